Background: an optimization exercise with open tools, aiming at small area and a short achievable clock period. Do not read the settings as production practice. RTL that was checked went through simulation tests only; none was proved equivalent to the original. Order is by start time. A run may have started before the one above it ended, and the first run may already hold edits. Some runs may be left out. An edit can pass the tests and still lose a function that they never use. For runs 1 and 2, only the layout was checked, not whether the RTL still works. Power is estimated from default activity; no workload was simulated.

**design/flow/config.mk**
```make
export PLATFORM = sky130hd
export DESIGN_NAME = cpu
export DESIGN_NICKNAME = cpu
export VERILOG_FILES = /design/flow/design.v
export SDC_FILE = /design/flow/constraint.sdc
export NUM_CORES = 4
export LEC_CHECK = 0
export CAP_MARGIN = 20
export CORE_MARGIN = 2
export CORE_UTILIZATION = 40
export PLACE_DENSITY = 0.6
export SLEW_MARGIN = 20
```
**design/flow/constraint.sdc**
```tcl
create_clock -name core_clock -period 10.0 [get_ports {clk}]
set_input_delay 2.0000 -clock core_clock [delete_from_list [all_inputs] [get_ports {clk}]]
set_output_delay 2.0000 -clock core_clock [all_outputs]
set_load 0.01 [all_outputs]
```
**design/flow/design.v**
```verilog
module cpu
(
  input wire clk,
  input wire res,
  output wire [31:0] a,
  input wire [17:0] din,
  output wire [17:0] dout,
  output wire wr
);
  localparam I_LL = 2'b00;
  localparam I_LH = 2'b01;
  localparam I_RI = 2'b10;
  localparam I_RR = 2'b11;
  localparam OP_LD    = 4'd0;
  localparam OP_ADD   = 4'd1;
  localparam OP_SUB   = 4'd2;
  localparam OP_AND   = 4'd3;
  localparam OP_OR    = 4'd4;
  localparam OP_XOR   = 4'd5;
  localparam OP_TST   = 4'd6;
  localparam OP_CP    = 4'd7;
  localparam OP_MUL   = 4'd8;
  localparam OP_DIV   = 4'd9;
  localparam OP_RD    = 4'd10;
  localparam OP_WR    = 4'd11;
  localparam OP_SH    = 4'd12;
  localparam OP_13    = 4'd13;
  localparam OP_14    = 4'd14;
  localparam OP_MISC  = 4'd15;
  localparam SH_RL  = 3'd0;
  localparam SH_RLC = 3'd1;
  localparam SH_SL0 = 3'd2;
  localparam SH_SL1 = 3'd3;
  localparam SH_RR  = 3'd4;
  localparam SH_RRC = 3'd5;
  localparam SH_SRU = 3'd6;
  localparam SH_SRS = 3'd7;
  localparam IM_SKIP = 8'b11111110;
  localparam IM_RSEL = 8'b11111111;
  reg [31:0] r[0:15];    
  reg c, z;
  reg [3:0] r_pfx;       
  wire [17:0] i = din;
  reg di_valid;
  wire [17:0] d = 18'b0;
  assign a = r[15];
  assign dout = d;
  assign wr = 1'b0;
  always @(posedge clk)
  begin
    if (res)
    begin
      r[15] <= 0;
      r_pfx <= 0;
      di_valid <= 0;
    end
    else
    begin
      di_valid <= 1'b1;
      r[15] <= r[15] + 32'b1;
      if (di_valid)
        case (i[17:16])
          I_LL:
          begin
            r[r_pfx][15:0] <= i[15:0];   
            r[r_pfx][31:16] <= 0;        
          end
          I_LH:
            r[r_pfx][31:16] <= i[15:0];  
          I_RI:
          begin
            r_pfx <= 0;    
            case (i[15:12])
              OP_LD   : r[i[11:8]] <= i[7:0];
              OP_ADD  : r[i[11:8]] <= r[i[11:8]] + i[7:0];
              OP_SUB  : r[i[11:8]] <= r[i[11:8]] - i[7:0];
              OP_AND  : r[i[11:8]] <= r[i[11:8]] & i[7:0];
              OP_OR   : r[i[11:8]] <= r[i[11:8]] | i[7:0];
              OP_XOR  : r[i[11:8]] <= r[i[11:8]] ^ i[7:0];
              OP_TST  : z <= ~|{r[i[11:8]][7:0] & i[7:0]};
              OP_SH:
                case (i[7:5])
                  SH_RL : begin r[i[11:8]] <= {r[i[11:8]][30:0], c}; c <= r[i[11:8]][31]; end
                  SH_RLC: begin r[i[11:8]] <= {r[i[11:8]][30:0], r[i[11:8]][31]}; c <= r[i[11:8]][31]; end
                  SH_SL0: begin r[i[11:8]] <= {r[i[11:8]][30:0], 1'b0}; c <= r[i[11:8]][31]; end
                  SH_SL1: begin r[i[11:8]] <= {r[i[11:8]][30:0], 1'b1}; c <= r[i[11:8]][31]; end
                  SH_RR : begin r[i[11:8]] <= {c, r[i[11:8]][31:1]}; c <= r[i[11:8]][0]; end
                  SH_RRC: begin r[i[11:8]] <= {r[i[11:8]][0], r[i[11:8]][31:1]}; c <= r[i[11:8]][0]; end
                  SH_SRU: begin r[i[11:8]] <= {1'b0, r[i[11:8]][31:1]}; c <= r[i[11:8]][0]; end
                  SH_SRS: begin r[i[11:8]] <= {r[i[11:8]][31], r[i[11:8]][31:1]}; c <= r[i[11:8]][0]; end
                endcase  
            endcase  
          end
          I_RR:
          begin
            r_pfx <= 0;    
            case (i[15:12])
              OP_LD   : r[i[11:8]] <= r[i[7:4]];
              OP_ADD  : r[i[11:8]] <= r[i[7:4]] + r[i[3:0]];
              OP_SUB  : r[i[11:8]] <= r[i[7:4]] - r[i[3:0]];
              OP_AND  : r[i[11:8]] <= r[i[7:4]] & r[i[3:0]];
              OP_OR   : r[i[11:8]] <= r[i[7:4]] | r[i[3:0]];
              OP_XOR  : r[i[11:8]] <= r[i[7:4]] ^ r[i[3:0]];
              OP_TST  : z <= ~|{r[i[7:4]] & r[i[3:0]]};
              OP_SH:
                case (i[7:5])
                  SH_RL : begin r[i[11:8]] <= {r[i[7:4]][30:0], c}; c <= r[i[7:4]][31]; end
                  SH_RLC: begin r[i[11:8]] <= {r[i[7:4]][30:0], r[i[7:4]][31]}; c <= r[i[7:4]][31]; end
                  SH_SL0: begin r[i[11:8]] <= {r[i[7:4]][30:0], 1'b0}; c <= r[i[7:4]][31]; end
                  SH_SL1: begin r[i[11:8]] <= {r[i[7:4]][30:0], 1'b1}; c <= r[i[7:4]][31]; end
                  SH_RR : begin r[i[11:8]] <= {c, r[i[7:4]][31:1]}; c <= r[i[7:4]][0]; end
                  SH_RRC: begin r[i[11:8]] <= {r[i[7:4]][0], r[i[7:4]][31:1]}; c <= r[i[7:4]][0]; end
                  SH_SRU: begin r[i[11:8]] <= {1'b0, r[i[7:4]][31:1]}; c <= r[i[7:4]][0]; end
                  SH_SRS: begin r[i[11:8]] <= {r[i[7:4]][31], r[i[7:4]][31:1]}; c <= r[i[7:4]][0]; end
                endcase   
              OP_MISC:
                case (i[11:4])
                  IM_RSEL:
                    r_pfx <= i[3:0];   
                  IM_SKIP:
                    ;
                endcase  
            endcase   
          end
        endcase   
    end
  end
endmodule
```
**design/flow/run.sh**
```bash
#!/bin/bash
# synth_recipe.tcl (not shown) runs the flow's synth.tcl, then flattens the netlist and writes it again
# the make line also repeats each setting of config.mk as NAME=value (left out here)
make -C /OpenROAD-flow-scripts/flow DESIGN_CONFIG=/design/flow/config.mk WORK_HOME=/design/flow/orfs CLKGATE_MAP_FILE= SYNTH_SCRIPT=/design/flow/synth_recipe.tcl finish
```
==> impl_metrics.json, run 1 <==
{
  "drc": 0,
  "min_path_type": "reg2reg",
  "initial_core_util_pct": 40.2,
  "ys_seq_area_share_pct": 39.9,
  "synthArstFlopShare_pct": 0,
  "clock_latency_ns": 0.64,
  "grt_first_pass_wirelength_microns": 203000,
  "rsz0062_at_grt": "no",
  "worstPathMaxFanout": 78,
  "cp.required_ns": 10.52,
  "path_buf_inv": 5,
  "rows": 113,
  "reg2regPathDepth": 16,
  "dr.pass1.iters": 7,
  "fin_crit_ns": 7.73,
  "cts.sinks": 518,
  "overflow": 0,
  "cp-endpoint": "r[15][31]$_DFF_P_",
  "grt_max_degree": 84,
  "routabilityCongestion": 1.01,
  "area_delta_synth_final_pct": 10.0,
  "routed_wl_microns": 140000,
  "grt_usage_pct": 28.0,
  "setup_viol": 0,
  "p_leak_nw": 14.3,
  "fin_area_sq_mm": 0.0418,
  "final_nets": 3214,
  "holdWs_ns": 0.616,
  "n_fill_cell": 8644,
  "yosysUniqueCellTypes": 92,
  "cp-end-kind": "flop",
  "postCtsSetupRepairBufs": 0,
  "synth_edf_count": 481,
  "die_w_microns": 312,
  "avgViaCountPerCell": 6.88,
  "ant_nets": 0,
  "finClkSkew_ns": 0.0212,
  "cp_top_family": "buffers and inverters",
  "antenna_found_initial": 3,
  "syn_area_sq_mm": 0.0380,
  "clkSlewWorstSetupHoldPaths_ns": 0.06,
  "cts_root_buf": "clkbuf_16",
  "critPathKind": "in2reg",
  "grt_pass1_vias": 28961,
  "ios": 71,
  "num_vias": 30139,
  "synth_area_leaders": "edfxtp_1, mux4_2, ha_1, nand2_1, nor2_1",
  "ys.flop_type": "edfxtp_1",
  "p_per_area_mw_per_mm2": 140,
  "fin_tns_setup_ns": 0,
  "slew_violations": 0,
  "die_y_microns": 312,
  "yosysWarnings": 1,
  "core-area_sq_mm": 0.0946,
  "portBuffers": 51,
  "fmax_mhz": 129,
  "crit_chain": "buf_8 > buf_4 > mux4_2 > mux4_2 > inv_1 > ha_1 > nor3_1 > nand2b_1 > nor2_1 > inv_1 > a211oi_1 > nor3_1 > o41ai_1 > mux2_2 > a21oi_1 > a32oi_1 > buf_2 > a22o_1",
  "hold_viol_final": 0,
  "crit_path_top_delay_cell": "buf_4",
  "htree_num_levels": 2,
  "synth_cells": 3085,
  "crit_path_start_kind": "input port",
  "worst_slew_pin_slew_ns": 1.09,
  "slew_headroom_pct": 27.1,
  "die_area_sq_mm": 0.0975,
  "ff2ff_setup_slack_ns": 4.05,
  "cts_buffers": 55,
  "drt_iter0_drc": 4303,
  "hold_buffers": 0,
  "seq_area_sq_mm": 0.0152,
  "status": "timing/DRC/antenna clean",
  "period_share_pct": 77.3,
  "maxCapViolCount": 0,
  "place_area_sq_mm": 0.0400,
  "cts_tree": "yes",
  "synth_top_area_share_pct": 38.0,
  "cts_resized": 0,
  "multiInputGateArea_sq_mm": 0.0213,
  "syn_avg_cell_area_sq_um": 12.3,
  "r2r-start": "r[15][0]$_DFF_P_",
  "finalPower_mw": 5.85,
  "cpPeakStageDelay_ns": 0.68,
  "critical_path.startpoint": "din[5]",
  "dp_hpwl_microns": 95800,
  "ctsLongestPathBuffers": 3,
  "critical_path_depth": 18,
  "ir_drop_v": 0.000130,
  "drive_gt1_share_pct": 23.0,
  "timing.rr.end": "r[2][30]$_DFFE_PP_",
  "wl_per_cell_microns": 31.9,
  "yosys.area.top_type": "edfxtp_1",
  "synth-seq-cells": 518,
  "crit_arrival_ns": 8.25
}
-- worst min-delay path: cells and delay by family, from the launching register on --
kind	cells	cell delay [ns]
AOI/OAI and AO/OA	1	0.17
DFF	1	0.35
and+or+nand+nor	1	0.05
-- report_power, final --
part	switching [mW]	leakage, nW	internal [mW]	total, mW
logic	0.817	8.74	0.477	1.29
registers	0.00917	4.67	2.41	2.42
clock network	0.875	0.902	1.26	2.13
-- flip-flops by register name, indices dropped and copies added, names as in the netlist --
name and flops:
c 1, di_valid 1, r 512, r_pfx 4
-- through the flow --
step / setup slack [ns] / instances / utilization (%)
6_report: 2.27 / 4381 / 44.2
5_1_grt: 1.98 / 4380 / 44.2
4_1_cts: 2.18 / 4379 / 44.2
3_5_place_dp: 1.54 / 4277 / 42.2
3_3_place_gp: 1.59 / 4276 / 42.2
2_1_floorplan: 2.62 / 3103 / -
-- cells by family (layout without fill, tap and decap cells) --
logic type      count (synthesis)  after routing  synth area share, %
mux                           484            484                 26.2
buf+inv                       395            407                 4.61
simple gates                  716            716                 8.93
fa+ha+maj                     124            124                 4.14
compound gates                768            768                 14.3
flops                         518            518                 39.9
xor+xnor                       79             79                 1.82
other cells                     1             20              0.00987
-- cell type report --
| type | count | area share [%] |
|---|---|---|
| clock inverters | 31 | 0.853 |
| inverters | 138 | 1.24 |
| diodes | 1 | 0.00598 |
| multi-input cells | 2190 | 50.9 |
| repair buffers | 167 | 3.33 |
| well taps | 1265 | 3.78 |
| flip-flops and latches | 518 | 36.3 |
| clock buffers | 71 | 3.58 |
-- metal layers --
layer  vias up  GRT usage (%)  part of all wire (%)
li1      12398              -                     -
met4         4           11.6                   4.6
met3       382           5.04                    11
met5         -              0                 0.015
met2      2057           43.8                    46
met1     15298           38.6                    39
-- how the worst min path moves through the flow --
stage	start	end	slack, ns	cells after the start
floorplan	r_pfx[2]$_SDFFE_PP0P_	r_pfx[2]$_SDFFE_PP0P_	0.54	2
finish	r_pfx[0]$_SDFFE_PP0P_	r_pfx[0]$_SDFFE_PP0P_	0.62	2
CTS	r_pfx[0]$_SDFFE_PP0P_	r_pfx[0]$_SDFFE_PP0P_	0.61	2
global route	r_pfx[3]$_SDFFE_PP0P_	r_pfx[3]$_SDFFE_PP0P_	0.65	2
global placement	r_pfx[3]$_SDFFE_PP0P_	r_pfx[3]$_SDFFE_PP0P_	0.58	2
detailed placement	r_pfx[0]$_SDFFE_PP0P_	r_pfx[0]$_SDFFE_PP0P_	0.59	2
-- cell usage in the layout (no fill, tap or decap), types with 57 or more instances in the layout --
cell,Yosys,routed
clkbuf_16,0,57
inv_1,133,133
o21ai_0,129,128
nor2_1,213,177
buf_4,28,115
a21oi_1,154,153
nand2_1,230,230
ha_1,121,121
edfxtp_1,481,481
mux4_2,408,408
mux2i_1,67,67
-- cells in the mapped netlist, types with 53 or more instances --
library cell and count:
edfxtp_1 481, mux4_2 408, nand2_1 230, nor2_1 213, a21oi_1 154, clkbuf_1 150
inv_1 133, o21ai_0 129, ha_1 121, mux2i_1 67, nor3_1 54, a221oi_1 53
==> run 2: changes to the inputs <==
==> design/flow/design.v (replaced) <==
module cpu
(
  input wire clk,
  input wire res,
  output wire [31:0] a,
  input wire [17:0] din,
  output wire [17:0] dout,
  output wire wr
);
  reg [31:0] r [0:14];   
  reg [31:0] pc;         
  reg        c;
  reg [3:0]  r_pfx;
  reg        di_valid;
  wire [17:0] i = din;
  wire [1:0]  cls = i[17:16];
  wire [3:0]  op  = i[15:12];
  wire [2:0]  sh  = i[7:5];
  assign a    = pc;
  assign dout = 18'b0;
  assign wr   = 1'b0;
  wire [3:0] xa = i[16] ? i[7:4] : i[11:8];
  wire [3:0] ya = i[3:0];
  wire [31:0] rx = (xa == 4'd15) ? pc : r[xa];
  wire [31:0] ry = (ya == 4'd15) ? pc : r[ya];
  wire [31:0] y = i[16] ? ry : {24'b0, i[7:0]};
  wire [31:0] sum = (op == 4'd2) ? rx - y : rx + y;
  reg [31:0] res_v;
  reg        c_n;
  always @* begin
    c_n = c;
    case (op)
      4'd0:    res_v = i[16] ? rx : y;
      4'd1,
      4'd2:    res_v = sum;
      4'd3:    res_v = rx & y;
      4'd4:    res_v = rx | y;
      4'd5:    res_v = rx ^ y;
      default: begin
        if (!sh[2]) begin
          res_v = {rx[30:0], sh[1] ? sh[0] : (sh[0] ? rx[31] : c)};
          c_n = rx[31];
        end else begin
          res_v = {sh[1] ? (sh[0] & rx[31]) : (sh[0] ? rx[0] : c), rx[31:1]};
          c_n = rx[0];
        end
      end
    endcase
  end
  wire run   = di_valid;
  wire is_l  = run & ~cls[1];                  
  wire is_op = run & cls[1];
  wire alu_w = is_op & ((op <= 4'd5) | (op == 4'd12));
  wire sh_w  = is_op & (op == 4'd12);
  wire rsel  = is_op & cls[0] & (op == 4'd15) & (i[11:4] == 8'hFF);
  wire [3:0]  wa    = is_l ? r_pfx : i[11:8];
  wire        we_lo = alu_w | (is_l & ~cls[0]);
  wire        we_hi = alu_w | is_l;
  wire [15:0] wd_lo = is_l ? i[15:0] : res_v[15:0];
  wire [15:0] wd_hi = is_l ? (cls[0] ? i[15:0] : 16'b0) : res_v[31:16];
  integer k;
  always @(posedge clk) begin
    for (k = 0; k < 15; k = k + 1) begin
      if (!res && we_lo && wa == k) r[k][15:0]  <= wd_lo;
      if (!res && we_hi && wa == k) r[k][31:16] <= wd_hi;
    end
  end
  wire [31:0] pc1 = pc + 32'd1;
  always @(posedge clk) begin
    if (res) begin
      pc       <= 32'b0;
      r_pfx    <= 4'b0;
      di_valid <= 1'b0;
    end else begin
      di_valid <= 1'b1;
      pc[15:0]  <= (we_lo && wa == 4'd15) ? wd_lo : pc1[15:0];
      pc[31:16] <= (we_hi && wa == 4'd15) ? wd_hi : pc1[31:16];
      if (is_op)
        r_pfx <= rsel ? i[3:0] : 4'b0;
      if (sh_w)
        c <= c_n;
    end
  end
endmodule
==> impl_metrics.json, run 2 <==
{
  "status": "timing/DRC/antenna clean",
  "finClkSkew_ns": 0.0392,
  "cts_buffers": 54,
  "rows": 100,
  "htree_num_levels": 2,
  "cp.required_ns": 10.27,
  "n_fill_cell": 6845,
  "cts_tree": "yes",
  "grt_pass1_vias": 26153,
  "period_share_pct": 89.3,
  "fin_tns_setup_ns": 0,
  "worst_slew_pin_slew_ns": 1.35,
  "area_delta_synth_final_pct": 14.3,
  "synth_most_common_cell": "edfxtp_1",
  "p_per_area_mw_per_mm2": 173,
  "cts_resized": 0,
  "wl_per_cell_microns": 39.4,
  "drive_gt1_share_pct": 14.1,
  "routabilityCongestion": 1.05,
  "ff2ff_setup_slack_ns": 2.96,
  "critPathKind": "in2reg",
  "fin_cells": 3880,
  "drc": 0,
  "cts.sinks": 518,
  "grt_first_pass_wirelength_microns": 208000,
  "dr.pass1.iters": 14,
  "final_nets": 2977,
  "ys_seq_area_share_pct": 50.3,
  "seq_area_sq_mm": 0.0152,
  "hold_viol_final": 0,
  "die_area_sq_mm": 0.0777,
  "drt_iter0_drc": 6326,
  "fmax_mhz": 112,
  "synth_area_leaders": "edfxtp_1, a22oi_1, ha_1, a21oi_1, dfxtp_1",
  "ys.flop_type": "edfxtp_1",
  "ctsLongestPathBuffers": 3,
  "timing.rr.end": "r[9][29]$_DFFE_PP_",
  "rsz0062_at_grt": "no",
  "syn_avg_cell_area_sq_um": 10.9,
  "slew_violations": 0,
  "synth_cells": 2784,
  "cp-end-kind": "flop",
  "die_w_microns": 279,
  "critical_path.startpoint": "din[1]",
  "maxCapViolCount": 0,
  "final_cell_mix": "edfxtp_1, a22oi_1, buf_4, a21oi_1, nand2_1",
  "hp-start": "r_pfx[1]$_SDFFE_PP0P_",
  "yosysUniqueCellTypes": 94,
  "yosys.area.top_type": "edfxtp_1",
  "dp_hpwl_microns": 105000,
  "clkSlewWorstSetupHoldPaths_ns": 0.06,
  "portBuffers": 51,
  "setup_viol": 0,
  "synth_top_area_share_pct": 47.8,
  "crit_path_start_kind": "input port",
  "hold_end": "r_pfx[1]$_SDFFE_PP0P_",
  "die_y_microns": 279,
  "r2r-start": "r[9][8]$_DFFE_PP_",
  "top_register": "r",
  "num_vias": 28489,
  "hold_buffers": 0,
  "core-area_sq_mm": 0.0746,
  "syn_area_sq_mm": 0.0302,
  "fin_crit_ns": 8.93,
  "overflow": 0,
  "reg2regPathDepth": 21,
  "antenna_found_initial": 9,
  "synth_commonest_cells": "edfxtp_1, a22oi_1, nor2_1, a21oi_1, nand2_1",
  "worstPathMaxFanout": 36,
  "ir_drop_v": 0.000107,
  "cts_root_buf": "clkbuf_16",
  "p_leak_nw": 11.9,
  "routed_wl_microns": 153000,
  "avgViaCountPerCell": 7.34,
  "postCtsSetupRepairBufs": 0,
  "synth-seq-cells": 518,
  "synthArstFlopShare_pct": 0,
  "slew_headroom_pct": 10.2,
  "finalPower_mw": 5.97,
  "yosysWarnings": 2,
  "initial_core_util_pct": 40.5,
  "clock_latency_ns": 0.64,
  "ios": 71,
  "final_common_cell": "edfxtp_1",
  "min_path_type": "reg2reg",
  "ant_nets": 0,
  "multiInputGateArea_sq_mm": 0.0139,
  "grt_usage_pct": 37.9,
  "grt_max_degree": 47,
  "whs_path_depth": 2,
  "crit_arrival_ns": 9.20,
  "synth_edf_count": 481,
  "largest_register_ffs": 480,
  "dp.cells": 3775,
  "top_regs": "r: 480 flops, pc: 32 flops, r_pfx: 4 flops"
}
[run 2: changes by cell type in the layout (fill, tap and decap cells not counted), moves of 23 or more]
cell / before / now
inv_1: 133 / 84
nand2_1: 230 / 167
nor2_1: 177 / 147
o22ai_1: 24 / 53
buf_4: 115 / 192
a21oi_1: 153 / 176
a222oi_1: 5 / 42
a22oi_1: 46 / 212
nand3b_1: 4 / 28
mux4_2: 408 / 6
ha_1: 121 / 94
[run 2: critical path: stages]
cell	delay, ns
buf_4	0.45
buf_4	0.37
mux4_2	0.53
nand2_1	0.08
o311ai_1	0.08
a211oi_1	0.66
or3_1	0.40
nand4_1	0.25
nor2_1	0.28
and2_1	0.25
nor2_1	0.07
xor2_1	0.14
ha_1	0.41
a21oi_1	0.32
o21ai_0	0.18
o41ai_1	0.42
o21ai_0	0.15
a41oi_1	0.40
o21ai_1	0.19
a211oi_1	0.33
xnor2_1	0.16
a21oi_1	0.09
nor2_1	0.91
[run 2: logic make-up (layout without fill, tap and decap cells)]
family / count (synthesis) / in the layout / share of synthesized area (%)
flops: 518 / 518 / 50.3
simple gates: 681 / 681 / 11.5
buf+inv: 323 / 428 / 4.89
compound gates: 982 / 982 / 23.2
xor+xnor: 81 / 81 / 2.35
other cells: 1 / 23 / 0.0124
fa+ha+maj: 95 / 95 / 3.96
mux: 103 / 103 / 3.81
[run 2: layout make-up]
type                       count  area share, %
antenna                        4         0.0290
inverter                      86          0.935
tap                          969           3.51
clock inverter                38           1.38
sequential                   518           44.0
multi-input combinational   1961           40.4
timing repair buffer         241           5.62
clock buffer                  63           4.16
[run 2: power breakdown]
| group | total (mW) | switching, mW | internal (mW) |
|---|---|---|---|
| registers | 2.49 | 0.0155 | 2.47 |
| clock network | 2.20 | 0.910 | 1.29 |
| logic | 1.29 | 0.904 | 0.384 |
[run 2: metal layers]
layer	routed length (microns)	part of all wire, %	track usage (%)
met5	184	0.12	1.25
met4	10200	6.7	20.4
met3	24100	16	14.2
met2	61300	40	53.2
met1	57000	37	50.5
[run 2: worst max path at each step]
stage | cells past startpoint | slack, ns | end
global route | 23 | 0.93 | r[2][29]$_DFFE_PP_
detailed placement | 25 | 0.82 | r[13][29]$_DFFE_PP_
CTS | 25 | 1.47 | r[1][29]$_DFFE_PP_
finish | 23 | 1.07 | r[9][29]$_DFFE_PP_
global placement | 23 | 0.96 | r[11][29]$_DFFE_PP_
floorplan | 27 | 2.11 | r[0][27]$_DFFE_PP_
[run 2: metrics by stage]
stage | hold WS, ns | cell area, sq um | util [%] | setup WS, ns
final | 0.608 | 34500 | 46.3 | 1.07
after global routing | 0.647 | 34500 | 46.3 | 0.930
after CTS | 0.607 | 34500 | 46.3 | 1.47
after detailed placement | 0.589 | 32600 | 43.7 | 0.819
after global placement | 0.575 | 32600 | 43.7 | 0.961
after floorplan | 0.528 | 30300 | - | 2.11
==> run 3: changes to the inputs <==
==> design/flow/design.v (replaced) <==
module cpu
(
  input wire clk,
  input wire res,
  output wire [31:0] a,
  input wire [17:0] din,
  output wire [17:0] dout,
  output wire wr
);
  reg [31:0] r [0:14];   
  reg [31:0] pc;         
  reg        c;
  reg [3:0]  r_pfx;
  reg        di_valid;
  reg [31:0] p_q, g_q;
  reg        cin_q;      
  reg        s_p_q;      
  reg        s_g_q;      
  reg        s_c_q;      
  reg        s_sl_q;     
  reg        s_sr_q;     
  reg [1:0]  shb_q;      
  reg        w_lo_q, w_hi_q, w_c_q;
  reg [3:0]  w_d_q;      
  assign dout = 18'b0;
  assign wr   = 1'b0;
  wire [31:0] cy;        
  cpu_carry u_cy (.p(p_q), .g(g_q), .cin(cin_q), .c(cy));
  wire b_in = shb_q[1] ? (shb_q[0] & (s_sr_q ? p_q[31] : 1'b1))
                       : (shb_q[0] ? (s_sr_q ? p_q[0] : p_q[31]) : c);
  wire [31:0] rb = ({32{s_p_q}} & p_q) ^ ({32{s_g_q}} & g_q) ^ ({32{s_c_q}} & cy)
                 | ({32{s_sl_q}} & {p_q[30:0], b_in})
                 | ({32{s_sr_q}} & {b_in, p_q[31:1]});
  wire pc_lo_w = w_lo_q & (w_d_q == 4'd15);
  wire pc_hi_w = w_hi_q & (w_d_q == 4'd15);
  assign a = {pc_hi_w ? rb[31:16] : pc[31:16], pc_lo_w ? rb[15:0] : pc[15:0]};
  integer k;
  always @(posedge clk) begin
    for (k = 0; k < 15; k = k + 1) begin
      if (w_lo_q && w_d_q == k) r[k][15:0]  <= rb[15:0];
      if (w_hi_q && w_d_q == k) r[k][31:16] <= rb[31:16];
    end
    if (w_c_q)
      c <= s_sl_q ? p_q[31] : p_q[0];
  end
  wire [17:0] i = din;
  wire [1:0]  cls = i[17:16];
  wire [3:0]  op  = i[15:12];
  wire        run = di_valid & ~res;
  wire is_ll = (cls == 2'b00);
  wire is_lh = (cls == 2'b01);
  wire is_ri = (cls == 2'b10);
  wire is_rr = (cls == 2'b11);
  wire o_ld  = (op == 4'd0);
  wire o_add = (op == 4'd1);
  wire o_sub = (op == 4'd2);
  wire o_and = (op == 4'd3);
  wire o_or  = (op == 4'd4);
  wire o_xor = (op == 4'd5);
  wire o_sh  = (op == 4'd12);
  wire alu_w = cls[1] & (o_ld | o_add | o_sub | o_and | o_or | o_xor | o_sh);
  wire rsel  = is_rr & (op == 4'd15) & (i[11:4] == 8'hFF);
  wire x_use = cls[1] & ~(is_ri & o_ld);
  wire y_use = is_rr & ~o_ld & ~o_sh;
  wire [3:0]  xa  = i[16] ? i[7:4] : i[11:8];
  wire [15:0] sx  = (16'b1 << xa)   & {16{x_use}};
  wire [15:0] sy  = (16'b1 << i[3:0]) & {16{y_use}};
  wire [31:0] rx, ry;
  genvar gb, gk;
  generate
    for (gb = 0; gb < 32; gb = gb + 1) begin : g_rd
      wire [15:0] col;
      for (gk = 0; gk < 15; gk = gk + 1) begin : g_col
        assign col[gk] = r[gk][gb];
      end
      assign col[15] = pc[gb];
      cpu_rmux16 u_x (.d(col), .s(sx), .y(rx[gb]));
      cpu_rmux16 u_y (.d(col), .s(sy), .y(ry[gb]));
    end
  endgenerate
  wire fx_lo = x_use & w_lo_q & (w_d_q == xa);
  wire fx_hi = x_use & w_hi_q & (w_d_q == xa);
  wire fy_lo = y_use & w_lo_q & (w_d_q == i[3:0]);
  wire fy_hi = y_use & w_hi_q & (w_d_q == i[3:0]);
  wire [31:0] xf = {fx_hi ? rb[31:16] : rx[31:16], fx_lo ? rb[15:0] : rx[15:0]};
  wire [31:0] yr = {fy_hi ? rb[31:16] : ry[31:16], fy_lo ? rb[15:0] : ry[15:0]};
  wire [31:0] yi = is_ll ? {16'b0, i[15:0]} :
                   is_lh ? {i[15:0], i[15:0]} :
                   is_ri ? {24'b0, i[7:0]} : 32'b0;
  wire        sub = cls[1] & o_sub;
  wire [31:0] yf  = (yr | (yi & {32{~(is_ri & o_sh)}})) ^ {32{sub}};
  wire [31:0] pn = xf ^ yf;
  wire [31:0] gn = xf & yf;
  always @(posedge clk) begin
    p_q    <= pn;
    g_q    <= gn;
    cin_q  <= sub;
    s_p_q  <= ~cls[1] | o_ld | o_or | o_xor | o_add | o_sub;
    s_g_q  <= cls[1] & (o_and | o_or);
    s_c_q  <= cls[1] & (o_add | o_sub);
    s_sl_q <= cls[1] & o_sh & ~i[7];
    s_sr_q <= cls[1] & o_sh & i[7];
    shb_q  <= i[6:5];
    w_d_q  <= cls[1] ? i[11:8] : r_pfx;
    w_lo_q <= run & (alu_w | is_ll);
    w_hi_q <= run & (alu_w | ~cls[1]);
    w_c_q  <= run & cls[1] & o_sh;
  end
  wire [31:0] a1 = a + 32'd1;
  always @(posedge clk) begin
    if (res) begin
      pc       <= 32'b0;
      r_pfx    <= 4'b0;
      di_valid <= 1'b0;
    end else begin
      di_valid <= 1'b1;
      pc       <= a1;
      if (run && cls[1])
        r_pfx <= rsel ? i[3:0] : 4'b0;
    end
  end
endmodule
module cpu_carry (input wire [31:0] p, input wire [31:0] g, input wire cin,
                  output wire [31:0] c);
  reg [31:0] gg, pp;
  integer l, j;
  always @* begin
    gg = g;
    pp = p;
    gg[0] = g[0] | (p[0] & cin);
    for (l = 0; l < 5; l = l + 1)
      for (j = 0; j < 32; j = j + 1)
        if (j & (1 << l)) begin
          gg[j] = gg[j] | (pp[j] & gg[((j >> l) << l) - 1]);
          pp[j] = pp[j] & pp[((j >> l) << l) - 1];
        end
  end
  assign c = {gg[30:0], cin};
endmodule
module cpu_rmux16 (input wire [15:0] d, input wire [15:0] s, output wire y);
  wire [5:0] t;
  wire u, v;
  cpu_aoi222 a0 (.a(d[0]),  .b(s[0]),  .c(d[1]),  .d(s[1]),  .e(d[2]),  .f(s[2]),  .y(t[0]));
  cpu_aoi222 a1 (.a(d[3]),  .b(s[3]),  .c(d[4]),  .d(s[4]),  .e(d[5]),  .f(s[5]),  .y(t[1]));
  cpu_aoi222 a2 (.a(d[6]),  .b(s[6]),  .c(d[7]),  .d(s[7]),  .e(d[8]),  .f(s[8]),  .y(t[2]));
  cpu_aoi222 a3 (.a(d[9]),  .b(s[9]),  .c(d[10]), .d(s[10]), .e(d[11]), .f(s[11]), .y(t[3]));
  cpu_aoi222 a4 (.a(d[12]), .b(s[12]), .c(d[13]), .d(s[13]), .e(d[14]), .f(s[14]), .y(t[4]));
  assign t[5] = ~(d[15] & s[15]);
  cpu_nand3 n0 (.a(t[0]), .b(t[1]), .c(t[2]), .y(u));
  cpu_nand3 n1 (.a(t[3]), .b(t[4]), .c(t[5]), .y(v));
  assign y = u | v;
endmodule
module cpu_aoi222 (input wire a, b, c, d, e, f, output wire y);
  assign y = ~((a & b) | (c & d) | (e & f));
endmodule
module cpu_nand3 (input wire a, b, c, output wire y);
  assign y = ~(a & b & c);
endmodule
--- a/design/flow/config.mk
+++ b/design/flow/config.mk
@@ -7,6 +7,9 @@
 export LEC_CHECK = 0
 export CAP_MARGIN = 20
 export CORE_MARGIN = 2
-export CORE_UTILIZATION = 40
-export PLACE_DENSITY = 0.6
+export CORE_UTILIZATION = 65
+export PLACE_DENSITY = 0.7
+export SETUP_SLACK_MARGIN = 5
 export SLEW_MARGIN = 20
+export SYNTH_HIERARCHICAL = 1
+export SYNTH_MINIMUM_KEEP_SIZE = 0
==> impl_metrics.json, run 3 <==
{
  "status": "timing/DRC/antenna clean",
  "yosysWarnings": 9,
  "cts.sinks": 597,
  "synth_edf_count": 481,
  "cts_buffers": 59,
  "seqPwrFrac_pct": 50.3,
  "rsz0062_at_grt": "yes",
  "avgViaCountPerCell": 7.70,
  "drive_gt1_share_pct": 22.9,
  "fin_util_pct": 77.9,
  "synth_top_area_share_pct": 52.6,
  "initial_core_util_pct": 65.6,
  "p_switching_mw": 1.45,
  "htree_num_levels": 2,
  "final_common_cell": "edfxtp_1",
  "ctsLongestPathBuffers": 3,
  "final_nets": 2380,
  "fin_crit_ns": 5.70,
  "wl_per_cell_microns": 31.7,
  "rows": 75,
  "cp_top_family": "compound AO/OA/AOI/OAI gates",
  "worst_slew_pin_slew_ns": 0.932,
  "finClkSkew_ns": 0.0393,
  "clock_latency_ns": 0.66,
  "overflow": 0,
  "min_path_type": "reg2reg",
  "final_cell_mix": "edfxtp_1, a222oi_1, nand2_1, buf_4, nand3_1",
  "syn_avg_cell_area_sq_um": 13.3,
  "dr.pass1.iters": 12,
  "ant_nets": 0,
  "critPathKind": "reg2out",
  "die_area_sq_mm": 0.0439,
  "grt_usage_pct": 40.8,
  "maxCapViolCount": 0,
  "hold_buffers": 0,
  "fmax_mhz": 175,
  "antenna_found_initial": 5,
  "cpPeakStageDelay_ns": 0.50,
  "cts_root_buf": "clkbuf_16",
  "crit_chain": "nand4_1 > or3_4 > o22a_4 > o21a_1 > a21oi_2 > buf_4 > a21o_1 > nand2_1 > xnor3_1 > a221o_4 > mux2i_2 > inv_2 > buf_6",
  "p_sw_share_pct": 25.0,
  "synth_commonest_cells": "edfxtp_1, a222oi_1, nand2_1, nand3_1, dfxtp_1",
  "yosys.area.top_type": "edfxtp_1",
  "top_register": "r",
  "cts_tree": "yes",
  "yosysUniqueCellTypes": 78,
  "path_buf_inv": 3,
  "ys_seq_area_share_pct": 61.1,
  "crit_arrival_ns": 3.70,
  "synth_cells": 2070,
  "layout_setup_ws_ns": 4.30,
  "grt_pass1_vias": 21094,
  "synth-seq-cells": 597,
  "largest_register_ffs": 480,
  "area_delta_synth_final_pct": 18.8,
  "synthArstFlopShare_pct": 0,
  "synth_area_leaders": "edfxtp_1, a222oi_1, dfxtp_1, nand2_1, nand3_1",
  "syn_area_sq_mm": 0.0274,
  "cp-end-kind": "output pin",
  "die_w_microns": 209,
  "grt_first_pass_wirelength_microns": 132000,
  "slew_violations": 0,
  "routabilityCongestion": 0.955,
  "num_vias": 22443,
  "ios": 71,
  "period_share_pct": 57.0,
  "ys.flop_type": "edfxtp_1",
  "core-area_sq_mm": 0.0419,
  "hold_viol_final": 0,
  "setup_viol": 0,
  "p_per_area_mw_per_mm2": 178,
  "intPower_mw": 4.35,
  "fin_tns_setup_ns": 0,
  "power_frac_comb_pct": 11.3,
  "drt_iter0_drc": 5201,
  "crit_path_top_delay_cell": "dfxtp_1",
  "cp.required_ns": 8.00,
  "post-place-ws_ns": 3.95,
  "p_leak_nw": 12.2,
  "routed_wl_microns": 92300,
  "crit_path_start_kind": "flop",
  "drc": 0,
  "dp_hpwl_microns": 54400,
  "die_y_microns": 209,
  "ir_drop_v": 0.000175,
  "portBuffers": 51,
  "grt_max_degree": 34,
  "synth_most_common_cell": "edfxtp_1",
  "worstPathMaxFanout": 5,
  "clkPwrFrac_pct": 38.3,
  "clkSlewWorstSetupHoldPaths_ns": 0.06,
  "slew_headroom_pct": 37.8,
  "finalPower_mw": 5.79
}
==> run 3: changes by cell type in the layout (fill, tap and decap cells not counted), sizes merged, moves of 61 or more <==
cell	delta
a222oi	+278
a22oi	-212
a21oi	-135
nand3	+93
o21ai	-90
dfxtp	+79
nor2	-78
or2	+65
ha	-61
==> run 3: worst paths after layout <==
| kind | depth (start not counted) | endpoint | from | slack (ns) |
|---|---|---|---|---|
| max reg2reg | 36 | pc[12]$_SDFF_PP0_ | p_q[2]$_DFF_P_ | 4.67 |
| min | 0 | c$_DFFE_PP_ | w_c_q$_DFF_P_ | 0.43 |
| min reg2reg | 0 | c$_DFFE_PP_ | w_c_q$_DFF_P_ | 0.43 |
| max | 13 | a[27] | p_q[16]$_DFF_P_ | 4.30 |
==> run 3: routing by layer <==
metal / part of all wire [%] / up-vias / GRT usage (%)
met5: 0.039 / - / 0
met4: 4.1 / 6 / 15.6
met3: 17 / 337 / 12.9
met2: 43 / 2088 / 59.6
met1: 36 / 10835 / 57.9
li1: - / 9177 / -
==> run 3: logic make-up after synthesis <==
logic type	Yosys count	synth area share, %
buf+inv	123	2.13
xor+xnor	94	4.46
compound gates	513	16.9
simple gates	647	11.4
flops	597	61.1
other cells	1	0.0137
mux	62	2.45
fa+ha+maj	33	1.50
==> run 3: timing repair <==
action / CTS / global route
setup endpoints to repair: 96 / 97
endpoints found under the hold margin: 0 / 0
gates cloned: 0 / 0
setup buffers: 99 / 36
gates resized for setup: 242 / 85
pin swaps: 43 / 31
==> run 3: power by group through the flow <==
stage	registers [mW]	clock network, mW	logic, mW
final	2.92	2.22	0.658
after global routing	2.92	2.32	0.686
after CTS	2.91	2.23	0.595
after detailed placement	2.96	0	0.522
after global placement	2.96	0	0.508
after floorplan	2.93	0	0.341
==> run 3: layout make-up <==
class | instances | area, sq um
multi-input combinational | 1368 | 10900
fill | 2507 | 9250
sequential | 597 | 16800
clock buffer | 79 | 1580
tap | 539 | 674
antenna | 1 | 2.50
clock inverter | 31 | 357
inverter | 41 | 154
timing repair buffer | 260 | 2140
==> run 3: Yosys stat by module, one instance, submodules excluded <==
| module | flip-flops and latches | area (sq um) | cells inside | times used |
|---|---|---|---|---|
| cpu_nand3 | 0 | 5.00 | 1 | 128 |
| cpu | 597 | 22400 | 1407 | 1 |
| cpu_aoi222 | 0 | 10.0 | 1 | 320 |
| cpu_rmux16 | 0 | 10.0 | 2 | 64 |
| cpu_carry | 0 | 598 | 87 | 1 |
==> run 3: through the flow <==
stage          cell area [sq um]  instances  hold WS [ns]
2_1_floorplan              27600       2088         0.413
3_5_place_dp               28900       2670         0.418
3_3_place_gp               28900       2670         0.422
5_1_grt                    32600       2915         0.463
4_1_cts                    32100       2879         0.431
6_report                   32600       2916         0.433
==> run 4: changes to the inputs <==
--- a/design/flow/design.v
+++ b/design/flow/design.v
@@ -28,12 +28,24 @@
   cpu_carry u_cy (.p(p_q), .g(g_q), .cin(cin_q), .c(cy));
   wire b_in = shb_q[1] ? (shb_q[0] & (s_sr_q ? p_q[31] : 1'b1))
                        : (shb_q[0] ? (s_sr_q ? p_q[0] : p_q[31]) : c);
-  wire [31:0] rb = ({32{s_p_q}} & p_q) ^ ({32{s_g_q}} & g_q) ^ ({32{s_c_q}} & cy)
+  wire [31:0] lr = ({32{s_p_q}} & p_q) ^ ({32{s_g_q}} & g_q)
                  | ({32{s_sl_q}} & {p_q[30:0], b_in})
                  | ({32{s_sr_q}} & {b_in, p_q[31:1]});
+  wire [31:0] x0n = ~(s_c_q ? p_q  : lr);
+  wire [31:0] x1n = ~(s_c_q ? ~p_q : lr);
   wire pc_lo_w = w_lo_q & (w_d_q == 4'd15);
   wire pc_hi_w = w_hi_q & (w_d_q == 4'd15);
-  assign a = {pc_hi_w ? rb[31:16] : pc[31:16], pc_lo_w ? rb[15:0] : pc[15:0]};
+  wire [31:0] pcw = {{16{pc_hi_w}}, {16{pc_lo_w}}};
+  wire [31:0] a0n = pcw & x0n | ~pcw & ~pc;
+  wire [31:0] a1n = pcw & x1n | ~pcw & ~pc;
+  wire [31:0] rb;
+  genvar gb, gk;
+  generate
+    for (gb = 0; gb < 32; gb = gb + 1) begin : g_out
+      cpu_mux2i u_rb (.s(cy[gb]), .a(x0n[gb]), .b(x1n[gb]), .y(rb[gb]));
+      cpu_mux2i u_a  (.s(cy[gb]), .a(a0n[gb]), .b(a1n[gb]), .y(a[gb]));
+    end
+  endgenerate
   integer k;
   always @(posedge clk) begin
     for (k = 0; k < 15; k = k + 1) begin
@@ -62,11 +74,17 @@
   wire rsel  = is_rr & (op == 4'd15) & (i[11:4] == 8'hFF);
   wire x_use = cls[1] & ~(is_ri & o_ld);
   wire y_use = is_rr & ~o_ld & ~o_sh;
-  wire [3:0]  xa  = i[16] ? i[7:4] : i[11:8];
-  wire [15:0] sx  = (16'b1 << xa)   & {16{x_use}};
-  wire [15:0] sy  = (16'b1 << i[3:0]) & {16{y_use}};
-  wire [31:0] rx, ry;
-  genvar gb, gk;
+  wire [3:0]  xa = i[16] ? i[7:4] : i[11:8];
+  wire [15:0] dx = (16'b1 << xa) & {16{x_use}};
+  wire [15:0] dy = (16'b1 << i[3:0]) & {16{y_use}};
+  wire [15:0] wd1 = 16'b1 << w_d_q;
+  wire [15:0] wp_lo = wd1 & {16{w_lo_q}};
+  wire [15:0] wp_hi = wd1 & {16{w_hi_q}};
+  wire [15:0] sx_lo = dx & ~wp_lo, sx_hi = dx & ~wp_hi;
+  wire [15:0] sy_lo = dy & ~wp_lo, sy_hi = dy & ~wp_hi;
+  wire fx_lo = |(dx & wp_lo), fx_hi = |(dx & wp_hi);
+  wire fy_lo = |(dy & wp_lo), fy_hi = |(dy & wp_hi);
+  wire [31:0] xf, yr;
   generate
     for (gb = 0; gb < 32; gb = gb + 1) begin : g_rd
       wire [15:0] col;
@@ -74,16 +92,15 @@
         assign col[gk] = r[gk][gb];
       end
       assign col[15] = pc[gb];
-      cpu_rmux16 u_x (.d(col), .s(sx), .y(rx[gb]));
-      cpu_rmux16 u_y (.d(col), .s(sy), .y(ry[gb]));
+      if (gb < 16) begin : g_lo
+        cpu_rmux17 u_x (.d(col), .s(sx_lo), .f(rb[gb]), .fs(fx_lo), .y(xf[gb]));
+        cpu_rmux17 u_y (.d(col), .s(sy_lo), .f(rb[gb]), .fs(fy_lo), .y(yr[gb]));
+      end else begin : g_hi
+        cpu_rmux17 u_x (.d(col), .s(sx_hi), .f(rb[gb]), .fs(fx_hi), .y(xf[gb]));
+        cpu_rmux17 u_y (.d(col), .s(sy_hi), .f(rb[gb]), .fs(fy_hi), .y(yr[gb]));
+      end
     end
   endgenerate
-  wire fx_lo = x_use & w_lo_q & (w_d_q == xa);
-  wire fx_hi = x_use & w_hi_q & (w_d_q == xa);
-  wire fy_lo = y_use & w_lo_q & (w_d_q == i[3:0]);
-  wire fy_hi = y_use & w_hi_q & (w_d_q == i[3:0]);
-  wire [31:0] xf = {fx_hi ? rb[31:16] : rx[31:16], fx_lo ? rb[15:0] : rx[15:0]};
-  wire [31:0] yr = {fy_hi ? rb[31:16] : ry[31:16], fy_lo ? rb[15:0] : ry[15:0]};
   wire [31:0] yi = is_ll ? {16'b0, i[15:0]} :
                    is_lh ? {i[15:0], i[15:0]} :
                    is_ri ? {24'b0, i[7:0]} : 32'b0;
@@ -106,7 +123,7 @@
     w_hi_q <= run & (alu_w | ~cls[1]);
     w_c_q  <= run & cls[1] & o_sh;
   end
-  wire [31:0] a1 = a + 32'd1;
+  wire [31:0] a_inc = a + 32'd1;
   always @(posedge clk) begin
     if (res) begin
       pc       <= 32'b0;
@@ -114,7 +131,7 @@
       di_valid <= 1'b0;
     end else begin
       di_valid <= 1'b1;
-      pc       <= a1;
+      pc       <= a_inc;
       if (run && cls[1])
         r_pfx <= rsel ? i[3:0] : 4'b0;
     end
@@ -137,18 +154,29 @@
   end
   assign c = {gg[30:0], cin};
 endmodule
-module cpu_rmux16 (input wire [15:0] d, input wire [15:0] s, output wire y);
+module cpu_rmux17 (input wire [15:0] d, input wire [15:0] s, input wire f,
+                   input wire fs, output wire y);
   wire [5:0] t;
-  wire u, v;
+  wire u, v, t6;
   cpu_aoi222 a0 (.a(d[0]),  .b(s[0]),  .c(d[1]),  .d(s[1]),  .e(d[2]),  .f(s[2]),  .y(t[0]));
   cpu_aoi222 a1 (.a(d[3]),  .b(s[3]),  .c(d[4]),  .d(s[4]),  .e(d[5]),  .f(s[5]),  .y(t[1]));
   cpu_aoi222 a2 (.a(d[6]),  .b(s[6]),  .c(d[7]),  .d(s[7]),  .e(d[8]),  .f(s[8]),  .y(t[2]));
   cpu_aoi222 a3 (.a(d[9]),  .b(s[9]),  .c(d[10]), .d(s[10]), .e(d[11]), .f(s[11]), .y(t[3]));
   cpu_aoi222 a4 (.a(d[12]), .b(s[12]), .c(d[13]), .d(s[13]), .e(d[14]), .f(s[14]), .y(t[4]));
-  assign t[5] = ~(d[15] & s[15]);
+  cpu_nand2 a5 (.a(d[15]), .b(s[15]), .y(t[5]));
+  cpu_nand2 a6 (.a(f), .b(fs), .y(t6));
   cpu_nand3 n0 (.a(t[0]), .b(t[1]), .c(t[2]), .y(u));
-  cpu_nand3 n1 (.a(t[3]), .b(t[4]), .c(t[5]), .y(v));
+  cpu_nand4 n1 (.a(t[3]), .b(t[4]), .c(t[5]), .d(t6), .y(v));
   assign y = u | v;
+endmodule
+module cpu_nand2 (input wire a, b, output wire y);
+  assign y = ~(a & b);
+endmodule
+module cpu_nand4 (input wire a, b, c, d, output wire y);
+  assign y = ~(a & b & c & d);
+endmodule
+module cpu_mux2i (input wire s, a, b, output wire y);
+  assign y = ~(s ? b : a);
 endmodule
 module cpu_aoi222 (input wire a, b, c, d, e, f, output wire y);
   assign y = ~((a & b) | (c & d) | (e & f));
==> design/flow/flow/run.sh (new file) <==
#!/bin/bash
# Standard ORFS layout, with the port buffers made from buf_4 instead of the
# default buffer_ports choice (a delay cell).
set -euo pipefail
echo 'export BUFFER_PORTS_ARGS = -buffer_cell sky130_fd_sc_hd__buf_4' >> config.mk
bash standard.sh > standard.log 2>&1
==> design/flow/standard.sh (new file) <==
#!/bin/bash
# synth_recipe.tcl (not shown) runs the flow's synth.tcl, then flattens the netlist and writes it again
# the make line also repeats each setting of config.mk as NAME=value (left out here)
make -C /OpenROAD-flow-scripts/flow DESIGN_CONFIG=/design/flow/config.mk WORK_HOME=/design/flow/orfs CLKGATE_MAP_FILE= SYNTH_SCRIPT=/design/flow/synth_recipe.tcl "${@:-finish}"
--- a/design/flow/config.mk
+++ b/design/flow/config.mk
@@ -13,3 +13,4 @@
 export SLEW_MARGIN = 20
 export SYNTH_HIERARCHICAL = 1
 export SYNTH_MINIMUM_KEEP_SIZE = 0
+export BUFFER_PORTS_ARGS = -buffer_cell sky130_fd_sc_hd__buf_4
removed: design/flow/run.sh
==> impl_metrics.json, run 4 <==
{
  "status": "timing/DRC/antenna clean",
  "post-place-ws_ns": 4.62,
  "dp_hpwl_microns": 59500,
  "grt_usage_pct": 41.4,
  "drive_gt1_share_pct": 17.1,
  "overflow": 0,
  "portBuffers": 51,
  "setup_viol": 0,
  "r2r-start": "p_q[0]$_DFF_P_",
  "synth_top_family_by_area": "compound AO/OA/AOI/OAI gates",
  "grt_pass1_vias": 22219,
  "num_vias": 23915,
  "synthXorXnorAreaFrac_pct": 2.74,
  "ir_drop_v": 0.000191,
  "core-area_sq_mm": 0.0431,
  "min_path_type": "reg2reg",
  "cts.sinks": 597,
  "grt_max_degree": 68,
  "ys.flop_type": "edfxtp_1",
  "synth_cells": 2347,
  "top_register": "r",
  "synth-seq-cells": 597,
  "die_area_sq_mm": 0.0454,
  "grt_first_pass_wirelength_microns": 137000,
  "cp_top_family": "compound AO/OA/AOI/OAI gates",
  "synth_fa_ha_area_share_pct": 1.45,
  "p_leak_nw": 11.6,
  "fin_tns_setup_ns": 0,
  "hold_buffers": 0,
  "fin_crit_ns": 5.06,
  "n_fill_cell": 2739,
  "ff2ff_setup_slack_ns": 5.93,
  "routed_wl_microns": 94900,
  "yosysWarnings": 9,
  "finalPower_mw": 6.15,
  "antenna_found_initial": 3,
  "cpPeakStageDelay_ns": 0.37,
  "layout_setup_ws_ns": 4.94,
  "synth_most_common_cell": "edfxtp_1",
  "crit_chain": "and4_4 > nand4_1 > or3_4 > o22a_4 > o21a_1 > a21oi_4 > a221o_1 > mux2i_4 > buf_6",
  "slew_headroom_pct": 17.7,
  "synth_mux_area_share_pct": 2.65,
  "fmax_mhz": 198,
  "drc": 0,
  "avgViaCountPerCell": 7.50,
  "crit_arrival_ns": 3.06,
  "synthSimpleGateAreaFrac_pct": 14.5,
  "crit_path_start_kind": "flop",
  "finClkSkew_ns": 0.0289,
  "period_share_pct": 50.6,
  "die_y_microns": 213,
  "synth_commonest_cells": "edfxtp_1, nand2_1, a222oi_1, nor2_1, dfxtp_1",
  "synthArstFlopShare_pct": 0,
  "maxCapViolCount": 0,
  "syn_avg_cell_area_sq_um": 12.1,
  "initial_core_util_pct": 65.9,
  "final_cell_mix": "edfxtp_1, nand2_1, a222oi_1, buf_4, nor2_1",
  "cts_root_buf": "clkbuf_16",
  "drt_iter0_drc": 5904,
  "area_delta_synth_final_pct": 16.4,
  "ant_nets": 0,
  "p_per_area_mw_per_mm2": 186,
  "cp-end-kind": "output pin",
  "synth-compound-area-share_pct": 17.8,
  "synth_edf_count": 481,
  "fin_cells": 3190,
  "worst_slew_pin_slew_ns": 1.23,
  "path_buf_inv": 1,
  "cp-endpoint": "a[28]",
  "final_nets": 2608,
  "holdWs_ns": 0.470,
  "yosys.area.top_type": "edfxtp_1",
  "reg2regPathDepth": 16,
  "dp.cells": 3035,
  "synth_area_leaders": "edfxtp_1, a222oi_1, dfxtp_1, nand2_1, mux2i_1",
  "clkSlewWorstSetupHoldPaths_ns": 0.06,
  "rsz0062_at_grt": "yes",
  "htree_num_levels": 2,
  "ys_seq_area_share_pct": 59.0,
  "cp.required_ns": 8.00,
  "ios": 71,
  "dr.pass1.iters": 14,
  "syn_area_sq_mm": 0.0284,
  "slew_violations": 0,
  "wl_per_cell_microns": 29.8,
  "die_w_microns": 213,
  "critPathKind": "reg2out",
  "timing.rr.end": "p_q[28]$_DFF_P_",
  "yosysUniqueCellTypes": 88,
  "routabilityCongestion": 0.986,
  "critical_path.startpoint": "p_q[12]$_DFF_P_",
  "largest_register_ffs": 480,
  "rows": 76,
  "ctsLongestPathBuffers": 3,
  "critical_path_depth": 9,
  "final_common_cell": "edfxtp_1",
  "hold_viol_final": 0,
  "synth_top_area_share_pct": 50.8,
  "worstPathMaxFanout": 4,
  "crit_path_top_delay_cell": "dfxtp_4",
  "clock_latency_ns": 0.65,
  "cts_tree": "yes",
  "cts_buffers": 59
}
[run 4: cell types whose count changed after synthesis, sizes merged, moves of 34 or more]
cell   previous run  this run
mux2             41         7
mux2i            21        67
nand2           215       374
nand3           148        87
nand4            13        87
nor2            100       143
o21a              3        63
[run 4: worst min path at each step]
stage / from / to / cells past startpoint
4_1_cts: w_c_q$_DFF_P_ / c$_DFFE_PP_ / 0
2_1_floorplan: w_c_q$_DFF_P_ / c$_DFFE_PP_ / 0
6_report: w_c_q$_DFF_P_ / c$_DFFE_PP_ / 0
3_5_place_dp: w_c_q$_DFF_P_ / c$_DFFE_PP_ / 0
5_1_grt: w_c_q$_DFF_P_ / c$_DFFE_PP_ / 0
3_3_place_gp: w_c_q$_DFF_P_ / c$_DFFE_PP_ / 0
[run 4: cell families (layout without fill, tap and decap cells)]
logic type | Yosys count | in the layout
buffers and inverters | 106 | 344
adder cells (fa/ha/maj) | 33 | 33
other | 1 | 20
AND/OR/NAND/NOR | 868 | 869
XOR/XNOR | 89 | 89
flip-flops | 597 | 597
AO/OA/AOI/OAI | 579 | 579
multiplexers | 74 | 74
[run 4: area by class of cell]
type	count	area, sq um	area share, %
inverter	17	67.6	0.204
tap	585	732	2.21
sequential	597	16800	50.9
timing repair buffer	216	1640	4.97
clock buffer	67	1530	4.62
clock inverter	43	567	1.71
timing repair inverter	1	7.51	0.0227
multi-input combinational	1663	11700	35.3
antenna	1	2.50	0.00757
[run 4: worst register-to-register path: cells and delay by family (launching register included)]
family                     cells  cell delay (ns)
AOI/OAI and AO/OA              8             1.59
xor gates and xnor gates       1             0.17
adders and majority gates      1             0.29
buffers and inverters          2             0.35
DFF                            1             0.35
muxes                          1             0.80
and+or+nand+nor                3             0.44
[run 4: power breakdown]
group | internal (mW) | switching (mW)
logic | 0.247 | 0.531
registers | 2.89 | 0.0969
clock network | 1.39 | 0.995
total | 4.53 | 1.62
[run 4: Yosys stat by module (local to each module, per instance)]
module / cells inside / times used / flops+latches / area (sq um)
cpu_nand2: 1 / 128 / 0 / 3.75
cpu_mux2i: 1 / 64 / 0 / 10.0
cpu_nand3: 1 / 64 / 0 / 5.00
cpu_rmux17: 1 / 64 / 0 / 6.26
cpu_carry: 87 / 1 / 0 / 598
cpu_aoi222: 1 / 320 / 0 / 10.0
cpu: 1556 / 1 / 597 / 22400
cpu_nand4: 1 / 64 / 0 / 6.26
[run 4: repair_timing]
item / CTS / global route
buffers inserted: 29 / 13
gates resized for setup: 81 / 32
endpoints found under the setup margin: 32 / 32
pin swaps: 14 / 8
cloned: 1 / 1
[run 4: per-layer routing]
| metal | global-route usage (%) | wire length (microns) |
|---|---|---|
| met1 | 58.0 | 34000 |
| met2 | 59.1 | 40200 |
| met3 | 15.0 | 17200 |
| met4 | 15.8 | 3430 |
| met5 | 0 | 121 |
[run 4: metrics by stage]
stage | util, % | cell area (sq um)
3_5_place_dp | 70.0 | 30200
5_1_grt | 76.7 | 33100
6_report | 76.7 | 33100
2_1_floorplan | - | 28500
3_3_place_gp | 70.0 | 30200
4_1_cts | 76.1 | 32800
==> run 5: changes to the inputs <==
==> design/flow/design.v (replaced) <==
module cpu
(
  input wire clk,
  input wire res,
  output wire [31:0] a,
  input wire [17:0] din,
  output wire [17:0] dout,
  output wire wr
);
  reg [31:0] r [0:14];   
  reg [31:0] pc;         
  reg        c;
  reg [3:0]  r_pfx;
  reg        di_valid;
  reg [31:0] p_q, g_q;
  reg        cin_q;      
  reg        s_p_q;      
  reg        s_g_q;      
  reg        s_c_q;      
  reg        s_sl_q;     
  reg        s_sr_q;     
  reg        b_c_q, b_31_q, b_0_q, b_1_q;   
  reg        w_q, w_c_q;
  reg        pcw_q;      
  reg        npcw_q;     
  reg [3:0]  w_d_q;      
  assign dout = 18'b0;
  assign wr   = 1'b0;
  genvar gb, gk;
  wire [31:0] cyn;       
  cpu_carry u_cy (.p(p_q), .g(g_q), .cin(cin_q), .cn(cyn));
  wire b_in = (b_c_q & c) | (b_31_q & p_q[31]) | (b_0_q & p_q[0]) | b_1_q;
  wire [31:0] lr = ({32{s_p_q}} & p_q) ^ ({32{s_g_q}} & g_q)
                 | ({32{s_sl_q}} & {p_q[30:0], b_in})
                 | ({32{s_sr_q}} & {b_in, p_q[31:1]});
  wire [31:0] x0n = ~(s_c_q ? p_q  : lr);
  wire [31:0] x1n = ~(s_c_q ? ~p_q : lr);
  wire [31:0] pcw = {{16{~npcw_q}}, {16{pcw_q}}};
  wire [31:0] a0n = pcw & x0n | ~pcw & ~pc;
  wire [31:0] a1n = pcw & x1n | ~pcw & ~pc;
  wire [31:0] rb;        
  generate
    for (gb = 0; gb < 32; gb = gb + 1) begin : g_out
      cpu_mux2i u_rb (.s(cyn[gb]), .a(x1n[gb]), .b(x0n[gb]), .y(rb[gb]));
      cpu_mux2i u_a  (.s(cyn[gb]), .a(a1n[gb]), .b(a0n[gb]), .y(a[gb]));
    end
  endgenerate
  integer k;
  always @(posedge clk) begin
    for (k = 0; k < 15; k = k + 1) begin
      if (w_q && w_d_q == k) r[k] <= rb;
    end
    if (w_c_q)
      c <= s_sl_q ? p_q[31] : p_q[0];
  end
  wire [17:0] i = din;
  wire [1:0]  cls = i[17:16];
  wire [3:0]  op  = i[15:12];
  wire        run = di_valid & ~res;
  wire        pfx15 = (r_pfx == 4'd15);
  wire is_ll = (cls == 2'b00);
  wire is_lh = (cls == 2'b01);
  wire is_ri = (cls == 2'b10);
  wire is_rr = (cls == 2'b11);
  wire o_ld  = (op == 4'd0);
  wire o_add = (op == 4'd1);
  wire o_sub = (op == 4'd2);
  wire o_and = (op == 4'd3);
  wire o_or  = (op == 4'd4);
  wire o_xor = (op == 4'd5);
  wire o_sh  = (op == 4'd12);
  wire alu_w = cls[1] & (o_ld | o_add | o_sub | o_and | o_or | o_xor | o_sh);
  wire rsel  = is_rr & (op == 4'd15) & (i[11:4] == 8'hFF);
  wire x_use = cls[1] & ~(is_ri & o_ld);
  wire y_use = is_rr & ~o_ld & ~o_sh;
  wire y_use_lo = y_use | is_lh;
  wire [3:0] d_rd_l, d_rd_h, d_rs_l, d_rs_h, d_ra_l, d_ra_h;
  cpu_dec2 u_d0 (.a(i[9:8]),   .y(d_rd_l));
  cpu_dec2 u_d1 (.a(i[11:10]), .y(d_rd_h));
  cpu_dec2 u_d2 (.a(i[5:4]),   .y(d_rs_l));
  cpu_dec2 u_d3 (.a(i[7:6]),   .y(d_rs_h));
  cpu_dec2 u_d4 (.a(i[1:0]),   .y(d_ra_l));
  cpu_dec2 u_d5 (.a(i[3:2]),   .y(d_ra_h));
  wire [3:0] d_pf_l = 4'b1 << r_pfx[1:0];
  wire [3:0] d_pf_h = 4'b1 << r_pfx[3:2];
  wire i16n = ~i[16];
  wire i17n = ~i[17];
  wire [3:0] xl, xh, yl, yh;
  generate
    for (gk = 0; gk < 4; gk = gk + 1) begin : g_pd
      cpu_ao22 u_xl (.a(i[16]), .b(d_rs_l[gk]), .c(i16n), .d(d_rd_l[gk]), .y(xl[gk]));
      cpu_ao22 u_xh (.a(i[16]), .b(d_rs_h[gk]), .c(i16n), .d(d_rd_h[gk]), .y(xh[gk]));
      cpu_ao22 u_yl (.a(i[17]), .b(d_ra_l[gk]), .c(i17n), .d(d_pf_l[gk]), .y(yl[gk]));
      cpu_ao22 u_yh (.a(i[17]), .b(d_ra_h[gk]), .c(i17n), .d(d_pf_h[gk]), .y(yh[gk]));
    end
  endgenerate
  wire [15:0] nw = ~((16'b1 << w_d_q) & {16{w_q}});
  wire [15:0] sx, sy;
  generate
    for (gk = 0; gk < 16; gk = gk + 1) begin : g_sel
      cpu_sel3 u_x (.a(xl[gk % 4]), .b(xh[gk / 4]), .c(nw[gk]), .y(sx[gk]));
      cpu_sel3 u_y (.a(yl[gk % 4]), .b(yh[gk / 4]), .c(nw[gk]), .y(sy[gk]));
    end
  endgenerate
  wire [3:0] d_w_l = 4'b1 << w_d_q[1:0];
  wire [3:0] d_w_h = (4'b1 << w_d_q[3:2]) & {4{w_q}};
  wire fx, fy;
  cpu_match u_fx (.al(xl), .bl(d_w_l), .ah(xh), .bh(d_w_h), .y(fx));
  cpu_match u_fy (.al(yl), .bl(d_w_l), .ah(yh), .bh(d_w_h), .y(fy));
  wire [31:0] yi = is_ll ? {16'b0, i[15:0]} :
                   is_lh ? {i[15:0], 16'b0} :
                   is_ri & ~o_sh ? {24'b0, i[7:0]} : 32'b0;
  wire        sub = cls[1] & o_sub;
  wire [31:0] yk  = yi ^ {32{sub}};
  wire [31:0] pn, gn;
  generate
    for (gb = 0; gb < 32; gb = gb + 1) begin : g_rd
      wire [15:0] col;
      for (gk = 0; gk < 15; gk = gk + 1) begin : g_col
        assign col[gk] = r[gk][gb];
      end
      assign col[15] = pc[gb];
      wire ux, vx, uy, vy;
      cpu_rmux17 u_x (.d(col), .s(sx), .f(rb[gb]), .fs(fx), .u(ux), .v(vx));
      cpu_rmux17 u_y (.d(col), .s(sy), .f(rb[gb]), .fs(fy), .u(uy), .v(vy));
      cpu_pg u_pg (.ux(ux), .vx(vx), .xu(x_use), .uy(uy), .vy(vy),
                   .yu(gb < 16 ? y_use_lo : y_use),
                   .k(yk[gb]), .p(pn[gb]), .g(gn[gb]));
    end
  endgenerate
  always @(posedge clk) begin
    p_q    <= pn;
    g_q    <= gn;
    cin_q  <= sub;
    s_p_q  <= ~cls[1] | o_ld | o_or | o_xor | o_add | o_sub;
    s_g_q  <= cls[1] & (o_and | o_or);
    s_c_q  <= cls[1] & (o_add | o_sub);
    s_sl_q <= cls[1] & o_sh & ~i[7];
    s_sr_q <= cls[1] & o_sh & i[7];
    b_c_q  <= i[6:5] == 2'd0;
    b_31_q <= (i[6:5] == 2'd1 & ~i[7]) | (i[6:5] == 2'd3 & i[7]);
    b_0_q  <= i[6:5] == 2'd1 & i[7];
    b_1_q  <= i[6:5] == 2'd3 & ~i[7];
    w_d_q  <= cls[1] ? i[11:8] : r_pfx;
    w_q    <= run & (alu_w | is_ll | (is_lh & ~pfx15));
    w_c_q  <= run & cls[1] & o_sh;
    pcw_q  <= pcw_n;
    npcw_q <= ~pcw_n;
  end
  wire [31:0] a_inc = ((pcw & rb) | (~pcw & pc)) + 32'd1;
  wire        lh15  = run & is_lh & pfx15;
  wire        pcw_n = run & (cls[1] ? alu_w & (i[11:8] == 4'd15) : is_ll & pfx15);
  always @(posedge clk) begin
    if (res) begin
      pc       <= 32'b0;
      r_pfx    <= 4'b0;
      di_valid <= 1'b0;
    end else begin
      di_valid <= 1'b1;
      pc       <= lh15 ? {i[15:0], a_inc[15:0]} : a_inc;
      if (run && cls[1])
        r_pfx <= rsel ? i[3:0] : 4'b0;
    end
  end
endmodule
module cpu_carry (input wire [31:0] p, input wire [31:0] g, input wire cin,
                  output wire [31:0] cn);
  wire [31:0] gl [0:5];
  wire [31:0] pl [0:5];
  assign gl[0] = {g[30:0], cin};
  assign pl[0] = {p[30:0], 1'b0};
  genvar l, j;
  generate
    for (l = 1; l <= 5; l = l + 1) begin : g_lv
      for (j = 0; j < 32; j = j + 1) begin : g_bit
        if (j >= (1 << (l - 1))) begin : g_comb
          if (l % 2 == 1) begin : g_odd    
            cpu_aoi21 u_g (.a(pl[l-1][j]), .b(gl[l-1][j - (1 << (l - 1))]), .c(gl[l-1][j]), .y(gl[l][j]));
            if (j >= (1 << l)) begin : g_p
              cpu_nand2 u_p (.a(pl[l-1][j]), .b(pl[l-1][j - (1 << (l - 1))]), .y(pl[l][j]));
            end else begin : g_np
              assign pl[l][j] = 1'b1;
            end
          end else begin : g_even         
            cpu_oai21 u_g (.a(pl[l-1][j]), .b(gl[l-1][j - (1 << (l - 1))]), .c(gl[l-1][j]), .y(gl[l][j]));
            if (j >= (1 << l)) begin : g_p
              cpu_nor2 u_p (.a(pl[l-1][j]), .b(pl[l-1][j - (1 << (l - 1))]), .y(pl[l][j]));
            end else begin : g_np
              assign pl[l][j] = 1'b0;
            end
          end
        end else begin : g_pass
          cpu_inv u_g (.a(gl[l-1][j]), .y(gl[l][j]));
          assign pl[l][j] = (l % 2 == 1) ? 1'b1 : 1'b0;
        end
      end
    end
  endgenerate
  assign cn = gl[5];
endmodule
module cpu_pg (input wire ux, vx, xu, uy, vy, yu, k, output wire p, g);
  wire xn, ym, ys;
  cpu_oai21 u0 (.a(ux), .b(vx), .c(xu), .y(xn));
  cpu_oai21 u1 (.a(uy), .b(vy), .c(yu), .y(ym));
  cpu_xor2  u2 (.a(ym), .b(k), .y(ys));
  cpu_xor2  u3 (.a(xn), .b(ys), .y(p));
  cpu_nor2  u4 (.a(xn), .b(ys), .y(g));
endmodule
module cpu_sel3 (input wire a, b, c, output wire y);
  wire n;
  cpu_nand3 u0 (.a(a), .b(b), .c(c), .y(n));
  cpu_inv   u1 (.a(n), .y(y));
endmodule
module cpu_rmux17 (input wire [15:0] d, input wire [15:0] s, input wire f,
                   input wire fs, output wire u, output wire v);
  wire [6:0] t;
  cpu_aoi222 a0 (.a(d[0]),  .b(s[0]),  .c(d[1]),  .d(s[1]),  .e(d[2]),  .f(s[2]),  .y(t[0]));
  cpu_aoi222 a1 (.a(d[3]),  .b(s[3]),  .c(d[4]),  .d(s[4]),  .e(d[5]),  .f(s[5]),  .y(t[1]));
  cpu_aoi222 a2 (.a(d[6]),  .b(s[6]),  .c(d[7]),  .d(s[7]),  .e(d[8]),  .f(s[8]),  .y(t[2]));
  cpu_aoi222 a3 (.a(d[9]),  .b(s[9]),  .c(d[10]), .d(s[10]), .e(d[11]), .f(s[11]), .y(t[3]));
  cpu_aoi222 a4 (.a(d[12]), .b(s[12]), .c(d[13]), .d(s[13]), .e(d[14]), .f(s[14]), .y(t[4]));
  cpu_nand2  a5 (.a(d[15]), .b(s[15]), .y(t[5]));
  cpu_nand2  a6 (.a(f), .b(fs), .y(t[6]));
  cpu_nand3  n0 (.a(t[0]), .b(t[1]), .c(t[2]), .y(u));
  cpu_nand4  n1 (.a(t[3]), .b(t[4]), .c(t[5]), .d(t[6]), .y(v));
endmodule
module cpu_dec2 (input wire [1:0] a, output wire [3:0] y);
  assign y = 4'b1 << a;
endmodule
module cpu_match (input wire [3:0] al, bl, ah, bh, output wire y);
  assign y = (|(al & bl)) & (|(ah & bh));
endmodule
module cpu_ao22 (input wire a, b, c, d, output wire y);
  assign y = (a & b) | (c & d);
endmodule
module cpu_aoi222 (input wire a, b, c, d, e, f, output wire y);
  assign y = ~((a & b) | (c & d) | (e & f));
endmodule
module cpu_aoi21 (input wire a, b, c, output wire y);
  assign y = ~((a & b) | c);
endmodule
module cpu_oai21 (input wire a, b, c, output wire y);
  assign y = ~((a | b) & c);
endmodule
module cpu_nand2 (input wire a, b, output wire y);
  assign y = ~(a & b);
endmodule
module cpu_nand3 (input wire a, b, c, output wire y);
  assign y = ~(a & b & c);
endmodule
module cpu_nand4 (input wire a, b, c, d, output wire y);
  assign y = ~(a & b & c & d);
endmodule
module cpu_nor2 (input wire a, b, output wire y);
  assign y = ~(a | b);
endmodule
module cpu_xor2 (input wire a, b, output wire y);
  assign y = a ^ b;
endmodule
module cpu_inv (input wire a, output wire y);
  assign y = ~a;
endmodule
module cpu_mux2i (input wire s, a, b, output wire y);
  assign y = ~(s ? b : a);
endmodule
==> design/flow/flow/run.sh (replaced) <==
#!/bin/bash
set -euo pipefail
cat >> config.mk <<'EOC'
export BUFFER_PORTS_ARGS = -buffer_cell sky130_fd_sc_hd__buf_4
export SETUP_SLACK_MARGIN = 5.5
EOC
bash standard.sh > standard.log 2>&1
--- a/design/flow/config.mk
+++ b/design/flow/config.mk
@@ -7,10 +7,12 @@
 export LEC_CHECK = 0
 export CAP_MARGIN = 20
 export CORE_MARGIN = 2
-export CORE_UTILIZATION = 65
-export PLACE_DENSITY = 0.7
-export SETUP_SLACK_MARGIN = 5
+export CORE_UTILIZATION = 70
+export CTS_CLUSTER_DIAMETER = 100
+export CTS_CLUSTER_SIZE = 22
+export PLACE_DENSITY = 0.76
 export SLEW_MARGIN = 20
 export SYNTH_HIERARCHICAL = 1
 export SYNTH_MINIMUM_KEEP_SIZE = 0
 export BUFFER_PORTS_ARGS = -buffer_cell sky130_fd_sc_hd__buf_4
+export SETUP_SLACK_MARGIN = 5.5
==> impl_metrics.json, run 5 <==
{
  "status": "timing/DRC/antenna clean",
  "antenna_found_initial": 4,
  "final_nets": 2729,
  "crit_arrival_ns": 2.49,
  "top_register": "r",
  "rows": 75,
  "area_delta_synth_final_pct": 9.22,
  "synth_edf_count": 481,
  "fin_util_pct": 77.3,
  "maxCapViolCount": 0,
  "final_cell_mix": "edfxtp_1, nand2_1, a222oi_1, buf_4, nand3_1",
  "period_share_pct": 44.9,
  "fin_cells": 3273,
  "ctsLongestPathBuffers": 3,
  "htree_num_levels": 1,
  "p_per_area_mw_per_mm2": 161,
  "fin_crit_ns": 4.49,
  "largest_register_ffs": 480,
  "drc": 0,
  "ir_drop_v": 0.000185,
  "cp.required_ns": 8.00,
  "ys.flop_type": "edfxtp_1",
  "core-area_sq_mm": 0.0419,
  "synth_cells": 2584,
  "drive_gt1_share_pct": 13.3,
  "grt_first_pass_wirelength_microns": 156000,
  "drt_iter0_drc": 7517,
  "final_common_cell": "edfxtp_1",
  "dp.cells": 3206,
  "cts.sinks": 600,
  "clock_latency_ns": 0.64,
  "synth_most_common_cell": "edfxtp_1",
  "rsz0062_at_grt": "yes",
  "yosysUniqueCellTypes": 69,
  "ant_nets": 0,
  "worst_slew_pin_slew_ns": 1.04,
  "ios": 71,
  "routabilityCongestion": 0.984,
  "grt_pass1_vias": 25087,
  "clkSlewWorstSetupHoldPaths_ns": 0.09,
  "setup_viol": 0,
  "cts_tree": "yes",
  "clkPwrFrac_pct": 26.3,
  "crit_path_start_kind": "flop",
  "avgViaCountPerCell": 8.11,
  "routed_wl_microns": 106000,
  "slew_violations": 0,
  "cts_root_buf": "clkbuf_16",
  "intPower_mw": 3.70,
  "fmax_mhz": 223,
  "p_switching_mw": 1.52,
  "hold_viol_final": 0,
  "grt_max_degree": 81,
  "dp_hpwl_microns": 67100,
  "yosysWarnings": 9,
  "holdWs_ns": 0.503,
  "finalPower_mw": 5.22,
  "power_frac_comb_pct": 16.3,
  "yosys.area.top_type": "edfxtp_1",
  "ys_seq_area_share_pct": 56.8,
  "die_area_sq_mm": 0.0440,
  "critPathKind": "reg2out",
  "synthArstFlopShare_pct": 0,
  "synth_area_leaders": "edfxtp_1, a222oi_1, dfxtp_1, nand2_1, mux2i_1",
  "finClkSkew_ns": 0.0211,
  "wl_per_cell_microns": 32.3,
  "cp-end-kind": "output pin",
  "synth_top_area_share_pct": 48.7,
  "overflow": 0,
  "p_leak_nw": 11.3,
  "min_path_type": "reg2reg",
  "num_vias": 26552,
  "dr.pass1.iters": 17,
  "fin_tns_setup_ns": 0,
  "syn_avg_cell_area_sq_um": 11.5,
  "seqPwrFrac_pct": 57.4,
  "die_w_microns": 210,
  "synth_commonest_cells": "edfxtp_1, nand2_1, a222oi_1, dfxtp_1, nor2_1",
  "initial_core_util_pct": 70.8,
  "syn_area_sq_mm": 0.0296,
  "slew_headroom_pct": 30.6,
  "die_y_microns": 210,
  "p_sw_share_pct": 29.1,
  "cts_buffers": 31,
  "portBuffers": 51,
  "grt_usage_pct": 47.4,
  "worstPathMaxFanout": 8,
  "synth-seq-cells": 600
}
-- run 5: metal layers --
layer,share of wire (%),global-route usage [%]
met3,19,15.4
met2,42,70.4
met5,0.051,0
met4,6.7,22.6
met1,32,63.7
-- run 5: cells by family (layout without fill, tap and decap cells) --
kind of cell,Yosys count,in the layout,synth area share (%)
xor+xnor,120,120,3.55
simple gates,829,829,12.8
flops,600,600,56.8
compound gates,776,776,21.6
mux,78,78,2.65
other cells,1,21,0.0127
buf+inv,179,309,2.58
fa+ha+maj,1,1,0.0422
-- run 5: repair_timing --
action                     CTS  global route
setup buffers                3             4
setup endpoints to repair   28            31
gates resized for setup     20            47
hold buffers                 0             0
cloned                       1             0
pin swaps                    0             4
-- run 5: worst max-delay path, stage by stage, from the launching register on --
cell     delay, ns
dfxtp_2       0.41
a21oi_2       0.19
o21ai_1       0.15
a21oi_2       0.19
inv_1         0.13
a21oi_2       0.42
mux2i_1       0.24
buf_4         0.14
-- run 5: worst paths after layout --
path | from | slack (ns) | depth (start not counted) | end
max | p_q[5]$_DFF_P_ | 5.51 | 7 | a[22]
min | w_c_q$_DFF_P_ | 0.50 | 0 | c$_DFFE_PP_
max reg2reg | w_q$_DFF_P_ | 6.02 | 12 | p_q[6]$_DFF_P_
min reg2reg | w_c_q$_DFF_P_ | 0.50 | 0 | c$_DFFE_PP_
-- run 5: power groups by stage --
stage,logic [mW],clock network (mW),registers [mW]
after floorplan,0.466,0,2.99
after global placement,0.753,0,3.03
after detailed placement,0.783,0,3.03
after CTS,0.792,1.35,2.98
after global routing,0.885,1.44,3.00
final,0.850,1.37,3.00
-- run 5: through the flow --
step                setup WS [ns]  instance area (sq um)
detailed placement           5.33                  31200
CTS                          5.50                  32200
floorplan                    5.51                  29700
global placement             5.37                  31200
finish                       5.51                  32400
global route                 5.49                  32400
-- run 5: final cells by class --
type / instances / area [sq um]
antenna: 2 / 5.00
clock buffer: 55 / 866
clock inverter: 2 / 25.0
fill: 2666 / 9490
inverter: 101 / 383
multi-input combinational: 1823 / 12400
sequential: 600 / 16900
tap: 539 / 674
timing repair buffer: 150 / 1170
timing repair inverter: 1 / 7.51
-- run 5: Yosys stat by module (local to each module, per instance), a selection --
module | cell area [sq um] | copies in the design | flip-flops and latches | cells
cpu | 21500 | 1 | 600 | 1412
cpu_ao22 | 8.76 | 16 | 0 | 1
cpu_aoi21 | 8.76 | 75 | 0 | 1
cpu_aoi222 | 10.0 | 320 | 0 | 1
cpu_dec2 | 26.3 | 6 | 0 | 4
cpu_inv | 3.75 | 63 | 0 | 1
cpu_match | 37.5 | 2 | 0 | 5
cpu_mux2i | 10.0 | 64 | 0 | 1
cpu_nand2 | 3.75 | 182 | 0 | 1
cpu_nand3 | 5.00 | 96 | 0 | 1
cpu_nand4 | 6.26 | 64 | 0 | 1
cpu_nor2 | 3.75 | 76 | 0 | 1
cpu_oai21 | 5.00 | 118 | 0 | 1
cpu_xor2 | 8.76 | 64 | 0 | 1
==> run 6: changes to the inputs <==
--- a/design/flow/config.mk
+++ b/design/flow/config.mk
@@ -8,8 +8,6 @@
 export CAP_MARGIN = 20
 export CORE_MARGIN = 2
 export CORE_UTILIZATION = 70
-export CTS_CLUSTER_DIAMETER = 100
-export CTS_CLUSTER_SIZE = 22
 export PLACE_DENSITY = 0.76
 export SLEW_MARGIN = 20
 export SYNTH_HIERARCHICAL = 1
==> impl_metrics.json, run 6 <==
{
  "clkSlewWorstSetupHoldPaths_ns": 0.06,
  "finClkSkew_ns": 0.0236,
  "dp_hpwl_microns": 67100,
  "final_nets": 2764,
  "ant_nets": 0,
  "period_share_pct": 45.7,
  "synth_most_common_cell": "edfxtp_1",
  "synth_area_leaders": "edfxtp_1, a222oi_1, dfxtp_1, nand2_1, mux2i_1",
  "antenna_found_initial": 6,
  "holdWs_ns": 0.503,
  "num_vias": 27275,
  "drt_iter0_drc": 7607,
  "grt_max_degree": 81,
  "n_fill_cell": 2492,
  "whs_path_depth": 0,
  "crit_path_top_delay_cell": "a222oi_1",
  "fin_tns_setup_ns": 0,
  "routed_wl_microns": 110000,
  "ctsLongestPathBuffers": 3,
  "path_buf_inv": 3,
  "grt_first_pass_wirelength_microns": 159000,
  "cpPeakStageDelay_ns": 0.69,
  "area_delta_synth_final_pct": 12.3,
  "cts_tree": "yes",
  "synth-seq-cells": 600,
  "overflow": 0,
  "crit_path_start_kind": "input port",
  "cts.sinks": 600,
  "timing.rr.end": "p_q[5]$_DFF_P_",
  "cp_top_family": "compound AO/OA/AOI/OAI gates",
  "cts_root_buf": "clkbuf_16",
  "top_register": "r",
  "wl_per_cell_microns": 33.1,
  "drc": 0,
  "yosysWarnings": 9,
  "synthArstFlopShare_pct": 0,
  "r2r-start": "w_d_q[0]$_DFF_P_",
  "post-place-ws_ns": 5.33,
  "p_sw_share_pct": 28.4,
  "largest_register_ffs": 480,
  "worst_slew_pin_slew_ns": 1.05,
  "power_frac_comb_pct": 14.4,
  "crit_top_cell": "buf_4",
  "p_leak_nw": 11.7,
  "reg2regPathDepth": 11,
  "worstPathMaxFanout": 16,
  "min_path_type": "reg2reg",
  "initial_core_util_pct": 70.8,
  "crit_arrival_ns": 5.08,
  "cts_buffers": 57,
  "die_y_microns": 210,
  "grt_pass1_vias": 25605,
  "layout_setup_ws_ns": 5.43,
  "die_w_microns": 210,
  "core-area_sq_mm": 0.0419,
  "maxCapViolCount": 0,
  "rsz0062_at_grt": "yes",
  "yosysUniqueCellTypes": 69,
  "seqPwrFrac_pct": 50.1,
  "dr.pass1.iters": 16,
  "ir_drop_v": 0.000163,
  "final_common_cell": "edfxtp_1",
  "htree_num_levels": 2,
  "hold_buffers": 0,
  "critPathKind": "in2reg",
  "setup_viol": 0,
  "syn_avg_cell_area_sq_um": 11.5,
  "slew_headroom_pct": 29.7,
  "synth_commonest_cells": "edfxtp_1, nand2_1, a222oi_1, dfxtp_1, nor2_1",
  "intPower_mw": 4.29,
  "cp-end-kind": "flop",
  "ff2ff_setup_slack_ns": 5.79,
  "ys.flop_type": "edfxtp_1",
  "slew_violations": 0,
  "avgViaCountPerCell": 8.19,
  "ys_seq_area_share_pct": 56.8,
  "status": "timing/DRC/antenna clean",
  "synth_top_area_share_pct": 48.7,
  "p_switching_mw": 1.70,
  "hp-start": "w_c_q$_DFF_P_",
  "drive_gt1_share_pct": 14.7,
  "fin_crit_ns": 4.57,
  "crit_chain": "buf_4 > and2b_2 > a22o_1 > nand3_2 > clkinvlp_4 > buf_4 > a222oi_1 > nand3_1 > o21ai_2 > xor2_1",
  "syn_area_sq_mm": 0.0296,
  "ios": 71,
  "clkPwrFrac_pct": 35.6,
  "fin_area_sq_mm": 0.0333,
  "final_cell_mix": "edfxtp_1, nand2_1, a222oi_1, buf_4",
  "place_area_sq_mm": 0.0312,
  "synth_edf_count": 481,
  "p_per_area_mw_per_mm2": 180,
  "die_area_sq_mm": 0.0440,
  "rows": 75,
  "hold_viol_final": 0,
  "hold_end": "c$_DFFE_PP_",
  "synth_cells": 2584,
  "fmax_mhz": 219,
  "routabilityCongestion": 0.984,
  "portBuffers": 51,
  "yosys.area.top_type": "edfxtp_1",
  "cp.required_ns": 10.51,
  "grt_usage_pct": 48.7,
  "clock_latency_ns": 0.61
}
==> run 6: per-stage QoR <==
step	power, mW	utilization [%]	cells
2_1_floorplan	3.45	-	2602
3_5_place_dp	3.82	74.6	3206
4_1_cts	5.89	79.0	3313
6_report	5.99	79.5	3330
5_1_grt	6.09	79.5	3325
3_3_place_gp	3.78	74.6	3206
==> run 6: logic make-up (layout without fill, tap and decap cells) <==
family,count (synthesis),in the layout,synth area share (%)
other cells,1,24,0.0127
simple gates,829,829,12.8
buf+inv,179,363,2.58
compound gates,776,776,21.6
fa+ha+maj,1,1,0.0422
flops,600,600,56.8
xor+xnor,120,120,3.55
mux,78,78,2.65
==> run 6: cell type report <==
type                            count  area (sq um)  area share, %
Sequential cell                   600         16900           50.7
Multi-Input combinational cell   1823         12300           37.0
Clock buffer                       72          1530           4.61
Timing Repair Buffer              158          1220           3.66
Tap cell                          539           674           2.03
Inverter                          101           387           1.16
Clock inverter                     30           270          0.812
Timing Repair inverter              2          12.5         0.0376
Antenna cell                        5          12.5         0.0376
==> run 6: worst max-delay path by stage <==
stage / start / endpoint / cells past startpoint
3_5_place_dp: din[17] / p_q[25]$_DFF_P_ / 11
2_1_floorplan: w_d_q[1]$_DFF_P_ / p_q[0]$_DFF_P_ / 10
4_1_cts: p_q[24]$_DFF_P_ / a[25] / 7
5_1_grt: p_q[6]$_DFF_P_ / a[12] / 7
6_report: din[5] / p_q[5]$_DFF_P_ / 10
3_3_place_gp: din[17] / p_q[25]$_DFF_P_ / 11
==> run 6: power groups by stage <==
stage          combinational, mW  sequential [mW]  clock (mW)
2_1_floorplan              0.466             2.99           0
3_3_place_gp               0.753             3.03           0
3_5_place_dp               0.783             3.03           0
4_1_cts                    0.795             2.98        2.11
5_1_grt                    0.889             3.00        2.21
6_report                   0.862             3.00        2.13
==> run 6: timing repair <==
action | 4_1_cts | 5_1_grt
gates cloned | 1 | 1
resized for setup | 15 | 39
setup buffers | 4 | 11
pin swaps | 0 | 6
endpoints found under the setup margin | 27 | 32
==> run 6: worst register-to-register path, delay by kind of cell (launching register included) <==
| kind | cells | cell delay (ns) |
|---|---|---|
| compound gates | 2 | 0.94 |
| xor+xnor | 1 | 0.17 |
| buf+inv | 4 | 1.26 |
| simple gates | 4 | 1.14 |
| flops | 1 | 0.61 |
==> run 6: Yosys stat by module, one instance, submodules excluded, excerpt <==
module / cells / copies in the design / flops+latches
cpu_ao22: 1 / 16 / 0
cpu_xor2: 1 / 64 / 0
cpu: 1412 / 1 / 600
cpu_inv: 1 / 63 / 0
cpu_nand3: 1 / 96 / 0
cpu_nand2: 1 / 182 / 0
cpu_match: 5 / 2 / 0
cpu_nor2: 1 / 76 / 0
cpu_aoi222: 1 / 320 / 0
cpu_mux2i: 1 / 64 / 0
cpu_nand4: 1 / 64 / 0
cpu_aoi21: 1 / 75 / 0
==> run 6: routing by layer <==
metal,vias to the layer above,wire length [microns],global-route usage (%)
li1,10816,-,-
met1,12543,34300,63.4
met2,3144,46600,72.1
met3,768,21000,18.8
met4,4,8140,23.5
met5,-,28,0
==> run 7: changes to the inputs <==
--- a/design/flow/design.v
+++ b/design/flow/design.v
@@ -30,18 +30,16 @@
   wire [31:0] cyn;       
   cpu_carry u_cy (.p(p_q), .g(g_q), .cin(cin_q), .cn(cyn));
   wire b_in = (b_c_q & c) | (b_31_q & p_q[31]) | (b_0_q & p_q[0]) | b_1_q;
-  wire [31:0] lr = ({32{s_p_q}} & p_q) ^ ({32{s_g_q}} & g_q)
+  wire [31:0] lr = ({32{s_p_q}} & p_q) | ({32{s_g_q}} & g_q)
                  | ({32{s_sl_q}} & {p_q[30:0], b_in})
                  | ({32{s_sr_q}} & {b_in, p_q[31:1]});
-  wire [31:0] x0n = ~(s_c_q ? p_q  : lr);
-  wire [31:0] x1n = ~(s_c_q ? ~p_q : lr);
+  wire [31:0] lr1 = lr ^ {32{s_c_q}};    
   wire [31:0] pcw = {{16{~npcw_q}}, {16{pcw_q}}};
-  wire [31:0] a0n = pcw & x0n | ~pcw & ~pc;
-  wire [31:0] a1n = pcw & x1n | ~pcw & ~pc;
-  wire [31:0] rb;        
+  wire [31:0] a0n = ~(pcw & lr  | ~pcw & pc);
+  wire [31:0] a1n = ~(pcw & lr1 | ~pcw & pc);
+  wire [31:0] rb = lr ^ (~cyn & {32{s_c_q}});
   generate
     for (gb = 0; gb < 32; gb = gb + 1) begin : g_out
-      cpu_mux2i u_rb (.s(cyn[gb]), .a(x1n[gb]), .b(x0n[gb]), .y(rb[gb]));
       cpu_mux2i u_a  (.s(cyn[gb]), .a(a1n[gb]), .b(a0n[gb]), .y(a[gb]));
     end
   endgenerate
@@ -147,7 +145,8 @@
     pcw_q  <= pcw_n;
     npcw_q <= ~pcw_n;
   end
-  wire [31:0] a_inc = ((pcw & rb) | (~pcw & pc)) + 32'd1;
+  wire [31:0] a_inc;
+  cpu_inc u_inc (.v((pcw & rb) | (~pcw & pc)), .y(a_inc));
   wire        lh15  = run & is_lh & pfx15;
   wire        pcw_n = run & (cls[1] ? alu_w & (i[11:8] == 4'd15) : is_ll & pfx15);
   always @(posedge clk) begin
@@ -263,3 +262,29 @@
 module cpu_mux2i (input wire s, a, b, output wire y);
   assign y = ~(s ? b : a);
 endmodule
+module cpu_inc (input wire [31:0] v, output wire [31:0] y);
+  wire [7:0] b;        
+  wire [7:0] cb;       
+  genvar k;
+  generate
+    for (k = 0; k < 8; k = k + 1) begin : g_b
+      assign b[k] = &v[4*k+3:4*k];
+    end
+  endgenerate
+  assign cb[0] = 1'b1;
+  assign cb[1] = b[0];
+  assign cb[2] = &b[1:0];
+  assign cb[3] = &b[2:0];
+  assign cb[4] = &b[3:0];
+  assign cb[5] = cb[4] & b[4];
+  assign cb[6] = cb[4] & (&b[5:4]);
+  assign cb[7] = cb[4] & (&b[6:4]);
+  generate
+    for (k = 0; k < 8; k = k + 1) begin : g_s
+      assign y[4*k]   = v[4*k]   ^ cb[k];
+      assign y[4*k+1] = v[4*k+1] ^ (cb[k] & v[4*k]);
+      assign y[4*k+2] = v[4*k+2] ^ (cb[k] & (&v[4*k+1:4*k]));
+      assign y[4*k+3] = v[4*k+3] ^ (cb[k] & (&v[4*k+2:4*k]));
+    end
+  endgenerate
+endmodule
==> design/flow/flow/run.sh (replaced) <==
#!/bin/bash
set -euo pipefail
cat >> config.mk <<'EOC'
export BUFFER_PORTS_ARGS = -buffer_cell sky130_fd_sc_hd__buf_4
export SETUP_SLACK_MARGIN = 5.8
EOC
bash standard.sh > standard.log 2>&1
--- a/design/flow/config.mk
+++ b/design/flow/config.mk
@@ -8,9 +8,11 @@
 export CAP_MARGIN = 20
 export CORE_MARGIN = 2
 export CORE_UTILIZATION = 70
+export CTS_CLUSTER_DIAMETER = 100
+export CTS_CLUSTER_SIZE = 22
 export PLACE_DENSITY = 0.76
 export SLEW_MARGIN = 20
 export SYNTH_HIERARCHICAL = 1
 export SYNTH_MINIMUM_KEEP_SIZE = 0
 export BUFFER_PORTS_ARGS = -buffer_cell sky130_fd_sc_hd__buf_4
-export SETUP_SLACK_MARGIN = 5.5
+export SETUP_SLACK_MARGIN = 5.8
==> impl_metrics.json, run 7 <==
{
  "cts_tree": "yes",
  "n_fill_cell": 2333,
  "synth_most_common_cell": "edfxtp_1",
  "slew_violations": 0,
  "initial_core_util_pct": 71.1,
  "min_path_type": "reg2reg",
  "drt_iter0_drc": 6896,
  "fin_util_pct": 80.7,
  "hold_buffers": 0,
  "drc": 0,
  "cp-end-kind": "output pin",
  "ir_drop_v": 0.000195,
  "wl_per_cell_microns": 33.5,
  "clock_latency_ns": 0.64,
  "overflow": 0,
  "hold_viol_final": 0,
  "die_y_microns": 208,
  "status": "timing/DRC/antenna clean",
  "seq_area_sq_mm": 0.0170,
  "fin_tns_setup_ns": 0,
  "grt_pass1_vias": 24546,
  "cts_buffers": 31,
  "slew_headroom_pct": 26.2,
  "synth-seq-cells": 600,
  "grt_max_degree": 65,
  "num_vias": 25306,
  "ant_nets": 0,
  "cts_root_buf": "clkbuf_16",
  "final_cell_mix": "edfxtp_1, a222oi_1, nand2_1, buf_4, xor2_1",
  "dp_hpwl_microns": 64000,
  "portBuffers": 51,
  "die_w_microns": 208,
  "setup_viol": 0,
  "p_leak_nw": 12.0,
  "syn_area_sq_mm": 0.0291,
  "diodes": 0,
  "final_common_cell": "edfxtp_1",
  "crit_path_start_kind": "flop",
  "synthArstFlopShare_pct": 0,
  "routed_wl_microns": 105000,
  "rsz0062_at_grt": "yes",
  "p_per_area_mw_per_mm2": 157,
  "avgViaCountPerCell": 8.05,
  "clkSlewWorstSetupHoldPaths_ns": 0.09,
  "rows": 74,
  "final_nets": 2617,
  "cp.required_ns": 8.00,
  "yosysUniqueCellTypes": 57,
  "grt_usage_pct": 47.2,
  "grt_first_pass_wirelength_microns": 152000,
  "multiInputGateArea_sq_mm": 0.0125,
  "top_register": "r",
  "fin_crit_ns": 4.52,
  "worst_slew_pin_slew_ns": 1.11,
  "yosysWarnings": 9,
  "cts.sinks": 600,
  "synth_top_area_share_pct": 49.6,
  "syn_avg_cell_area_sq_um": 12.0,
  "largest_register_ffs": 480,
  "synth_edf_count": 481,
  "area_delta_synth_final_pct": 13.4,
  "yosys.area.top_type": "edfxtp_1",
  "core-area_sq_mm": 0.0409,
  "critPathKind": "reg2out",
  "fmax_mhz": 221,
  "htree_num_levels": 1,
  "drive_gt1_share_pct": 20.8,
  "maxCapViolCount": 0,
  "ctsLongestPathBuffers": 3,
  "ys_seq_area_share_pct": 57.8,
  "synth_commonest_cells": "edfxtp_1, a222oi_1, nand2_1, o21ai_1, dfxtp_1",
  "ys.flop_type": "edfxtp_1",
  "ios": 71,
  "period_share_pct": 45.2,
  "synth_cells": 2421,
  "dr.pass1.iters": 15,
  "crit_arrival_ns": 2.52,
  "synth_area_leaders": "edfxtp_1, a222oi_1, dfxtp_1, nand2_1, xor2_1",
  "finClkSkew_ns": 0.0196,
  "antenna_found_initial": 0,
  "die_area_sq_mm": 0.0432,
  "routabilityCongestion": 1.00,
  "worstPathMaxFanout": 4
}
==> run 7: cell types whose count changed in the layout (fill, tap and decap cells not counted), sizes merged, moves of 28 or more <==
cell	previous run	this run
a221oi	32	0
buf	158	186
o21a	35	1
a22oi	16	72
nand2	413	267
xor2	69	104
==> run 7: worst paths after layout <==
kind                                       from                 to  slack (ns)  cells past startpoint
worst min register to register    w_c_q$_DFF_P_        c$_DFFE_PP_        0.44                      0
worst min-delay path              w_c_q$_DFF_P_        c$_DFFE_PP_        0.44                      0
worst max register to register  p_q[12]$_DFF_P_  pc[25]$_SDFF_PP0_        5.90                     15
worst max-delay path             s_sr_q$_DFF_P_               a[0]        5.48                      7
==> run 7: layout make-up <==
type,count,share of cell area (%)
Sequential cell,600,51.4
Multi-Input combinational cell,1674,38.0
Timing Repair Buffer,188,4.84
Clock buffer,55,2.62
Tap cell,532,2.02
Inverter,93,1.09
Clock inverter,3,0.0871
==> run 7: modules after synthesis (local to each module, per instance), excerpt <==
module,times used,area (sq um),cells
cpu,1,20700,1207
cpu_nor2,76,3.75,1
cpu_aoi21,75,8.76,1
cpu_mux2i,32,10.0,1
cpu_nand2,182,3.75,1
cpu_inc,1,604,74
cpu_dec2,6,26.3,4
cpu_match,2,37.5,5
cpu_oai21,118,5.00,1
cpu_inv,63,3.75,1
cpu_nand4,64,6.26,1
cpu_ao22,16,8.76,1
cpu_aoi222,320,10.0,1
==> run 7: worst max-delay path, stage by stage (launching register included) <==
cell and delay (ns):
dfxtp_4 0.36, buf_12 0.13, a222oi_1 0.43, inv_1 0.14, or3_1 0.33, a31oi_1 0.17, mux2i_1 0.15, buf_4 0.18
==> run 7: stage by stage <==
| step | area, sq um | setup WS, ns | power [mW] | hold WS (ns) | cells |
|---|---|---|---|---|---|
| finish | 33000 | 5.48 | 5.19 | 0.445 | 3145 |
| global route | 33000 | 5.32 | 5.28 | 0.459 | 3145 |
| CTS | 32500 | 5.55 | 5.06 | 0.447 | 3128 |
| detailed placement | 30700 | 5.28 | 3.66 | 0.425 | 3029 |
| global placement | 30700 | 5.41 | 3.64 | 0.416 | 3029 |
| floorplan | 29200 | 5.80 | 3.36 | 0.413 | 2439 |
==> run 7: repair_timing <==
action / CTS / global route
pin swaps: 57 / 27
buffers inserted: 37 / 17
endpoints found under the setup margin: 35 / 45
gates cloned: 4 / 0
resized for setup: 173 / 76
==> run 7: cells by family after synthesis <==
| kind of cell | Yosys count | synth area share [%] |
|---|---|---|
| simple gates | 693 | 11.6 |
| compound gates | 713 | 20.1 |
| other cells | 1 | 0.0129 |
| xor+xnor | 157 | 4.72 |
| mux | 83 | 2.94 |
| buf+inv | 165 | 2.49 |
| fa+ha+maj | 9 | 0.387 |
| flops | 600 | 57.8 |
==> run 7: power by group <==
| group | internal [mW] | switching (mW) |
|---|---|---|
| Sequential | 2.85 | 0.121 |
| Clock | 0.594 | 0.793 |
| Combinational | 0.265 | 0.569 |
==> run 7: metal layers <==
metal	routed length [microns]	GRT usage [%]	share of wire (%)
met2	45200	70.0	43
met3	19200	15.4	18
met1	34000	62.6	32
met4	6940	24.7	6.6
met5	0	0	0
==> run 8: changes to the inputs <==
==> design/flow/flow/run.sh (replaced) <==
#!/bin/bash
set -euo pipefail
cat >> config.mk <<'EOC'
export BUFFER_PORTS_ARGS = -buffer_cell sky130_fd_sc_hd__buf_4
export SETUP_SLACK_MARGIN = 5.5
EOC
bash standard.sh > standard.log 2>&1
--- a/design/flow/config.mk
+++ b/design/flow/config.mk
@@ -15,4 +15,4 @@
 export SYNTH_HIERARCHICAL = 1
 export SYNTH_MINIMUM_KEEP_SIZE = 0
 export BUFFER_PORTS_ARGS = -buffer_cell sky130_fd_sc_hd__buf_4
-export SETUP_SLACK_MARGIN = 5.8
+export SETUP_SLACK_MARGIN = 5.5
==> impl_metrics.json, run 8 <==
{
  "slew_headroom_pct": 25.9,
  "fmax_mhz": 221,
  "synth_edf_count": 481,
  "top_register": "r",
  "cp_top_family": "simple AND/OR/NAND/NOR gates",
  "clkSlewWorstSetupHoldPaths_ns": 0.09,
  "hold_viol_final": 0,
  "largest_register_ffs": 480,
  "grt_first_pass_wirelength_microns": 150000,
  "routed_wl_microns": 103000,
  "initial_core_util_pct": 71.1,
  "routabilityCongestion": 0.990,
  "avgViaCountPerCell": 8.05,
  "grt_pass1_vias": 24053,
  "overflow": 0,
  "die_area_sq_mm": 0.0432,
  "ant_nets": 0,
  "synth_commonest_cells": "edfxtp_1, a222oi_1, nand2_1, o21ai_1, dfxtp_1",
  "cts.sinks": 600,
  "p_leak_nw": 11.6,
  "syn_area_sq_mm": 0.0291,
  "rows": 74,
  "cts_tree": "yes",
  "portBuffers": 51,
  "setup_viol": 0,
  "cpPeakStageDelay_ns": 0.49,
  "core-area_sq_mm": 0.0409,
  "rsz0062_at_grt": "yes",
  "die_y_microns": 208,
  "crit_path_top_delay_cell": "dfxtp_1",
  "hold_buffers": 0,
  "drt_iter0_drc": 7198,
  "finalPower_mw": 5.11,
  "ys.flop_type": "edfxtp_1",
  "status": "timing/DRC/antenna clean",
  "crit_arrival_ns": 2.52,
  "slew_violations": 0,
  "cts_root_buf": "clkbuf_16",
  "crit_chain": "nand2_1 > nor2_1 > nand2_1 > nor2_1 > a21oi_2 > mux2i_1 > buf_4",
  "htree_num_levels": 1,
  "path_buf_inv": 1,
  "yosysUniqueCellTypes": 57,
  "synth_area_leaders": "edfxtp_1, a222oi_1, dfxtp_1, nand2_1, xor2_1",
  "num_vias": 24908,
  "fin_tns_setup_ns": 0,
  "diodes": 0,
  "fin_crit_ns": 4.52,
  "dr.pass1.iters": 15,
  "wl_per_cell_microns": 33.3,
  "synthArstFlopShare_pct": 0,
  "area_delta_synth_final_pct": 9.38,
  "ios": 71,
  "antenna_found_initial": 1,
  "cp-end-kind": "output pin",
  "min_path_type": "reg2reg",
  "maxCapViolCount": 0,
  "dp_hpwl_microns": 64400,
  "yosysWarnings": 9,
  "period_share_pct": 45.2,
  "cts_buffers": 31,
  "finClkSkew_ns": 0.0198,
  "syn_avg_cell_area_sq_um": 12.0,
  "drc": 0,
  "synth_most_common_cell": "edfxtp_1",
  "worst_slew_pin_slew_ns": 1.11,
  "synth_cells": 2421,
  "clock_latency_ns": 0.66,
  "grt_usage_pct": 46.3,
  "ctsLongestPathBuffers": 3,
  "final_common_cell": "edfxtp_1",
  "final_cell_mix": "edfxtp_1, a222oi_1, nand2_1, buf_4, o21ai_1",
  "p_per_area_mw_per_mm2": 160,
  "final_nets": 2567,
  "synth-seq-cells": 600,
  "drive_gt1_share_pct": 14.5,
  "yosys.area.top_type": "edfxtp_1",
  "critPathKind": "reg2out",
  "worstPathMaxFanout": 6,
  "ys_seq_area_share_pct": 57.8,
  "cp.required_ns": 8.00,
  "synth_top_area_share_pct": 49.6,
  "ir_drop_v": 0.000205,
  "grt_max_degree": 65,
  "crit_path_start_kind": "flop",
  "die_w_microns": 208
}
## run 8: cell counts after synthesis
Identical to the previous run, type by type.
## run 8: worst paths after layout
kind / startpoint / end / slack [ns] / depth (start not counted)
setup / recovery: p_q[11]$_DFF_P_ / a[17] / 5.48 / 7
hold / removal: w_c_q$_DFF_P_ / c$_DFFE_PP_ / 0.45 / 0
setup reg to reg: p_q[11]$_DFF_P_ / pc[25]$_SDFF_PP0_ / 5.63 / 16
hold reg to reg: w_c_q$_DFF_P_ / c$_DFFE_PP_ / 0.45 / 0
## run 8: final cells by class
class	count	area (sq um)
Inverter	93	353
Sequential cell	600	16900
Timing Repair Buffer	138	1070
Fill cell	2524	9080
Clock inverter	3	66.3
Clock buffer	55	866
Multi-Input combinational cell	1674	12000
Tap cell	532	666
## run 8: kinds of logic after synthesis
logic type      Yosys count  synth area share (%)
compound gates          713                  20.1
buf+inv                 165                  2.49
fa+ha+maj                 9                 0.387
mux                      83                  2.94
flops                   600                  57.8
xor+xnor                157                  4.72
simple gates            693                  11.6
other cells               1                0.0129
## run 8: layer usage
layer | up-vias | track usage (%) | share of wire (%)
met4 | 0 | 21.9 | 6.2
met1 | 11589 | 61.7 | 32
met5 | - | 0 | 0
met2 | 2700 | 68.1 | 43
met3 | 577 | 17.0 | 19
li1 | 10042 | - | -
## run 8: Yosys stat by module, one instance, submodules excluded, a selection
module / copies in the design / area, sq um / flops+latches / cells inside
cpu_xor2: 64 / 8.76 / 0 / 1
cpu_dec2: 6 / 26.3 / 0 / 4
cpu_nor2: 76 / 3.75 / 0 / 1
cpu_nand4: 64 / 6.26 / 0 / 1
cpu_nand2: 182 / 3.75 / 0 / 1
cpu_match: 2 / 37.5 / 0 / 5
cpu_oai21: 118 / 5.00 / 0 / 1
cpu_aoi222: 320 / 10.0 / 0 / 1
## run 8: what timing repair did
item,4_1_cts,5_1_grt
gates resized for setup,16,43
setup buffers,2,2
pin swaps,1,3
endpoints found under the hold margin,0,0
endpoints found under the setup margin,29,41
## run 8: through the flow
stage / instance area [sq um] / setup WS [ns] / instances / util (%) / hold WS [ns]
floorplan: 29200 / 5.51 / 2439 / - / 0.413
global placement: 30700 / 5.12 / 3031 / 74.9 / 0.420
detailed placement: 30700 / 5.05 / 3031 / 74.9 / 0.427
CTS: 31700 / 5.43 / 3091 / 77.4 / 0.449
global route: 31800 / 5.47 / 3095 / 77.8 / 0.472
finish: 31800 / 5.48 / 3095 / 77.8 / 0.450
## run 8: where the power goes
| group | switching (mW) | internal [mW] | total [mW] |
|---|---|---|---|
| Clock | 0.797 | 0.620 | 1.42 |
| Combinational | 0.538 | 0.214 | 0.752 |
| Sequential | 0.101 | 2.84 | 2.94 |
==> run 9: changes to the inputs <==
--- a/design/flow/config.mk
+++ b/design/flow/config.mk
@@ -7,10 +7,10 @@
 export LEC_CHECK = 0
 export CAP_MARGIN = 20
 export CORE_MARGIN = 2
-export CORE_UTILIZATION = 70
+export CORE_UTILIZATION = 75
 export CTS_CLUSTER_DIAMETER = 100
 export CTS_CLUSTER_SIZE = 22
-export PLACE_DENSITY = 0.76
+export PLACE_DENSITY = 0.8
 export SLEW_MARGIN = 20
 export SYNTH_HIERARCHICAL = 1
 export SYNTH_MINIMUM_KEEP_SIZE = 0
==> impl_metrics.json, run 9 <==
{
  "ios": 71,
  "avgViaCountPerCell": 8.43,
  "fin_util_pct": 82.5,
  "cp-end-kind": "output pin",
  "top_layer": "met5",
  "drc": 0,
  "cts_buffers": 31,
  "cp.required_ns": 8.00,
  "crit_path_start_kind": "flop",
  "worst_slew_pin_slew_ns": 1.21,
  "synth_commonest_cells": "edfxtp_1, a222oi_1, nand2_1, o21ai_1, dfxtp_1",
  "die_area_sq_mm": 0.0404,
  "die_w_microns": 201,
  "slew_violations": 0,
  "cts.sinks": 600,
  "synth_most_common_cell": "edfxtp_1",
  "ctsLongestPathBuffers": 3,
  "wl_per_cell_microns": 34.7,
  "final_nets": 2569,
  "multiInputGateArea_sq_mm": 0.0119,
  "die_y_microns": 201,
  "seq_area_sq_mm": 0.0169,
  "p_per_area_mw_per_mm2": 161,
  "p_leak_nw": 11.6,
  "final_common_cell": "edfxtp_1",
  "rsz0062_at_grt": "yes",
  "htree_num_levels": 1,
  "ys.flop_type": "edfxtp_1",
  "ys_seq_area_share_pct": 57.8,
  "largest_register_ffs": 480,
  "core-area_sq_mm": 0.0385,
  "setup_viol": 0,
  "overflow": 0,
  "worstPathMaxFanout": 32,
  "rows": 72,
  "r2r-start": "p_q[4]$_DFF_P_",
  "area_delta_synth_final_pct": 9.07,
  "critPathKind": "reg2out",
  "finalPower_mw": 5.11,
  "fmax_mhz": 222,
  "yosys.area.top_type": "edfxtp_1",
  "wl_met2_microns": 44100,
  "hold_viol_final": 0,
  "yosysWarnings": 9,
  "slew_headroom_pct": 19.1,
  "grt_usage_pct": 51.8,
  "fin_crit_ns": 4.50,
  "period_share_pct": 45.0,
  "drt_iter0_drc": 7362,
  "grt_first_pass_wirelength_microns": 156000,
  "cts_root_buf": "clkbuf_16",
  "final_cell_mix": "edfxtp_1, a222oi_1, nand2_1, buf_4, o21ai_1",
  "synth-seq-cells": 600,
  "critical_path.startpoint": "s_sr_q$_DFF_P_",
  "layout_setup_ws_ns": 5.50,
  "dr.pass1.iters": 22,
  "portBuffers": 51,
  "clock_latency_ns": 0.66,
  "top_register": "r",
  "wl_met3_microns": 21200,
  "synth_edf_count": 481,
  "synth_top_area_share_pct": 49.6,
  "grt_pass1_vias": 25513,
  "syn_avg_cell_area_sq_um": 12.0,
  "yosysUniqueCellTypes": 57,
  "ir_drop_v": 0.000204,
  "maxCapViolCount": 0,
  "clkSlewWorstSetupHoldPaths_ns": 0.09,
  "dp_hpwl_microns": 65400,
  "status": "timing/DRC/antenna clean",
  "hp-start": "w_c_q$_DFF_P_",
  "crit_arrival_ns": 2.50,
  "synth_area_leaders": "edfxtp_1, a222oi_1, dfxtp_1, nand2_1, xor2_1",
  "finClkSkew_ns": 0.0377,
  "syn_area_sq_mm": 0.0291,
  "min_path_type": "reg2reg",
  "grt_max_degree": 68,
  "wl_met1_microns": 32000,
  "n_fill_cell": 2111,
  "fin_tns_setup_ns": 0,
  "routabilityCongestion": 0.990,
  "num_vias": 25984,
  "initial_core_util_pct": 75.7,
  "routed_wl_microns": 107000,
  "antenna_found_initial": 4,
  "post-place-ws_ns": 5.24,
  "synth_cells": 2421,
  "hold_buffers": 0,
  "cts_tree": "yes",
  "ant_nets": 0,
  "synthArstFlopShare_pct": 0,
  "drive_gt1_share_pct": 13.9
}
run 9: cell counts after synthesis:
Identical to the previous run, type by type.
run 9: worst paths after layout:
kind / depth (start not counted) / slack (ns) / endpoint
setup / recovery: 8 / 5.50 / a[0]
hold / removal: 0 / 0.45 / c$_DFFE_PP_
hold reg to reg: 0 / 0.45 / c$_DFFE_PP_
setup reg to reg: 15 / 5.77 / pc[29]$_SDFF_PP0_
run 9: logic make-up (layout without fill, tap and decap cells):
kind of cell             Yosys count  count (layout)  share of synthesized area, %
AO/OA/AOI/OAI                    713             713                          20.1
XOR/XNOR                         157             157                          4.72
adder cells (fa/ha/maj)            9               9                         0.387
buffers and inverters            165             289                          2.49
flip-flops                       600             600                          57.8
multiplexers                      83              83                          2.94
other                              1              20                        0.0129
AND/OR/NAND/NOR                  693             693                          11.6
run 9: routing by layer:
metal  up-vias  global-route usage [%]
li1      10044                       -
met2      3214                    75.2
met5         -                       0
met3       936                    22.8
met1     11778                    64.9
met4        12                    29.5
run 9: per-stage QoR:
step	cell area, sq um	instances	hold slack [ns]
floorplan	29200	2439	0.413
global placement	30600	3018	0.416
detailed placement	30700	3020	0.429
CTS	31600	3078	0.451
global route	31800	3081	0.454
finish	31800	3082	0.452
run 9: final cells by class:
class / instances / area share [%]
Clock inverter: 2 / 0.114
Multi-Input combinational cell: 1674 / 37.4
Sequential cell: 600 / 53.1
Clock buffer: 54 / 2.71
Tap cell: 518 / 2.04
Antenna cell: 1 / 0.00788
Inverter: 93 / 1.10
Timing Repair Buffer: 140 / 3.53
run 9: timing repair:
item	CTS	global route
pin swaps	2	5
buffers inserted	2	2
endpoints found under the setup margin	12	19
gates resized for setup	11	28
run 9: Yosys stat by module, one instance, submodules excluded, a selection:
module	cell area, sq um	flops+latches	times used
cpu	20700	600	1
cpu_ao22	8.76	0	16
cpu_aoi21	8.76	0	75
cpu_aoi222	10.0	0	320
cpu_dec2	26.3	0	6
cpu_inc	604	0	1
cpu_inv	3.75	0	63
cpu_match	37.5	0	2
cpu_mux2i	10.0	0	32
cpu_nand2	3.75	0	182
cpu_nand3	5.00	0	96
cpu_nand4	6.26	0	64
cpu_nor2	3.75	0	76
cpu_oai21	5.00	0	118
cpu_xor2	8.76	0	64
run 9: worst max-delay path, cell delays in order, from the launching register on:
cell and delay (ns):
dfxtp_2 0.34, buf_12 0.16, a222oi_1 0.36, buf_4 0.18
inv_1 0.05, or3_1 0.31, a31oi_1 0.16, mux2i_1 0.10
buf_4 0.15
run 9: report_power, final:
group | switching [mW] | internal [mW] | leakage (nW) | total (mW)
clock | 0.817 | 0.594 | 0.426 | 1.41
sequential | 0.0980 | 2.84 | 5.38 | 2.94
combinational | 0.552 | 0.211 | 5.76 | 0.763

[port drivers added, routing unchanged]
The results above use ideal ports. As a check the final layouts listed here were re-extracted and re-timed, cells and wires unchanged.
Step 1: set_driving_cell puts a clkbuf_16 on clk and a buf_2 on each other input, an assumption about the parent block.
Step 2 adds t to the input delays and takes it off the output delays; t is the mean of the earliest and latest rising clock arrival at the registers after step 1. Input paths then give back, and output paths get back, about the clock's delay inside the block.
Three values: ideal ports, drivers, drivers and shift; two values: the first two.
run | shift t [ns] | setup WS [ns] | worst hold slack (ns) | worst setup path after step 2
run 1 | 0.682 | 2.273 / 2.270 / 1.587 | 0.616 / 0.616 / 0.616 | input to register
run 2 | 0.684 | 1.073 / 1.106 / 0.421 | 0.608 / 0.608 / 0.608 | input to register
run 3 | 0.701 | 4.298 / 4.239 / 4.341 | 0.433 / 0.433 / 0.433 | input to register
run 4 | 0.696 | 4.945 / 4.885 / 4.488 | 0.470 / 0.470 / 0.470 | input to register
run 5 | 0.681 | 5.509 / 5.453 / 5.087 | 0.503 / 0.503 / 0.503 | input to register
run 6 | 0.652 | 5.435 / 5.457 / 4.805 | 0.503 / 0.503 / 0.503 | input to register
run 7 | 0.688 | 5.480 / 5.420 / 5.129 | 0.445 / 0.445 / 0.445 | input to register
run 8 | 0.706 | 5.485 / 5.424 / 4.881 | 0.450 / 0.450 / 0.450 | input to register
run 9 | 0.705 | 5.495 / 5.439 / 4.822 | 0.452 / 0.452 / 0.452 | input to register
After both steps setup and hold are still met in every run listed. For run 1, which loses most, drivers alone change the setup slack by -0.003 ns; drivers and shift together by -0.686 ns.
